This design comes from an exercise in tuning for a short achievable clock period and few clock cycles on the open sky130 flow, not from production work.
At most, simulation tests tie the RTL to the original design; equivalence was not proved.
The runs stand in the order in which they began. Some may have run side by side, so a run need not build on the results above it, and the first need not be the original design.
Not every run is shown, and edits may drop behaviour that the tests do not exercise.
For runs 2 and 3, only the layout was checked, not whether the RTL still works.
Power and IR drop assume default switching activity.

## config.mk

```make
export PLATFORM = sky130hd
export DESIGN_NAME = CPU
export DESIGN_NICKNAME = CPU
export VERILOG_FILES = /design/flow/design.v
export SDC_FILE = /design/flow/constraint.sdc
export NUM_CORES = 4
export LEC_CHECK = 0
export CAP_MARGIN = 20
export CORE_MARGIN = 2
export CORE_UTILIZATION = 40
export SETUP_SLACK_MARGIN = 0.5
export SLEW_MARGIN = 20
```

## constraint.sdc

```tcl
create_clock -name core_clock -period 11.0 [get_ports {clk}]
set_input_delay 2.2000 -clock core_clock [delete_from_list [all_inputs] [get_ports {clk}]]
set_output_delay 2.2000 -clock core_clock [all_outputs]
set_load 0.01 [all_outputs]
```

## design.v

```verilog
`timescale 1ns / 1ps
module CPU(
    input clk,
    input rst,
    output [31:0] imem_addr,
    input  [31:0] imem_rdata,
    output [31:0] dmem_addr,
    output [31:0] dmem_wdata,
    output dmem_we,
    input  [31:0] dmem_rdata
    );
    wire [31:0] nextPC,inst;
    reg [31:0] newPC;
    wire [5:0] opcode,funct;
    wire [4:0] rs,rt,rd,shamt;
    wire [15:0] imm;
    wire [25:0] addr;
    reg [4:0] rd_rt_ra;
    reg [31:0] f_mem_pc;
    wire [31:0] dataA,dataB;
    wire [31:0] f,imme,b_imme;
    wire [31:0] mem;
    wire [2:0] ALU_OP;
    wire [1:0] rd_rt_ra_s;
    wire [1:0] f_mem_pc_s;
    wire [1:0] pc_jr_b_ja_s;
    wire WriteReg;
    wire b_imme_s;
    wire imme_s;
    wire MemWrite;
    wire ZF, OF;
    InstGetter getter (
        .clk(clk),
        .rst(rst),
        .newPC(newPC),
        .imem_rdata(imem_rdata),
        .inst(inst),
        .nextPC(nextPC),
        .PCo(imem_addr)
    );
    assign {opcode,rs,rt,rd,shamt,funct} = inst;  
    assign imm = inst[15:0];  
    assign addr = inst[25:0];  
    always @(*)
        case (pc_jr_b_ja_s)
            2'b00 : newPC = nextPC;
            2'b01 : newPC = dataA;
            2'b10 : newPC = nextPC + (imme<<2);
            default: newPC = {nextPC[31:28],addr,2'b00};
        endcase
    RegHeap regs (
        .clk(clk),
        .rst(rst),
        .WriteReg(WriteReg),
        .addrA(rs),
        .addrB(rt),
        .addrW(rd_rt_ra),
        .dataW(f_mem_pc),
        .dataA(dataA),
        .dataB(dataB)
    );
    always @(*)
        case (rd_rt_ra_s)
            2'b00 : rd_rt_ra = rd;
            2'b01 : rd_rt_ra = rt;
            2'b10 : rd_rt_ra = 5'h1f;
            default: rd_rt_ra = 5'b0;
        endcase
    always @(*)
        case (f_mem_pc_s)
            2'b00 : f_mem_pc = f;
            2'b01 : f_mem_pc = mem;
            2'b10 : f_mem_pc = nextPC;
            default: f_mem_pc = 32'h0;
        endcase
    SimpleALU alu (
        .ALU_OP(ALU_OP),
        .A(dataA),
        .B(b_imme),
        .ZF(ZF),
        .OF(OF),
        .F(f)
    );
    assign imme = imme_s ? {imm[15]?16'hffff:16'h0,imm} : {16'h0,imm};
    assign b_imme = b_imme_s ? imme : dataB;
    assign dmem_addr = f;
    assign dmem_wdata = dataB;
    assign dmem_we = MemWrite;
    assign mem = dmem_rdata;
    Controller controller(
        .opcode(opcode),
        .funct(funct),
        .ZF(ZF),
        .w_r_s(rd_rt_ra_s),
        .imm_s(imme_s),
        .w_r_data_s(f_mem_pc_s),
        .rt_imm_s(b_imme_s),
        .ALU_OP(ALU_OP),
        .WriteReg(WriteReg),
        .MemWrite(MemWrite),
        .PC_s(pc_jr_b_ja_s)
    );
endmodule
`timescale 1ns / 1ps
module InstGetter(
    input clk,
    input rst,
    input [31:0] newPC,
    input [31:0] imem_rdata,
    output [31:0] inst,
    output [31:0] nextPC,
    output [31:0] PCo
    );
    reg [31:0] PC;
    assign nextPC = PC + 4;
    assign PCo = PC;
    assign inst = imem_rdata;
    always @ (posedge clk or posedge rst)
        if (rst) PC <= 32'b0;
        else PC <= newPC;
endmodule
`timescale 1ns / 1ps
module Controller(
    input [5:0] opcode,
    input [5:0] funct,
    input ZF,
    output reg [1:0] w_r_s,
    output reg imm_s,
    output reg [1:0] w_r_data_s,
    output reg rt_imm_s,
    output reg [2:0] ALU_OP,
    output reg MemWrite,
    output reg WriteReg,
    output reg [1:0] PC_s
);
    always @(*) begin
        casex (opcode)
            6'b000_000: begin  
                {w_r_s,w_r_data_s,rt_imm_s,MemWrite} = 0;
                imm_s = 1'b0;
                WriteReg = 1;
                casex(funct)
                    6'b100_000 : ALU_OP = 3'b100;
                    6'b100_010 : ALU_OP = 3'b101;
                    6'b100_1xx : ALU_OP = {1'b0,funct[1:0]};
                    6'b101_011 : ALU_OP = 3'b110;
                    6'b000_100 : ALU_OP = 3'b111;
                    default : ALU_OP = 3'b000;
                endcase
                PC_s = funct == 6'b001000;  
            end
            6'b001xxx : begin   
                {rt_imm_s,WriteReg,MemWrite,w_r_data_s,w_r_s,PC_s} = 9'b1100001_00;
                imm_s = opcode[2:0] == 3'b000;
                case(opcode[2:0])
                    3'b000 : ALU_OP = 3'b100;
                    3'b100 : ALU_OP = 3'b000;
                    3'b110 : ALU_OP = 3'b010;
                    3'b011 : ALU_OP = 3'b110;
                    default: ALU_OP = 3'b000;
                endcase
            end
            6'b100011 : {w_r_s,imm_s,w_r_data_s,rt_imm_s,MemWrite,PC_s,WriteReg,ALU_OP} = 13'b0110110001100;
            6'b101011 : {w_r_s,imm_s,w_r_data_s,rt_imm_s,MemWrite,PC_s,WriteReg,ALU_OP} = 13'b0010011000100;
            6'b00010x : begin
                {w_r_s,imm_s,rt_imm_s,w_r_data_s,ALU_OP,WriteReg,MemWrite} = 11'b00_1_0_00_101_0_0;
                PC_s = {ZF^opcode[0],1'b0};
            end
            6'b000_01x: begin
                {imm_s,rt_imm_s,ALU_OP,MemWrite,PC_s} = 8'b0_0_000_0_11;
                w_r_s = {opcode[0],1'b0};
                w_r_data_s = {opcode[0],1'b0};
                WriteReg = opcode[0];
            end
            default : {w_r_s,imm_s,w_r_data_s,rt_imm_s,MemWrite,PC_s,WriteReg,ALU_OP} = 0;
        endcase
    end
endmodule
`timescale 1ns / 1ps
module SimpleALU(
    input [2:0] ALU_OP,
    input [31:0] A,
    input [31:0] B,
    output reg ZF,
    output reg OF,
    output reg [31:0] F
    );
	 wire exSign,as;
	 wire [31:0] FAdd;
	 assign as = ALU_OP[1] ^ ALU_OP[0];
	 assign {exSign,FAdd} = A+(as?~B:B)+as;
    always @(*) begin
        casex(ALU_OP)
            3'b000 : F = A & B;
            3'b001 : F = A | B;
            3'b010 : F = A ^ B;
            3'b011 : F = ~(A | B);
            3'b10x : F = FAdd;
            3'b110 : F = {31'b0,A<B};
            3'b111 : F = B<<A;
            default: F = 32'b0;
        endcase
        ZF = ~| F;
    end
	always @(*) begin
		casex(ALU_OP)
			3'b10x : OF = A[31] ^ B[31] ^ FAdd[31] ^ exSign;
			default: OF = 0;
		endcase
	end
endmodule
`timescale 1ns / 1ps
module RegHeap(
    input [4:0] addrA,
    input [4:0] addrB,
    input [4:0] addrW,
    input [31:0] dataW,
    input WriteReg,
    input clk,
    input rst,
    output [31:0] dataA,
    output [31:0] dataB
    );
    reg [31:0] heap[31:0];
    assign dataA = heap[addrA];
    assign dataB = heap[addrB];
    integer i;
    always @(posedge clk or posedge rst)
        if (rst) for (i=0;i<32;i=i+1) heap[i] <=0;
        else if (WriteReg && addrW) heap[addrW] <= dataW;
endmodule
```

## run.sh

```bash
#!/bin/bash
# synth_recipe.tcl (not shown) runs the flow's synth.tcl, then flattens the netlist and writes it again
# the make line also repeats each setting of config.mk as NAME=value (left out here)
make -C /OpenROAD-flow-scripts/flow DESIGN_CONFIG=/design/flow/config.mk WORK_HOME=/design/flow/orfs CLKGATE_MAP_FILE= SYNTH_SCRIPT=/design/flow/synth_recipe.tcl finish
```

==> qor.yml, run 1 <==
sta:
  hold_viol: 0
  setup_viol: 0
  fin_crit_ps: 10500
  grt_setup_unrepaired: "true"
  timing.setup.tns_ps: 0
  period_share: 0.955
  finalClockSkew_ps: 73.6
  report.final.slew_viol_count: 0
  max_freq_mhz: 95.2
  slew_headroom: 0.186
  worst_pin_slew_ps: 1220
yosys:
  synth_area_mm2: 0.0636
  netlist_instances: 7746
  synth_warnings: 6
  async_flop_share: 1.00
  synthDistinctLibCells: 98
  synth-seq-cells: 1056
  avgSynthCellArea_um2: 8.21
  synth_top_flop_cell: "dfrtp_1"
  synth_edf_count: 0
  seq_area_frac_synth: 0.416
run:
  drv_cap: 0
worst_hold_path:
  hold_class: "reg2reg"
  min-delay-start: "regs.heap[0][22]"
place:
  hpwl_mm: 293
  gp_congestion: 1.06
  io_buffers: 162
clock_network:
  numCtsBuffers: 115
  h-tree-depth: 3
  clockBufferDepth: 3
  clk_pin_slew_ps: 60
  clock-sinks: 1056
  cts_tree: "yes"
  clockRootBuffer: "clkbuf_16"
  insertion_delay_ps: 830
pwr:
  intPower_mw: 7.57
  p_leak_nw: 34.2
  power_mw: 11.5
  power.switching_mw: 3.90
  switching_share: 0.340
  power.density_mw_per_mm2: 151
  combinationalPowerShare: 0.223
  max-vdd-ir-drop_uv: 158
  sequentialPowerShare: 0.394
  p_clk_frac: 0.384
route:
  vias: 71000
  drc: 0
  vias_per_cell: 6.98
  first_pass_iters: 9
  ant_nets: 0
  postRouteWirelength_mm: 414
  avgRoutedWirePerCell_um: 40.7
  drtIter0Drc: 12400
floorplanning:
  die_x_um: 403
  num_io_pins: 163
  die_h_um: 403
  die_area_mm2: 0.162
  start_util: 0.402
  core_area_mm2: 0.158
  rows: 146
setup_path:
  crit_arrival_ps: 8300
  worstSetupPathType: "in2out"
  start_kind: "input pin"
  crit_fanout: 17
  required_ps: 8800
  cp-startpoint: "imem_rdata[23]"
  worstSetupEndpointType: "output port"
  reg2reg_from: "regs.heap[18][1]"
cells_and_area:
  area_delta_synth_final_pct: 19.6
  fin_nets: 8210
  drive_gt1_frac: 0.146
  final_cell_mix: "nand2_1, o21ai_0, dfrtp_1"
  final_common_cell: "nand2_1"
global_route:
  grt.total_usage: 0.497
  antenna_found_initial: 32
  overflow: 0
  grt_max_degree: 162
  grt_pass1_wl_mm: 558
  grt_pass1_vias: 65600
run_status:
  status: "complete, no violations"
worst paths after layout:
kind / endpoint / slack (ps) / cells after the start
max: dmem_addr[31] / 500 / 26
max in group asynchronous: getter.PC[31] / 6750 / 5
min in group asynchronous: regs.heap[13][27] / 1800 / 2
max reg2reg: getter.PC[7] / 3060 / 28
min reg2reg: regs.heap[0][22] / 400 / 0
min: regs.heap[0][22] / 400 / 0
what timing repair did:
| item | CTS | global route |
|---|---|---|
| buffers inserted | 8 | 5 |
| resized for setup | 43 | 61 |
| hold buffers | 0 | 0 |
| pin swaps | 4 | 6 |
| endpoints found under the setup margin | 15 | 24 |
| gates cloned | 0 | 0 |
registers in the layout, summed over array words and instances, names as in the netlist:
| register | cells |
|---|---|
| getter.PC | 32 |
| regs.heap | 1024 |
worst max-delay path: stages:
cell and delay [ps]:
clkbuf_4 230, buf_4 210, and3b_2 350, and3_1 230
a2111oi_0 400, buf_4 200, nand4_1 160, o32ai_1 390
buf_4 230, inv_1 80, ha_1 300, buf_4 120
and3_1 170, nand4_1 140, or3_1 380, a211oi_2 210
buf_4 170, nor2_1 100, o311a_4 440, nor4_4 290
o31a_1 220, mux2i_1 230, a311oi_1 70, buf_4 170
inv_1 70, clkdlybuf4s50_1 530
per-layer routing:
metal | track usage | wire (um)
met1 | 0.622 | 151000
met2 | 0.706 | 168000
met3 | 0.177 | 57300
met4 | 0.362 | 37300
met5 | 0.00149 | 163
cells in the mapped netlist (21+ instances only):
cell type | instances | area share
a211oi_1 | 48 | 0.0057
inv_1 | 134 | 0.0079
nor4_1 | 57 | 0.0056
o211ai_1 | 33 | 0.0039
nand3b_1 | 24 | 0.0028
and2_1 | 21 | 0.0021
mux2i_1 | 63 | 0.0099
a221oi_1 | 55 | 0.0076
or4_1 | 24 | 0.0028
a21o_1 | 31 | 0.0037
dfrtp_1 | 1056 | 0.42
a31oi_1 | 25 | 0.0025
or3_1 | 29 | 0.0029
xor2_1 | 52 | 0.0072
nor3_1 | 65 | 0.0051
a2111oi_0 | 97 | 0.013
a21oi_1 | 221 | 0.017
clkbuf_1 | 607 | 0.036
and4_1 | 36 | 0.0050
nand3_1 | 622 | 0.049
xnor2_1 | 48 | 0.0066
buf_1 | 27 | 0.0016
a22oi_1 | 348 | 0.041
nand2_1 | 1232 | 0.073
a22o_1 | 48 | 0.0066
nand4_1 | 229 | 0.023
nand2b_1 | 36 | 0.0035
nor2_1 | 324 | 0.019
ha_1 | 159 | 0.031
and3_1 | 379 | 0.037
o21ai_0 | 1124 | 0.088
buf_2 | 96 | 0.0076
kinds of logic after synthesis:
group / count (synthesis) / synth area share
AO/OA/AOI/OAI: 2297 / 0.228
XOR/XNOR: 100 / 0.0138
adder cells (fa/ha/maj): 161 / 0.0319
buffers and inverters: 881 / 0.0550
flip-flops: 1056 / 0.416
multiplexers: 78 / 0.0129
AND/OR/NAND/NOR: 3173 / 0.243
through the flow:
stage	instances	utilization	hold slack (ps)	setup slack [ps]	cell area, um^2
4_1_cts	10100	0.479	399	490	75700
2_1_floorplan	7746	-	444	-5760	63600
6_report	10200	0.481	399	500	76100
3_3_place_gp	9924	0.450	383	-189	71300
5_1_grt	10100	0.480	416	348	76000
3_5_place_dp	9925	0.451	384	-111	71300
layout make-up:
type | instances | area, um^2
Inverter | 137 | 518
Multi-Input combinational cell | 5809 | 34800
Timing Repair Buffer | 864 | 7440
Fill cell | 15400 | 82100
Antenna cell | 26 | 65.1
Sequential cell | 1056 | 26400
Clock buffer | 144 | 3130
Tap cell | 2072 | 2590
Clock inverter | 63 | 1060
power by group through the flow:
stage / clock network [mW] / logic [mW] / registers, mW
after detailed placement: 0 / 2.44 / 4.55
after floorplan: 0 / 1.28 / 4.42
after global routing: 4.54 / 2.67 / 4.52
after global placement: 0 / 2.41 / 4.55
final: 4.40 / 2.55 / 4.52
after CTS: 4.39 / 2.46 / 4.48
Testbench counts, summed over its fixed seeds: cycles 425,573.
==> inputs of run 2 (changes only) <==
==> design.v (replaced) <==
`timescale 1ns / 1ps
module CPU(
    input clk,
    input rst,
    output [31:0] imem_addr,
    input  [31:0] imem_rdata,
    output [31:0] dmem_addr,
    output [31:0] dmem_wdata,
    output dmem_we,
    input  [31:0] dmem_rdata
    );
    wire        stall;         
    wire        mis;           
    wire [31:0] mis_pc;        
    wire [9:0]  f_idx;
    wire [9:0]  ras_top;
    wire [31:0] f_pc;          
    InstGetter getter (
        .clk(clk),
        .rst(rst),
        .inst(imem_rdata),
        .stall(stall),
        .mis(mis),
        .mis_pc(mis_pc),
        .idx(f_idx),
        .ras_top(ras_top)
    );
    assign imem_addr = {20'b0, f_idx, 2'b00};
    reg         d_valid;
    reg  [31:0] d_ir;
    reg  [31:0] d_pc;
    reg  [9:0]  d_ras;
    reg  [31:0] r_pc;          
    always @(posedge clk or posedge rst)
        if (rst) begin
            d_valid <= 1'b0;
            r_pc <= 32'b0;
        end else begin
            if (mis) begin
                d_valid <= 1'b0;
                r_pc <= mis_pc;
            end else if (!stall)
                d_valid <= 1'b1;
        end
    always @(posedge clk)
        if (!stall) begin
            d_ir  <= imem_rdata;
            d_pc  <= f_pc;
            d_ras <= ras_top;
        end
    wire [4:0]  rs = d_ir[25:21];
    wire [4:0]  rt = d_ir[20:16];
    wire        c_wr, c_load, c_store, c_br, c_bne, c_jr, c_j, c_link;
    wire        c_use_rs, c_use_rt, c_bimm, c_pred;
    wire [4:0]  c_rd;
    wire [31:0] c_imm;
    wire [8:0]  c_alu;
    Controller controller (
        .inst(d_ir),
        .wr(c_wr), .rd(c_rd), .load(c_load), .store(c_store),
        .br(c_br), .bne(c_bne), .pred(c_pred), .jr(c_jr), .j(c_j), .link(c_link),
        .use_rs(c_use_rs), .use_rt(c_use_rt), .bimm(c_bimm), .imm(c_imm),
        .alu(c_alu)
    );
    wire [31:0] pc4   = d_pc + 32'd4;
    wire [31:0] pcbr  = pc4 + {c_imm[29:0], 2'b00};
    wire [31:0] pcjr  = {d_pc[31:12], d_ras, 2'b00};
    wire [31:0] id_next = c_j ? {pc4[31:28], d_ir[25:0], 2'b00} :
                          (c_br & c_pred) ? pcbr :
                          (c_jr & rs == 5'd31) ? pcjr : pc4;
    assign f_pc = d_valid ? id_next : r_pc;
    reg         w_wr;
    reg  [4:0]  w_rd;
    reg  [31:0] w_res;
    wire [31:0] rf_a, rf_b;
    RegHeap regs (
        .clk(clk),
        .rst(rst),
        .WriteReg(w_wr),
        .addrA(rs),
        .addrB(rt),
        .addrW(w_rd),
        .dataW(w_res),
        .dataA(rf_a),
        .dataB(rf_b)
    );
    wire [31:0] id_a = (w_wr && w_rd == rs) ? w_res : rf_a;
    wire [31:0] id_t = (w_wr && w_rd == rt) ? w_res : rf_b;
    reg         e_wr, e_load, e_store, e_br, e_bne, e_pred, e_jr, e_link;
    reg  [4:0]  e_rd;
    reg         m_wr, m_load;
    reg  [4:0]  m_rd;
    wire        d_wr = d_valid & c_wr;
    assign stall = d_valid & e_load & e_wr &
                   ((c_use_rs & rs == e_rd) | (c_use_rt & rt == e_rd));
    wire fa_m = e_wr & (e_rd == rs);
    wire fa_w = m_wr & (m_rd == rs);
    wire ft_m = e_wr & (e_rd == rt);
    wire ft_w = m_wr & (m_rd == rt);
    reg  [31:0] e_a, e_b, e_t, e_alt, e_pnext, e_link_v;
    reg  [8:0]  e_alu;
    reg         e_fa_m, e_fa_w, e_fb_m, e_fb_w, e_ft_m, e_ft_w;
    wire        bubble = !d_valid | stall | mis;
    always @(posedge clk or posedge rst)
        if (rst) begin
            {e_wr, e_load, e_store, e_br, e_bne, e_pred, e_jr, e_link} <= 8'b0;
            e_rd <= 5'b0;
            e_alu <= 9'b0;
            {e_fa_m, e_fa_w, e_fb_m, e_fb_w, e_ft_m, e_ft_w} <= 6'b0;
        end else if (bubble) begin
            {e_wr, e_load, e_store, e_br, e_bne, e_pred, e_jr, e_link} <= 8'b0;
            e_rd <= 5'b0;
            e_alu <= 9'b0;
            {e_fa_m, e_fa_w, e_fb_m, e_fb_w, e_ft_m, e_ft_w} <= 6'b0;
        end else begin
            e_wr <= c_wr;
            e_load <= c_load;
            e_store <= c_store;
            e_br <= c_br;
            e_bne <= c_bne;
            e_pred <= c_pred;
            e_jr <= c_jr;
            e_link <= c_link;
            e_rd <= c_rd;
            e_alu <= c_alu;
            e_fa_m <= fa_m;
            e_fa_w <= fa_w & !fa_m;
            e_fb_m <= !c_bimm & ft_m;
            e_fb_w <= !c_bimm & ft_w & !ft_m;
            e_ft_m <= ft_m;
            e_ft_w <= ft_w & !ft_m;
        end
    always @(posedge clk) begin
        e_a <= id_a;
        e_b <= c_bimm ? c_imm : id_t;
        e_t <= id_t;
        e_alt <= c_pred ? pc4 : pcbr;
        e_pnext <= id_next;
        e_link_v <= pc4;
    end
    reg  [31:0] m_res;
    wire [31:0] A = e_fa_m ? m_res : e_fa_w ? w_res : e_a;
    wire [31:0] B = e_fb_m ? m_res : e_fb_w ? w_res : e_b;
    wire [31:0] T = e_ft_m ? m_res : e_ft_w ? w_res : e_t;
    wire [31:0] alu_f, alu_sum;
    SimpleALU alu (
        .op(e_alu),
        .A(A),
        .B(B),
        .link(e_link_v),
        .F(alu_f),
        .sum(alu_sum)
    );
    wire eq = (A == T);
    wire br_mis = e_br & ((eq ^ e_bne) ^ e_pred);
    wire jr_mis = e_jr & (A != e_pnext);
    assign mis = br_mis | jr_mis;
    assign mis_pc = e_jr ? A : e_alt;
    reg  [31:0] m_addr, m_wdata;
    reg         m_we;
    always @(posedge clk or posedge rst)
        if (rst) begin
            m_wr <= 1'b0;
            m_load <= 1'b0;
            m_we <= 1'b0;
            m_rd <= 5'b0;
        end else begin
            m_wr <= e_wr;
            m_load <= e_load;
            m_we <= e_store;
            m_rd <= e_rd;
        end
    always @(posedge clk) begin
        m_res <= alu_f;
        m_addr <= alu_sum;
        m_wdata <= T;
    end
    assign dmem_addr = m_addr;
    assign dmem_wdata = m_wdata;
    assign dmem_we = m_we;
    always @(posedge clk or posedge rst)
        if (rst) begin
            w_wr <= 1'b0;
            w_rd <= 5'b0;
        end else begin
            w_wr <= m_wr;
            w_rd <= m_rd;
        end
    always @(posedge clk)
        w_res <= m_load ? dmem_rdata : m_res;
endmodule
`timescale 1ns / 1ps
module InstGetter(
    input clk,
    input rst,
    input [31:0] inst,
    input stall,
    input mis,
    input [31:0] mis_pc,
    output [9:0] idx,
    output [9:0] ras_top
    );
    reg  [9:0] idx_r;
    assign idx = idx_r;
    wire [5:0] op = inst[31:26];
    wire is_j   = op[5:1] == 5'b00001;
    wire is_jal = op == 6'b000011;
    wire is_br  = op[5:1] == 5'b00010;
    wire br_tk  = is_br & ((inst[25:21] == inst[20:16]) ^ op[0]);
    wire is_ret = op == 6'b000000 && inst[5:0] == 6'b001000 && inst[25:21] == 5'd31;
    reg  [9:0] ras0, ras1, ras2, ras3;      
    reg  [9:0] cr0, cr1, cr2, cr3;          
    wire [9:0] seq = idx + 10'd1;
    wire [9:0] tgt = seq + inst[9:0];
    wire [9:0] nxt = is_j ? inst[9:0] : br_tk ? tgt : is_ret ? ras0 : seq;
    assign ras_top = ras0;
    reg        e_push, e_pop;
    reg  [9:0] e_ret;
    reg        d_push, d_pop;
    reg  [9:0] d_ret;
    wire [9:0] cn0 = e_push ? e_ret : e_pop ? cr1 : cr0;
    wire [9:0] cn1 = e_push ? cr0   : e_pop ? cr2 : cr1;
    wire [9:0] cn2 = e_push ? cr1   : e_pop ? cr3 : cr2;
    wire [9:0] cn3 = e_push ? cr2   : e_pop ? 10'd0 : cr3;
    always @(posedge clk or posedge rst)
        if (rst) begin
            idx_r <= 10'd0;
            {ras0, ras1, ras2, ras3} <= 40'b0;
            {cr0, cr1, cr2, cr3} <= 40'b0;
            {d_push, d_pop, e_push, e_pop} <= 4'b0;
            d_ret <= 10'd0;
            e_ret <= 10'd0;
        end else begin
            idx_r <= mis ? mis_pc[11:2] : stall ? idx : nxt;
            {cr0, cr1, cr2, cr3} <= {cn0, cn1, cn2, cn3};
            if (mis) begin
                {ras0, ras1, ras2, ras3} <= {cn0, cn1, cn2, cn3};
                {d_push, d_pop, e_push, e_pop} <= 4'b0;
            end else if (stall) begin
                e_push <= 1'b0;
                e_pop <= 1'b0;
            end else begin
                if (is_jal) {ras0, ras1, ras2, ras3} <= {seq, ras0, ras1, ras2};
                else if (is_ret) {ras0, ras1, ras2, ras3} <= {ras1, ras2, ras3, 10'd0};
                d_push <= is_jal;
                d_pop <= is_ret;
                d_ret <= seq;
                e_push <= d_push;
                e_pop <= d_pop;
                e_ret <= d_ret;
            end
        end
endmodule
`timescale 1ns / 1ps
module Controller(
    input [31:0] inst,
    output wr,
    output [4:0] rd,
    output load,
    output store,
    output br,
    output bne,
    output pred,
    output jr,
    output j,
    output link,
    output use_rs,
    output use_rt,
    output bimm,
    output [31:0] imm,
    output reg [8:0] alu
);
    wire [5:0] op = inst[31:26];
    wire [5:0] fn = inst[5:0];
    wire rtype = op == 6'b000000;
    wire itype = op[5:3] == 3'b001;
    assign load  = op == 6'b100011;
    assign store = op == 6'b101011;
    assign br    = op[5:1] == 5'b00010;
    assign bne   = op[0];
    assign pred  = br & ((inst[25:21] == inst[20:16]) ^ op[0]);
    assign jr    = rtype & fn == 6'b001000;
    assign j     = op[5:1] == 5'b00001;
    assign link  = op == 6'b000011;
    assign rd = rtype ? inst[15:11] : link ? 5'd31 : inst[20:16];
    assign wr = (rtype | itype | load | link) & (rd != 5'd0);
    assign use_rs = rtype | itype | load | store | br;
    assign use_rt = rtype | store | br;
    assign bimm   = itype | load | store;
    wire sext = !itype | op[2:0] == 3'b000;
    assign imm = {sext & inst[15] ? 16'hffff : 16'h0000, inst[15:0]};
    always @(*) begin
        alu = 9'b0;
        if (link) alu[8] = 1'b1;
        else if (rtype)
            casez (fn)
                6'b100000: alu[0] = 1'b1;
                6'b100010: alu[1] = 1'b1;
                6'b100100: alu[2] = 1'b1;
                6'b100101: alu[3] = 1'b1;
                6'b100110: alu[4] = 1'b1;
                6'b100111: alu[5] = 1'b1;
                6'b101011: alu[6] = 1'b1;
                6'b000100: alu[7] = 1'b1;
                default:   alu[2] = 1'b1;
            endcase
        else if (itype)
            case (op[2:0])
                3'b000:  alu[0] = 1'b1;
                3'b110:  alu[4] = 1'b1;
                3'b011:  alu[6] = 1'b1;
                default: alu[2] = 1'b1;
            endcase
        else alu[0] = 1'b1;
    end
endmodule
`timescale 1ns / 1ps
module SimpleALU(
    input [8:0] op,
    input [31:0] A,
    input [31:0] B,
    input [31:0] link,
    output [31:0] F,
    output [31:0] sum
    );
    assign sum = A + B;
    wire [31:0] diff = A - B;
    wire        lt = A < B;
    wire [31:0] shl = (|A[31:5]) ? 32'b0 : (B << A[4:0]);
    assign F = ({32{op[0]}} & sum)
             | ({32{op[1]}} & diff)
             | ({32{op[2]}} & (A & B))
             | ({32{op[3]}} & (A | B))
             | ({32{op[4]}} & (A ^ B))
             | ({32{op[5]}} & ~(A | B))
             | ({32{op[6]}} & {31'b0, lt})
             | ({32{op[7]}} & shl)
             | ({32{op[8]}} & link);
endmodule
`timescale 1ns / 1ps
module RegHeap(
    input [4:0] addrA,
    input [4:0] addrB,
    input [4:0] addrW,
    input [31:0] dataW,
    input WriteReg,
    input clk,
    input rst,
    output [31:0] dataA,
    output [31:0] dataB
    );
    reg [31:0] heap[31:1];
    reg [31:1] written;
    assign dataA = (addrA == 5'd0 || !written[addrA]) ? 32'b0 : heap[addrA];
    assign dataB = (addrB == 5'd0 || !written[addrB]) ? 32'b0 : heap[addrB];
    always @(posedge clk or posedge rst)
        if (rst) written <= 31'b0;
        else if (WriteReg && addrW != 5'd0) written[addrW] <= 1'b1;
    always @(posedge clk)
        if (WriteReg && addrW != 5'd0) heap[addrW] <= dataW;
endmodule
==> qor.yml, run 2 <==
setup_path:
  crit_arrival_ps: 6930
  crit_fanout: 39
  worstSetupPathType: "reg2reg"
  critPathSlowestCell: "a31oi_1"
  required_ps: 11720
  worstSetupEndpointType: "flop"
  crit_top_cell: "buf_4"
  worstPathCellList: "buf_4, o21a_1, buf_4, inv_1, buf_4, fa_1, a211oi_1, nor2_1, o41ai_2, o211ai_1, a31oi_1, o21ai_0, a21oi_1, o311ai_0, o221ai_1, or3b_1"
  ff2ff_path_depth: 16
  max_stage_delay_ps: 700
  start_kind: "flop"
pwr:
  power.density_mw_per_mm2: 198
  p_clk_frac: 0.326
  power.switching_mw: 5.70
  p_leak_nw: 32.4
  max-vdd-ir-drop_uv: 168
  switching_share: 0.317
  sequentialPowerShare: 0.453
  intPower_mw: 12.3
  combinationalPowerShare: 0.221
sta:
  setup_viol: 0
  worst_pin_slew_ps: 1190
  max_freq_mhz: 161
  finalClockSkew_ps: 63.2
  timing.hold.ws_ps: 356
  grt_setup_unrepaired: "false"
  setup_slack_ps: 4790
  slew_headroom: 0.200
  fin_crit_ps: 6210
  hold_viol: 0
  period_share: 0.565
  timing.setup.tns_ps: 0
  report.final.slew_viol_count: 0
yosys:
  seq_area_frac_synth: 0.545
  synth_most_common_cell: "edfxtp_1"
  async_flop_share: 0.136
  synth_area_mm2: 0.0809
  synth_top_flop_cell: "edfxtp_1"
  netlist_instances: 5912
  avgSynthCellArea_um2: 13.7
  netlist_top_cells_count: "edfxtp_1, mux4_2, nand2_1, nor2_1, mux2i_1"
  yosys-top-cells-area: "edfxtp_1, mux4_2, dfxtp_1, dfrtp_1, mux2i_1"
  yosys.area.top_type: "edfxtp_1"
  synth_edf_count: 1066
  synth-seq-cells: 1613
  synthDistinctLibCells: 95
  synth_top_cell_area_share: 0.396
  synth_warnings: 4
place:
  preCtsSetupSlack_ps: 4940
  io_buffers: 140
  placed_area_mm2: 0.0854
  gp_congestion: 0.983
  hpwl_mm: 178
global_route:
  overflow: 0
  grt_pass1_vias: 53500
  antenna_found_initial: 6
  grt.total_usage: 0.261
  grt_pass1_wl_mm: 389
  grt_max_degree: 119
clock_network:
  numCtsBuffers: 173
  cts_tree: "yes"
  cts_resized: 0
  clockRootBuffer: "clkbuf_16"
  postCtsSetupRepairBufs: 0
  clk_pin_slew_ps: 60
  clock-sinks: 1613
  cts_hold_buf: 0
  h-tree-depth: 4
  insertion_delay_ps: 850
  clockBufferDepth: 3
cells_and_area:
  final_common_cell: "edfxtp_1"
  fin_nets: 6190
  design_area_mm2: 0.0912
  final_cell_mix: "edfxtp_1, mux4_2, nand2_1"
  area_delta_synth_final_pct: 12.7
  regMostFlops: "regs.heap"
  largest_reg_flops: 992
  drive_gt1_frac: 0.205
worst_hold_path:
  hold_class: "reg2reg"
  hold_depth: 0
floorplanning:
  num_io_pins: 163
  die_h_um: 454
  die_x_um: 454
  start_util: 0.401
  core_area_mm2: 0.202
  die_area_mm2: 0.206
  rows: 165
route:
  drtIter0Drc: 6762
  drc: 0
  ant_nets: 0
  avgRoutedWirePerCell_um: 30.9
  vias_per_cell: 6.14
  first_pass_iters: 8
  postRouteWirelength_mm: 272
  vias: 54000
run:
  drv_cap: 0
run_status:
  status: "complete, no violations"
-- run 2: cell types whose count changed after synthesis, sizes merged, moves of 102 or more --
cell,change
a22oi,-335
and3,-350
clkbuf,-310
dfrtp,-837
dfxtp,+328
edfxtp,+1066
mux2,+111
mux2i,+299
mux4,+590
nand2,-731
nand3,-561
nand4,-185
o21ai,-796
xnor2,+102
-- run 2: final cells by class --
cell class | count | area [um^2]
fillers | 17700 | 111000
inverters | 148 | 564
clock inverters | 94 | 1040
well taps | 2672 | 3340
flip-flops and latches | 1613 | 44100
multi-input cells | 3740 | 34800
diodes | 4 | 10.0
clock buffers | 225 | 4690
repair buffers | 293 | 2590
-- run 2: layer usage --
metal / vias up / routed length, um / track usage
li1: 22900 / - / -
met1: 28000 / 112000 / 0.361
met2: 2559 / 124000 / 0.404
met3: 529 / 20400 / 0.0405
met4: 4 / 14900 / 0.127
met5: - / 27 / 0
-- run 2: through the flow --
step,total power [mW],std cells,utilization
floorplan,10.5,5933,-
global route,18.7,8785,0.452
CTS,18.0,8785,0.452
global placement,12.1,8465,0.423
finish,18.0,8789,0.452
detailed placement,12.2,8466,0.424
-- run 2: critical path, delay by kind of cell (launching register included) --
| family | cells | cell delay [ps] |
|---|---|---|
| AOI/OAI and AO/OA | 9 | 2940 |
| buffers and inverters | 4 | 1560 |
| DFF | 1 | 630 |
| adders and majority gates | 1 | 470 |
| and+or+nand+nor | 2 | 470 |
-- run 2: power by group through the flow --
| stage | clock network [mW] | registers, mW | logic (mW) |
|---|---|---|---|
| floorplan | 0 | 7.97 | 2.52 |
| finish | 5.88 | 8.16 | 3.97 |
| CTS | 5.97 | 8.14 | 3.92 |
| global placement | 0 | 8.25 | 3.87 |
| global route | 6.21 | 8.22 | 4.28 |
| detailed placement | 0 | 8.26 | 3.90 |
-- run 2: path summary, 6_finish.rpt --
path / slack [ps] / endpoint / from
max in group asynchronous: 7690 / e_fa_m / rst
hold reg to reg: 360 / m_we / e_store
setup reg to reg: 4790 / m_res[28] / e_fa_m
hold / removal: 360 / m_we / e_store
setup / recovery: 4790 / m_res[28] / e_fa_m
min in group asynchronous: 1930 / getter.e_pop / rst
-- run 2: logic make-up after synthesis --
| kind of cell | synth area share |
|---|---|
| adder cells (fa/ha/maj) | 0.0243 |
| flip-flops | 0.545 |
| AO/OA/AOI/OAI | 0.0837 |
| buffers and inverters | 0.0291 |
| XOR/XNOR | 0.0258 |
| AND/OR/NAND/NOR | 0.0638 |
| multiplexers | 0.229 |
| other | 0.0000464 |
==> inputs of run 3 (changes only) <==
--- a/config.mk
+++ b/config.mk
@@ -7,2 +7,3 @@
 export LEC_CHECK = 0
+export ABC_CLOCK_PERIOD_IN_PS = 3000
 export CAP_MARGIN = 20
@@ -10,3 +11,3 @@
 export CORE_UTILIZATION = 40
-export SETUP_SLACK_MARGIN = 0.5
+export SETUP_SLACK_MARGIN = 5
 export SLEW_MARGIN = 20
==> qor.yml, run 3 <==
setup_path:
  required_ps: 11710
  worstSetupEndpointType: "flop"
  start_kind: "flop"
  crit_arrival_ps: 6480
  worstSetupPathType: "reg2reg"
  crit_fanout: 39
place:
  dp_cells: 8470
  gp_congestion: 0.994
  preCtsSetupSlack_ps: 5020
  hpwl_mm: 174
  io_buffers: 140
yosys:
  synth_area_mm2: 0.0809
  netlist_instances: 5912
  synth_top_flop_cell: "edfxtp_1"
  synthDistinctLibCells: 95
  async_flop_share: 0.136
  synth_top_cell_area_share: 0.396
  avgSynthCellArea_um2: 13.7
  synth_most_common_cell: "edfxtp_1"
  yosys-top-cells-area: "edfxtp_1, mux4_2, dfxtp_1, dfrtp_1, mux2i_1"
  synth-seq-cells: 1613
  seq_area_frac_synth: 0.545
  synth_warnings: 4
  yosys.area.top_type: "edfxtp_1"
  netlist_top_cells_count: "edfxtp_1, mux4_2, nand2_1, nor2_1, mux2i_1"
  synth_edf_count: 1066
sta:
  worst_pin_slew_ps: 1220
  hold_viol: 0
  timing.setup.tns_ps: 0
  setup_viol: 0
  setup_slack_ps: 5230
  period_share: 0.525
  grt_setup_unrepaired: "true"
  slew_headroom: 0.176
  max_freq_mhz: 173
  fin_crit_ps: 5770
  finalClockSkew_ps: 43.3
  report.final.slew_viol_count: 0
cells_and_area:
  final_common_cell: "edfxtp_1"
  fin_cells: 8790
  area_delta_synth_final_pct: 12.8
  regMostFlops: "regs.heap"
  drive_gt1_frac: 0.207
  fin_nets: 6191
  largest_reg_flops: 992
  final_cell_mix: "edfxtp_1, mux4_2, nand2_1"
floorplanning:
  die_area_mm2: 0.206
  start_util: 0.401
  rows: 165
  core_area_mm2: 0.202
  num_io_pins: 163
  die_x_um: 454
  die_h_um: 454
route:
  ant_nets: 0
  drtIter0Drc: 6438
  vias: 53900
  drc: 0
  first_pass_iters: 8
  avgRoutedWirePerCell_um: 30.5
  postRouteWirelength_mm: 268
  vias_per_cell: 6.13
clock_network:
  postCtsSetupRepairBufs: 0
  clockRootBuffer: "clkbuf_16"
  insertion_delay_ps: 830
  clk_pin_slew_ps: 70
  numCtsBuffers: 170
  h-tree-depth: 4
  clockBufferDepth: 3
  clock-sinks: 1613
  cts_tree: "yes"
pwr:
  power.density_mw_per_mm2: 197
  max-vdd-ir-drop_uv: 192
  p_leak_nw: 32.5
global_route:
  antenna_found_initial: 4
  grt_pass1_wl_mm: 384
  overflow: 0
  grt_max_degree: 163
  grt.total_usage: 0.258
  grt_pass1_vias: 53200
run_status:
  status: "complete, no violations"
worst_hold_path:
  hold_class: "reg2reg"
run:
  drv_cap: 0
[run 3: critical path, cell delays in order (launching register included)]
cell,delay (ps)
dfrtp_4,650
buf_4,560
o21a_1,210
buf_4,410
inv_1,80
buf_4,270
fa_1,470
a211oi_1,230
nor2_1,130
o41ai_2,450
o211ai_1,360
a31oi_2,490
o21ai_0,230
a21oi_1,360
o311ai_0,180
o221ai_1,110
or3b_1,370
[run 3: cells by family (layout without fill, tap and decap cells)]
kind of cell / Yosys count / after routing / share of synthesized area
buf+inv: 580 / 760 / 0.0291
mux: 1078 / 1078 / 0.229
other cells: 1 / 27 / 0.0000464
compound gates: 1076 / 1076 / 0.0837
flops: 1613 / 1613 / 0.545
fa+ha+maj: 155 / 155 / 0.0243
xor+xnor: 236 / 236 / 0.0258
simple gates: 1173 / 1173 / 0.0638
[run 3: worst paths after layout]
check | startpoint | endpoint | slack [ps] | cells past startpoint
setup / recovery | e_fa_m | m_res[28] | 5230 | 16
hold / removal | e_store | m_we | 370 | 0
setup reg to reg | e_fa_m | m_res[28] | 5230 | 16
hold reg to reg | e_store | m_we | 370 | 0
max in group asynchronous | rst | d_valid | 7600 | 4
min in group asynchronous | rst | m_we | 2000 | 3
[run 3: area by class of cell]
class	count	area [um^2]
Fill cell	17700	110000
Sequential cell	1613	44100
Multi-Input combinational cell	3740	34900
Clock buffer	229	4730
Tap cell	2672	3340
Timing Repair Buffer	297	2630
Clock inverter	86	1020
Inverter	148	561
Antenna cell	5	12.5
[run 3: through the flow]
stage | power, mW | hold WS [ps] | util | cell area [um^2]
6_report | 18.0 | 369 | 0.452 | 91300
4_1_cts | 18.0 | 367 | 0.452 | 91200
5_1_grt | 18.7 | 383 | 0.452 | 91300
3_3_place_gp | 12.1 | 343 | 0.424 | 85500
2_1_floorplan | 10.5 | 331 | - | 81000
3_5_place_dp | 12.1 | 346 | 0.424 | 85500
[run 3: repair_timing]
item	4_1_cts	5_1_grt
resized for setup	1	2
hold endpoints to repair	0	0
hold buffers	0	0
pin swaps	0	0
endpoints found under the setup margin	1	3
[run 3: routing by layer]
layer  global-route usage  vias to the layer above  part of all wire  wire length [um]
li1                     -                    22900                 -                 -
met1                0.359                    27700              0.41            110000
met2                0.392                     2613              0.45            121000
met3               0.0451                      572             0.084             22500
met4                0.125                        8             0.055             14800
met5                    0                        -           0.00019                50
[run 3: where the power goes]
part,total [mW],internal [mW],switching [mW]
clock network,5.89,3.33,2.56
registers,8.07,7.39,0.677
logic,4.00,1.59,2.41
==> inputs of run 4 (changes only) <==
--- a/design.v
+++ b/design.v
@@ -12,7 +12,13 @@
     wire        stall;         
-    wire        mis;           
+    wire        ex_mis;        
+    wire        id_mis;        
+    wire        mis = ex_mis | id_mis;
     wire [31:0] mis_pc;        
     wire [9:0]  f_idx;
-    wire [9:0]  ras_top;
+    wire        f_jrp_v;
+    wire [9:0]  f_jrp;
     wire [31:0] f_pc;          
+    wire        li_v;
+    wire [4:0]  li_rd;
+    wire [9:0]  li_idx;
     InstGetter getter (
@@ -24,4 +30,8 @@
         .mis_pc(mis_pc),
+        .li_v(li_v),
+        .li_rd(li_rd),
+        .li_idx(li_idx),
         .idx(f_idx),
-        .ras_top(ras_top)
+        .jrp_v(f_jrp_v),
+        .jrp(f_jrp)
     );
@@ -31,3 +41,5 @@
     reg  [31:0] d_pc;
-    reg  [9:0]  d_ras;
+    reg  [31:0] d_boff;        
+    reg         d_jrp_v;
+    reg  [9:0]  d_jrp;
     reg  [31:0] r_pc;          
@@ -46,5 +58,7 @@
         if (!stall) begin
-            d_ir  <= imem_rdata;
-            d_pc  <= f_pc;
-            d_ras <= ras_top;
+            d_ir    <= imem_rdata;
+            d_pc    <= f_pc;
+            d_boff  <= {{14{imem_rdata[15]}}, imem_rdata[15:0], 2'b00} + 32'd4;
+            d_jrp_v <= f_jrp_v;
+            d_jrp   <= f_jrp;
         end
@@ -64,8 +78,12 @@
     );
+    assign li_v = d_valid & d_ir[31:26] == 6'b001000 & rs == 5'd0 & rt != 5'd0;
+    assign li_rd = rt;
+    assign li_idx = d_ir[11:2];
     wire [31:0] pc4   = d_pc + 32'd4;
-    wire [31:0] pcbr  = pc4 + {c_imm[29:0], 2'b00};
-    wire [31:0] pcjr  = {d_pc[31:12], d_ras, 2'b00};
+    wire [31:0] pcbr  = d_pc + d_boff;
+    wire [31:0] pcjr  = {d_pc[31:12], d_jrp, 2'b00};
     wire [31:0] id_next = c_j ? {pc4[31:28], d_ir[25:0], 2'b00} :
                           (c_br & c_pred) ? pcbr :
-                          (c_jr & rs == 5'd31) ? pcjr : pc4;
+                          (c_jr & d_jrp_v) ? pcjr : pc4;
+    wire [31:0] id_alt = c_pred ? pc4 : pcbr;
     assign f_pc = d_valid ? id_next : r_pc;
@@ -88,28 +106,34 @@
     wire [31:0] id_t = (w_wr && w_rd == rt) ? w_res : rf_b;
-    reg         e_wr, e_load, e_store, e_br, e_bne, e_pred, e_jr, e_link;
+    reg         e_wr, e_load, e_store, e_br, e_bne, e_pred, e_jr, e_link, e_addi;
     reg  [4:0]  e_rd;
+    reg  [31:0] e_a, e_b, e_t;
     reg         m_wr, m_load;
     reg  [4:0]  m_rd;
-    wire        d_wr = d_valid & c_wr;
+    reg  [31:0] m_res;
+    wire [31:0] alu_f;
     assign stall = d_valid & e_load & e_wr &
                    ((c_use_rs & rs == e_rd) | (c_use_rt & rt == e_rd));
-    wire fa_m = e_wr & (e_rd == rs);
-    wire fa_w = m_wr & (m_rd == rs);
-    wire ft_m = e_wr & (e_rd == rt);
-    wire ft_w = m_wr & (m_rd == rt);
-    reg  [31:0] e_a, e_b, e_t, e_alt, e_pnext, e_link_v;
+    wire fa_e = e_wr & (e_rd == rs);
+    wire fa_m = m_wr & (m_rd == rs);
+    wire ft_e = e_wr & (e_rd == rt);
+    wire ft_m = m_wr & (m_rd == rt);
+    wire [31:0] mem_v = m_load ? dmem_rdata : m_res;
+    wire [31:0] nx_a = fa_e ? alu_f : fa_m ? mem_v : id_a;
+    wire [31:0] nx_t = ft_e ? alu_f : ft_m ? mem_v : id_t;
+    reg  [31:0] e_negimm;
+    wire        fz = e_addi & ((rt == 5'd0 & fa_e) | (rs == 5'd0 & ft_e));
+    wire        fz_eq = (e_a == e_negimm);
+    assign id_mis = d_valid & c_br & fz & ((fz_eq ^ c_bne) ^ c_pred) & !ex_mis;
+    reg  [31:0] e_alt, e_pnext, e_link_v;
     reg  [8:0]  e_alu;
-    reg         e_fa_m, e_fa_w, e_fb_m, e_fb_w, e_ft_m, e_ft_w;
-    wire        bubble = !d_valid | stall | mis;
+    wire        bubble = !d_valid | stall | ex_mis;
     always @(posedge clk or posedge rst)
         if (rst) begin
-            {e_wr, e_load, e_store, e_br, e_bne, e_pred, e_jr, e_link} <= 8'b0;
+            {e_wr, e_load, e_store, e_br, e_bne, e_pred, e_jr, e_link, e_addi} <= 9'b0;
             e_rd <= 5'b0;
             e_alu <= 9'b0;
-            {e_fa_m, e_fa_w, e_fb_m, e_fb_w, e_ft_m, e_ft_w} <= 6'b0;
         end else if (bubble) begin
-            {e_wr, e_load, e_store, e_br, e_bne, e_pred, e_jr, e_link} <= 8'b0;
+            {e_wr, e_load, e_store, e_br, e_bne, e_pred, e_jr, e_link, e_addi} <= 9'b0;
             e_rd <= 5'b0;
             e_alu <= 9'b0;
-            {e_fa_m, e_fa_w, e_fb_m, e_fb_w, e_ft_m, e_ft_w} <= 6'b0;
         end else begin
@@ -118,3 +142,3 @@
             e_store <= c_store;
-            e_br <= c_br;
+            e_br <= c_br & !fz;
             e_bne <= c_bne;
@@ -123,28 +147,20 @@
             e_link <= c_link;
+            e_addi <= c_wr & c_bimm & c_alu[0] & !c_load & !c_store;
             e_rd <= c_rd;
             e_alu <= c_alu;
-            e_fa_m <= fa_m;
-            e_fa_w <= fa_w & !fa_m;
-            e_fb_m <= !c_bimm & ft_m;
-            e_fb_w <= !c_bimm & ft_w & !ft_m;
-            e_ft_m <= ft_m;
-            e_ft_w <= ft_w & !ft_m;
         end
     always @(posedge clk) begin
-        e_a <= id_a;
-        e_b <= c_bimm ? c_imm : id_t;
-        e_t <= id_t;
-        e_alt <= c_pred ? pc4 : pcbr;
+        e_a <= nx_a;
+        e_b <= c_bimm ? c_imm : nx_t;
+        e_t <= nx_t;
+        e_alt <= id_alt;
         e_pnext <= id_next;
         e_link_v <= pc4;
+        e_negimm <= 32'd0 - c_imm;
     end
-    reg  [31:0] m_res;
-    wire [31:0] A = e_fa_m ? m_res : e_fa_w ? w_res : e_a;
-    wire [31:0] B = e_fb_m ? m_res : e_fb_w ? w_res : e_b;
-    wire [31:0] T = e_ft_m ? m_res : e_ft_w ? w_res : e_t;
-    wire [31:0] alu_f, alu_sum;
+    wire [31:0] alu_sum;
     SimpleALU alu (
         .op(e_alu),
-        .A(A),
-        .B(B),
+        .A(e_a),
+        .B(e_b),
         .link(e_link_v),
@@ -153,7 +169,7 @@
     );
-    wire eq = (A == T);
+    wire eq = (e_a == e_t);
     wire br_mis = e_br & ((eq ^ e_bne) ^ e_pred);
-    wire jr_mis = e_jr & (A != e_pnext);
-    assign mis = br_mis | jr_mis;
-    assign mis_pc = e_jr ? A : e_alt;
+    wire jr_mis = e_jr & (e_a != e_pnext);
+    assign ex_mis = br_mis | jr_mis;
+    assign mis_pc = !ex_mis ? id_alt : e_jr ? e_a : e_alt;
     reg  [31:0] m_addr, m_wdata;
@@ -175,3 +191,3 @@
         m_addr <= alu_sum;
-        m_wdata <= T;
+        m_wdata <= e_t;
     end
@@ -189,3 +205,3 @@
     always @(posedge clk)
-        w_res <= m_load ? dmem_rdata : m_res;
+        w_res <= mem_v;
 endmodule
@@ -199,4 +215,8 @@
     input [31:0] mis_pc,
+    input li_v,              
+    input [4:0] li_rd,
+    input [9:0] li_idx,      
     output [9:0] idx,
-    output [9:0] ras_top
+    output jrp_v,            
+    output [9:0] jrp
     );
@@ -209,3 +229,5 @@
     wire br_tk  = is_br & ((inst[25:21] == inst[20:16]) ^ op[0]);
-    wire is_ret = op == 6'b000000 && inst[5:0] == 6'b001000 && inst[25:21] == 5'd31;
+    wire is_jr  = op == 6'b000000 && inst[5:0] == 6'b001000;
+    wire is_ret = is_jr && inst[25:21] == 5'd31;
+    wire is_jli = is_jr && li_v && inst[25:21] == li_rd;
     reg  [9:0] ras0, ras1, ras2, ras3;      
@@ -214,4 +236,5 @@
     wire [9:0] tgt = seq + inst[9:0];
-    wire [9:0] nxt = is_j ? inst[9:0] : br_tk ? tgt : is_ret ? ras0 : seq;
-    assign ras_top = ras0;
+    assign jrp_v = is_jli | is_ret;
+    assign jrp = is_jli ? li_idx : ras0;
+    wire [9:0] nxt = is_j ? inst[9:0] : br_tk ? tgt : jrp_v ? jrp : seq;
     reg        e_push, e_pop;
==> flow/run.sh (new file) <==
#!/bin/bash
# Standard layout, with the resizer's setup repair aiming further below the
# clock period (same clock and constraints; only repair_timing's margin).
set -euo pipefail
bash standard.sh SETUP_SLACK_MARGIN=7.5 finish > standard_flow.log 2>&1
==> standard.sh (new file) <==
#!/bin/bash
# synth_recipe.tcl (not shown) runs the flow's synth.tcl, then flattens the netlist and writes it again
# the make line also repeats each setting of config.mk as NAME=value (left out here)
make -C /OpenROAD-flow-scripts/flow DESIGN_CONFIG=/design/flow/config.mk WORK_HOME=/design/flow/orfs CLKGATE_MAP_FILE= SYNTH_SCRIPT=/design/flow/synth_recipe.tcl "${@:-finish}"
removed: run.sh
==> qor.yml, run 4 <==
run_status:
  status: "complete, no violations"
floorplanning:
  core_area_mm2: 0.207
  die_area_mm2: 0.213
  num_io_pins: 163
  die_h_um: 461
  die_x_um: 461
  start_util: 0.403
  rows: 167
clock_network:
  clk_pin_slew_ps: 60
  cts_hold_buf: 0
  clock-sinks: 1658
  cts_tree: "yes"
  insertion_delay_ps: 880
  clockBufferDepth: 3
  h-tree-depth: 4
  clockRootBuffer: "clkbuf_16"
  numCtsBuffers: 172
cells_and_area:
  regMostFlops: "regs.heap"
  seq_area_mm2: 0.0453
  drive_gt1_frac: 0.295
  final_common_cell: "edfxtp_1"
  area_delta_synth_final_pct: 18.0
  final_cell_mix: "edfxtp_1, mux4_2, nand2_1"
  fillers: 17900
  largest_reg_flops: 992
  fin_nets: 6614
  multi_input_comb_area_mm2: 0.0382
worst_hold_path:
  min-delay-start: "e_store"
  hold_class: "reg2reg"
  min_to: "m_we"
  hold_depth: 0
place:
  hpwl_mm: 185
  gp_congestion: 0.983
  io_buffers: 140
yosys:
  synth-seq-cells: 1658
  synth_area_mm2: 0.0836
  netlist_instances: 6194
  synth_warnings: 4
  async_flop_share: 0.129
  yosys.area.top_type: "edfxtp_1"
  synth_top_flop_cell: "edfxtp_1"
  avgSynthCellArea_um2: 13.5
  synth_most_common_cell: "edfxtp_1"
  yosys-top-cells-area: "edfxtp_1, mux4_2, dfxtp_1, dfrtp_1, mux2i_1"
  seq_area_frac_synth: 0.540
  synth_edf_count: 1084
  synthDistinctLibCells: 91
  synth_top_cell_area_share: 0.389
  netlist_top_cells_count: "edfxtp_1, mux4_2, nand2_1, nor2_1, dfxtp_1"
route:
  dr_wl_met2_mm: 135
  first_pass_iters: 8
  routed.top_layer: "met5"
  drt-met1-wl_mm: 117
  drtIter0Drc: 7995
  ant_nets: 0
  drc: 0
  met3_wirelength_mm: 29.2
  avgRoutedWirePerCell_um: 32.2
  vias: 58700
  postRouteWirelength_mm: 300
  vias_per_cell: 6.29
setup_path:
  crit_arrival_ps: 4490
  worstSetupPathType: "reg2reg"
  worstSetupEndpointType: "flop"
  reg2reg_from: "getter.idx_r[0]"
  worst-r2r-setup-slack_ps: 7260
  required_ps: 11750
  ff2ff_path_depth: 13
  r2r-end: "getter.idx_r[9]"
  crit_fanout: 8
  cp-startpoint: "getter.idx_r[0]"
  start_kind: "flop"
sta:
  slew_headroom: 0.225
  report.final.slew_viol_count: 0
  worst_pin_slew_ps: 1160
  timing.hold.ws_ps: 346
  grt_setup_unrepaired: "true"
  fin_crit_ps: 3740
  finalClockSkew_ps: 72.6
  hold_viol: 0
  timing.setup.tns_ps: 0
  max_freq_mhz: 268
  period_share: 0.340
  setup_viol: 0
run:
  drv_cap: 0
global_route:
  grt_pass1_vias: 56800
  grt_pass1_wl_mm: 421
  grt.total_usage: 0.277
  overflow: 0
  grt_max_degree: 150
  antenna_found_initial: 16
pwr:
  power.density_mw_per_mm2: 201
  max-vdd-ir-drop_uv: 136
  p_leak_nw: 35.3
## run 4: changes by cell type in the layout (fill, tap and decap cells not counted), sizes merged, moves of 29 or more
cell           change
a21o              -32
a31oi             +31
and3              +31
buf              +235
clkdlybuf4s50     -99
dfxtp             +32
inv               +47
mux2i            -115
nand2             -58
nand3             +34
nor2              +48
nor4              +29
o21ai            -102
xor2              +57
## run 4: cell families after synthesis
logic type	Yosys count	synth area share
xor gates and xnor gates	296	0.0312
DFF	1658	0.540
adders and majority gates	160	0.0243
muxes	997	0.214
AOI/OAI and AO/OA	1078	0.0853
and+or+nand+nor	1332	0.0731
other	1	0.0000449
buffers and inverters	672	0.0323
## run 4: worst max-delay path by stage
| stage | endpoint | depth (start not counted) |
|---|---|---|
| final | getter.idx_r[9] | 13 |
| after global routing | getter.idx_r[9] | 13 |
| after CTS | dmem_we | 1 |
| after detailed placement | getter.idx_r[1] | 10 |
| after global placement | getter.idx_r[1] | 10 |
| after floorplan | d_valid | 1 |
## run 4: area by class of cell
| class | instances | share of cell area |
|---|---|---|
| Sequential cell | 1658 | 0.460 |
| Multi-Input combinational cell | 3893 | 0.387 |
| Timing Repair Buffer | 464 | 0.0491 |
| Clock buffer | 217 | 0.0478 |
| Tap cell | 2788 | 0.0354 |
| Clock inverter | 101 | 0.0120 |
| Inverter | 199 | 0.00816 |
| Antenna cell | 12 | 0.000305 |
## run 4: through the flow
step | instance area (um^2) | util | worst slack (ps) | std cells | power [mW]
after floorplan | 84200 | - | 6020 | 6215 | 11.2
after global placement | 88300 | 0.426 | 4930 | 8800 | 13.0
after detailed placement | 88300 | 0.426 | 4950 | 8801 | 13.0
after CTS | 96800 | 0.467 | 7290 | 9242 | 19.4
after global routing | 98600 | 0.475 | 7220 | 9322 | 20.4
final | 98600 | 0.475 | 7260 | 9332 | 19.8
## run 4: power by group
part / internal [mW] / total, mW / switching (mW) / leakage, nW
combinational: 2.11 / 4.94 / 2.83 / 16.7
clock: 3.41 / 6.04 / 2.64 / 2.87
sequential: 7.74 / 8.79 / 1.06 / 15.8
## run 4: repair_timing
item | CTS | global route
cloned | 20 | 5
pin swaps | 48 | 69
buffers inserted | 103 | 73
setup endpoints to repair | 490 | 392
gates resized for setup | 760 | 237
## run 4: critical path: stages (launching register included)
cell and delay (ps):
dfrtp_2 460, buf_4 230, ha_1 260, nand3_1 150
nor2_1 90, xnor2_1 800, inv_1 120, ha_2 400
nor2_1 70, o41ai_2 330, xnor2_1 180, a211oi_1 80
or4_1 410, nand3_1 100
## run 4: per-layer routing
layer | GRT usage | vias to the layer above
met3 | 0.0576 | 686
met2 | 0.423 | 3268
li1 | - | 24400
met5 | 0 | -
met1 | 0.370 | 30400
met4 | 0.151 | 6
Testbench counts for the RTL of run 4, summed over its fixed seeds: cycles 435,520.
==> inputs of run 5 (changes only) <==
--- a/design.v
+++ b/design.v
@@ -17,2 +17,3 @@
     wire [9:0]  f_idx;
+    wire [9:0]  f_imem_idx;
     wire        f_jrp_v;
@@ -30,2 +31,3 @@
         .mis_pc(mis_pc),
+        .rst_s(rst),
         .li_v(li_v),
@@ -34,2 +36,3 @@
         .idx(f_idx),
+        .imem_idx(f_imem_idx),
         .jrp_v(f_jrp_v),
@@ -37,3 +40,3 @@
     );
-    assign imem_addr = {20'b0, f_idx, 2'b00};
+    assign imem_addr = {20'b0, f_imem_idx, 2'b00};
     reg         d_valid;
@@ -180,3 +183,2 @@
             m_load <= 1'b0;
-            m_we <= 1'b0;
             m_rd <= 5'b0;
@@ -185,5 +187,6 @@
             m_load <= e_load;
-            m_we <= e_store;
             m_rd <= e_rd;
         end
+    always @(posedge clk)
+        m_we <= e_store;
     always @(posedge clk) begin
@@ -215,2 +218,3 @@
     input [31:0] mis_pc,
+    input rst_s,             
     input li_v,              
@@ -219,2 +223,3 @@
     output [9:0] idx,
+    output [9:0] imem_idx,
     output jrp_v,            
@@ -223,11 +228,10 @@
     reg  [9:0] idx_r;
+    reg  [9:0] idx_o;         
     assign idx = idx_r;
+    assign imem_idx = idx_o;
     wire [5:0] op = inst[31:26];
-    wire is_j   = op[5:1] == 5'b00001;
     wire is_jal = op == 6'b000011;
-    wire is_br  = op[5:1] == 5'b00010;
-    wire br_tk  = is_br & ((inst[25:21] == inst[20:16]) ^ op[0]);
     wire is_jr  = op == 6'b000000 && inst[5:0] == 6'b001000;
     wire is_ret = is_jr && inst[25:21] == 5'd31;
-    wire is_jli = is_jr && li_v && inst[25:21] == li_rd;
+    wire li_hit = li_v && inst[25:21] == li_rd;
     reg  [9:0] ras0, ras1, ras2, ras3;      
@@ -236,5 +240,13 @@
     wire [9:0] tgt = seq + inst[9:0];
-    assign jrp_v = is_jli | is_ret;
-    assign jrp = is_jli ? li_idx : ras0;
-    wire [9:0] nxt = is_j ? inst[9:0] : br_tk ? tgt : jrp_v ? jrp : seq;
+    assign jrp_v = is_jr;
+    assign jrp = li_hit ? li_idx : ras0;
+    wire       ctl  = op[5:3] == 3'b000 && !(op[2] && op[1]);
+    wire       jr_f = !op[0] && inst[5:0] == 6'b001000;
+    wire       br_t = (inst[25:21] == inst[20:16]) ^ op[0];
+    wire [9:0] c_br = br_t ? tgt : seq;
+    wire [9:0] c_jr = jr_f ? jrp : seq;
+    wire [9:0] cand = op[2] ? c_br : op[1] ? inst[9:0] : c_jr;
+    wire [9:0] nxt  = ctl ? cand : seq;
+    wire       go   = !stall & !mis;
+    wire       hold = stall & !mis;
     reg        e_push, e_pop;
@@ -247,2 +259,5 @@
     wire [9:0] cn3 = e_push ? cr2   : e_pop ? 10'd0 : cr3;
+    wire [9:0] idx_nx = ({10{mis}} & mis_pc[11:2]) | ({10{hold}} & idx) | ({10{go}} & nxt);
+    always @(posedge clk)
+        idx_o <= rst_s ? 10'd0 : idx_nx;
     always @(posedge clk or posedge rst)
@@ -256,3 +271,3 @@
         end else begin
-            idx_r <= mis ? mis_pc[11:2] : stall ? idx : nxt;
+            idx_r <= idx_nx;
             {cr0, cr1, cr2, cr3} <= {cn0, cn1, cn2, cn3};
@@ -265,4 +280,4 @@
             end else begin
-                if (is_jal) {ras0, ras1, ras2, ras3} <= {seq, ras0, ras1, ras2};
-                else if (is_ret) {ras0, ras1, ras2, ras3} <= {ras1, ras2, ras3, 10'd0};
+                if (d_push) {ras0, ras1, ras2, ras3} <= {d_ret, ras0, ras1, ras2};
+                else if (d_pop) {ras0, ras1, ras2, ras3} <= {ras1, ras2, ras3, 10'd0};
                 d_push <= is_jal;
==> qor.yml, run 5 <==
yosys:
  synthAdderAreaFrac: 0.0243
  synthXorXnorAreaFrac: 0.0305
  yosys.area_share.simple: 0.0652
  synth_top_family_by_area: "multiplexers"
  yosys.area.top_type: "edfxtp_1"
  netlist_top_cells_count: "edfxtp_1, mux4_2, nand2_1, a21oi_1, dfxtp_1"
  synth_edf_count: 1084
  synth_top_flop_cell: "edfxtp_1"
  async_flop_share: 0.128
  synth.area.mux_share: 0.216
  yosys-top-cells-area: "edfxtp_1, mux4_2, dfxtp_1, dfrtp_1, mux2i_1"
  seq_area_frac_synth: 0.543
  synth_warnings: 4
  netlist_instances: 6139
  avgSynthCellArea_um2: 13.6
  synth_compound_area_frac: 0.0888
  synth_most_common_cell: "edfxtp_1"
  synth-seq-cells: 1668
  synth_area_mm2: 0.0835
  synthDistinctLibCells: 106
  synth_top_cell_area_share: 0.390
cells_and_area:
  regMostFlops: "regs.heap"
  drive_gt1_frac: 0.290
  final_common_cell: "edfxtp_1"
  area_delta_synth_final_pct: 18.2
  fillers: 17900
  fin_cells: 9309
  final_cell_mix: "edfxtp_1, mux4_2, nand2_1"
  fin_nets: 6602
  largest_reg_flops: 992
pwr:
  power_mw: 19.9
  max-vdd-ir-drop_uv: 172
  power.density_mw_per_mm2: 202
  p_leak_nw: 35.5
floorplanning:
  die_area_mm2: 0.212
  rows: 167
  core_area_mm2: 0.207
  die_h_um: 461
  die_x_um: 461
  start_util: 0.403
  num_io_pins: 163
run_status:
  status: "complete, no violations"
clock_network:
  cts_tree: "yes"
  insertion_delay_ps: 860
  numCtsBuffers: 175
  clk_pin_slew_ps: 60
  clockRootBuffer: "clkbuf_16"
  h-tree-depth: 4
  clock-sinks: 1668
  cts_hold_buf: 0
  clockBufferDepth: 3
route:
  first_pass_iters: 6
  postRouteWirelength_mm: 290
  drc: 0
  vias_per_cell: 6.14
  drtIter0Drc: 7177
  ant_nets: 0
  avgRoutedWirePerCell_um: 31.2
  vias: 57200
sta:
  period_share: 0.342
  max_freq_mhz: 266
  finalClockSkew_ps: 68.8
  timing.setup.tns_ps: 0
  fin_crit_ps: 3770
  hold_viol: 0
  report.final.slew_viol_count: 0
  slew_headroom: 0.221
  worst_pin_slew_ps: 1170
  grt_setup_unrepaired: "true"
  setup_viol: 0
setup_path:
  worstSetupPathType: "in2reg"
  crit_buf_inv: 4
  start_kind: "input pin"
  worst-r2r-setup-slack_ps: 7240
  required_ps: 11730
  crit_arrival_ps: 4490
  critPathSlowestCell: "or4b_4"
  crit_family: "simple AND/OR/NAND/NOR gates"
  worstSetupEndpointType: "flop"
  worstPathCellList: "buf_12, inv_12, ha_4, or4b_4, nor3b_4, buf_6, nand2_8, o221a_4, buf_6, nor3_4, nor3_2, nor3_2, o21ai_1, and2_1"
  reg2reg_from: "e_a[0]"
  max_stage_delay_ps: 470
  r2r-end: "e_b[16]"
  ff2ff_path_depth: 17
  crit_fanout: 4
worst_hold_path:
  min-delay-start: "e_t[16]"
  min_to: "m_wdata[16]"
  hold_class: "reg2reg"
  hold_depth: 0
place:
  gp_congestion: 0.957
  io_buffers: 140
  dp_cells: 8781
  hpwl_mm: 185
global_route:
  grt_pass1_wl_mm: 409
  grt_max_degree: 94
  antenna_found_initial: 8
  grt_pass1_vias: 56000
  overflow: 0
  grt.total_usage: 0.268
run:
  drv_cap: 0
run 5: cell types whose count changed after synthesis, moves of 26 or more:
cell	change
a21oi_1	+117
mux2i_1	+98
nor2_1	-57
mux2_2	-50
nand2_1	-38
o31ai_1	-32
xnor2_1	-32
a211oi_1	-31
a31oi_1	-29
buf_1	-27
xor2_1	+26
run 5: worst max path at each step:
stage / start / end / slack [ps] / cells after the start
floorplan: rst / getter.idx_o[0] / 5080 / 2
global placement: imem_rdata[0] / getter.idx_o[0] / 5020 / 12
detailed placement: imem_rdata[0] / getter.idx_o[0] / 5030 / 12
CTS: e_a[0] / e_b[16] / 7230 / 17
global route: e_a[0] / e_a[26] / 7130 / 19
finish: imem_rdata[0] / getter.idx_o[0] / 7230 / 14
run 5: timing repair:
action	4_1_cts	5_1_grt
cloned	9	3
gates resized for setup	811	216
hold endpoints to repair	0	0
setup endpoints to repair	588	318
setup buffers	125	69
pin swaps	96	90
run 5: final cells by class:
| type | count | area [um^2] | area share |
|---|---|---|---|
| sequential | 1668 | 45500 | 0.461 |
| multi-input combinational | 3833 | 37900 | 0.385 |
| clock buffer | 243 | 4970 | 0.0504 |
| timing repair buffer | 495 | 4900 | 0.0497 |
| tap | 2788 | 3490 | 0.0354 |
| clock inverter | 74 | 975 | 0.00988 |
| inverter | 201 | 848 | 0.00860 |
| timing repair inverter | 2 | 12.5 | 0.000127 |
| antenna | 5 | 12.5 | 0.000127 |
run 5: logic make-up after synthesis:
logic type,after synthesis
compound gates,1149
xor+xnor,290
fa+ha+maj,160
buf+inv,661
flops,1668
mux,1033
other cells,1
simple gates,1177
run 5: metrics by stage:
| step | utilization | area (um^2) | setup WS (ps) | hold WS (ps) |
|---|---|---|---|---|
| 5_1_grt | 0.476 | 98600 | 7130 | 363 |
| 4_1_cts | 0.468 | 97000 | 7230 | 356 |
| 3_3_place_gp | 0.425 | 88200 | 5020 | 353 |
| 3_5_place_dp | 0.425 | 88200 | 5030 | 360 |
| 6_report | 0.476 | 98600 | 7230 | 351 |
| 2_1_floorplan | - | 83800 | 5080 | 324 |
run 5: per-layer routing:
metal	part of all wire	vias to the layer above	global-route usage
met5	0.000024	-	0
met4	0.056	2	0.133
met3	0.089	561	0.0511
met2	0.46	2877	0.419
met1	0.39	29600	0.359
li1	-	24100	-
run 5: power breakdown:
| part | internal, mW | switching, mW | leakage (nW) |
|---|---|---|---|
| logic | 2.16 | 2.82 | 16.6 |
| clock network | 3.56 | 2.58 | 2.89 |
| registers | 7.77 | 0.995 | 15.9 |
| total | 13.5 | 6.40 | 35.5 |
Testbench counts for the RTL of run 5, summed over its fixed seeds: cycles 435,520.
==> inputs of run 6 (changes only) <==
--- a/design.v
+++ b/design.v
@@ -19,2 +19,5 @@
     wire        f_jrp_v;
+    wire        f_bpred;
+    wire        lx_set, lx_next;
+    wire [9:0]  lx_pc;
     wire [9:0]  f_jrp;
@@ -38,2 +41,6 @@
         .jrp_v(f_jrp_v),
+        .bpred(f_bpred),
+        .lx_set(lx_set),
+        .lx_next(lx_next),
+        .lx_pc(lx_pc),
         .jrp(f_jrp)
@@ -47,2 +54,3 @@
     reg  [9:0]  d_jrp;
+    reg         d_bpred;       
     reg  [31:0] r_pc;          
@@ -65,2 +73,3 @@
             d_jrp_v <= f_jrp_v;
+            d_bpred <= f_bpred;
             d_jrp   <= f_jrp;
@@ -88,5 +97,5 @@
     wire [31:0] id_next = c_j ? {pc4[31:28], d_ir[25:0], 2'b00} :
-                          (c_br & c_pred) ? pcbr :
+                          (c_br & d_bpred) ? pcbr :
                           (c_jr & d_jrp_v) ? pcjr : pc4;
-    wire [31:0] id_alt = c_pred ? pc4 : pcbr;
+    wire [31:0] id_alt = d_bpred ? pc4 : pcbr;
     assign f_pc = d_valid ? id_next : r_pc;
@@ -123,4 +132,17 @@
     wire [31:0] mem_v = m_load ? dmem_rdata : m_res;
-    wire [31:0] nx_a = fa_e ? alu_f : fa_m ? mem_v : id_a;
-    wire [31:0] nx_t = ft_e ? alu_f : ft_m ? mem_v : id_t;
+    wire        sa_e = fa_e;
+    wire        sa_l = !fa_e & fa_m & m_load;
+    wire        sa_m = !fa_e & fa_m & !m_load;
+    wire        sa_r = !fa_e & !fa_m;
+    wire        st_e = ft_e;
+    wire        st_l = !ft_e & ft_m & m_load;
+    wire        st_m = !ft_e & ft_m & !m_load;
+    wire        st_r = !ft_e & !ft_m;
+    wire [31:0] nx_a = ({32{sa_e}} & alu_f) | ({32{sa_l}} & dmem_rdata)
+                     | ({32{sa_m}} & m_res) | ({32{sa_r}} & id_a);
+    wire [31:0] nx_t = ({32{st_e}} & alu_f) | ({32{st_l}} & dmem_rdata)
+                     | ({32{st_m}} & m_res) | ({32{st_r}} & id_t);
+    wire [31:0] nx_b = ({32{c_bimm}} & c_imm)
+                     | ({32{!c_bimm & st_e}} & alu_f) | ({32{!c_bimm & st_l}} & dmem_rdata)
+                     | ({32{!c_bimm & st_m}} & m_res) | ({32{!c_bimm & st_r}} & id_t);
     reg  [31:0] e_negimm;
@@ -128,3 +150,9 @@
     wire        fz_eq = (e_a == e_negimm);
-    assign id_mis = d_valid & c_br & fz & ((fz_eq ^ c_bne) ^ c_pred) & !ex_mis;
+    wire        fz_tk = fz_eq ^ c_bne;
+    assign id_mis = d_valid & c_br & fz & (fz_tk ^ d_bpred) & !ex_mis;
+    reg  [31:0] e_neg2imm;
+    wire        fz_nx = (e_a == e_neg2imm);
+    assign lx_set = d_valid & c_br & fz & !ex_mis;
+    assign lx_next = fz_tk & !(fz_nx ^ c_bne) & c_pred;
+    assign lx_pc = d_pc[11:2];
     reg  [31:0] e_alt, e_pnext, e_link_v;
@@ -134,9 +162,5 @@
         if (rst) begin
-            {e_wr, e_load, e_store, e_br, e_bne, e_pred, e_jr, e_link, e_addi} <= 9'b0;
-            e_rd <= 5'b0;
-            e_alu <= 9'b0;
+            {e_wr, e_load, e_store, e_br, e_jr} <= 5'b0;
         end else if (bubble) begin
-            {e_wr, e_load, e_store, e_br, e_bne, e_pred, e_jr, e_link, e_addi} <= 9'b0;
-            e_rd <= 5'b0;
-            e_alu <= 9'b0;
+            {e_wr, e_load, e_store, e_br, e_jr} <= 5'b0;
         end else begin
@@ -146,13 +170,15 @@
             e_br <= c_br & !fz;
-            e_bne <= c_bne;
-            e_pred <= c_pred;
             e_jr <= c_jr;
-            e_link <= c_link;
-            e_addi <= c_wr & c_bimm & c_alu[0] & !c_load & !c_store;
-            e_rd <= c_rd;
-            e_alu <= c_alu;
         end
     always @(posedge clk) begin
+        e_bne <= c_bne;
+        e_pred <= d_bpred;
+        e_link <= c_link;
+        e_addi <= c_wr & c_bimm & c_alu[0] & !c_load & !c_store;
+        e_rd <= c_rd;
+        e_alu <= c_alu;
+    end
+    always @(posedge clk) begin
         e_a <= nx_a;
-        e_b <= c_bimm ? c_imm : nx_t;
+        e_b <= nx_b;
         e_t <= nx_t;
@@ -162,2 +188,3 @@
         e_negimm <= 32'd0 - c_imm;
+        e_neg2imm <= 32'd0 - {c_imm[30:0], 1'b0};
     end
@@ -224,2 +251,6 @@
     output [9:0] imem_idx,
+    output bpred,            
+    input lx_set,            
+    input lx_next,           
+    input [9:0] lx_pc,
     output jrp_v,            
@@ -227,2 +258,17 @@
     );
+    function [9:0] ks_add10(input [9:0] a, input [9:0] b);
+        reg [9:0] g, p, g1, p1, g2, p2, g3, p3, g4;
+        begin
+            g = a & b;
+            p = a ^ b;
+            g1 = g | (p & {g[8:0], 1'b0});
+            p1 = p & {p[8:0], 1'b0};
+            g2 = g1 | (p1 & {g1[7:0], 2'b0});
+            p2 = p1 & {p1[7:0], 2'b0};
+            g3 = g2 | (p2 & {g2[5:0], 4'b0});
+            p3 = p2 & {p2[5:0], 4'b0};
+            g4 = g3 | (p3 & {g3[1:0], 8'b0});
+            ks_add10 = p ^ {g4[8:0], 1'b0};
+        end
+    endfunction
     reg  [9:0] idx_r;
@@ -239,3 +285,3 @@
     wire [9:0] seq = idx + 10'd1;
-    wire [9:0] tgt = seq + inst[9:0];
+    wire [9:0] tgt = ks_add10(seq, inst[9:0]);
     assign jrp_v = is_jr;
@@ -244,3 +290,7 @@
     wire       jr_f = !op[0] && inst[5:0] == 6'b001000;
-    wire       br_t = (inst[25:21] == inst[20:16]) ^ op[0];
+    reg        lx_v;
+    reg  [9:0] lx_idx;
+    wire       lx_hit = lx_v && idx == lx_idx;
+    wire       br_t = !lx_hit && ((inst[25:21] == inst[20:16]) ^ op[0]);
+    assign bpred = op[5:1] == 5'b00010 && br_t;
     wire [9:0] c_br = br_t ? tgt : seq;
@@ -251,2 +301,5 @@
     wire       hold = stall & !mis;
+    wire       go_o   = go & !rst_s;
+    wire       hold_o = hold & !rst_s;
+    wire       mis_o  = mis & !rst_s;
     reg        e_push, e_pop;
@@ -261,3 +314,3 @@
     always @(posedge clk)
-        idx_o <= rst_s ? 10'd0 : idx_nx;
+        idx_o <= ({10{mis_o}} & mis_pc[11:2]) | ({10{hold_o}} & idx) | ({10{go_o}} & nxt);
     always @(posedge clk or posedge rst)
@@ -269,2 +322,4 @@
             d_ret <= 10'd0;
+            lx_v <= 1'b0;
+            lx_idx <= 10'd0;
             e_ret <= 10'd0;
@@ -272,2 +327,6 @@
             idx_r <= idx_nx;
+            if (lx_set) begin
+                lx_v <= lx_next;
+                lx_idx <= lx_pc;
+            end
             {cr0, cr1, cr2, cr3} <= {cn0, cn1, cn2, cn3};
==> qor.yml, run 6 <==
clock_network:
  clk_pin_slew_ps: 60
  clockBufferDepth: 3
  numCtsBuffers: 178
  h-tree-depth: 4
  cts_tree: "yes"
  cts_hold_buf: 0
  clockRootBuffer: "clkbuf_16"
  insertion_delay_ps: 860
  clock-sinks: 1680
pwr:
  power_mw: 20.0
  max-vdd-ir-drop_uv: 193
  power.density_mw_per_mm2: 201
  p_leak_nw: 35.6
yosys:
  async_flop_share: 0.123
  synth-seq-cells: 1680
  synth_area_mm2: 0.0849
  synth_warnings: 4
  seq_area_frac_synth: 0.536
  netlist_instances: 6285
  synth_top_cell_area_share: 0.384
  synth_edf_count: 1085
  synthDistinctLibCells: 105
  yosys-top-cells-area: "edfxtp_1, mux4_2, dfxtp_1, dfrtp_1, mux2i_1"
  yosys.area.top_type: "edfxtp_1"
  netlist_top_cells_count: "edfxtp_1, mux4_2, dfxtp_1, nor2_1, nand2_1"
  synth_top_flop_cell: "edfxtp_1"
  avgSynthCellArea_um2: 13.5
  synth_most_common_cell: "edfxtp_1"
sta:
  fin_crit_ps: 3680
  hold_viol: 0
  grt_setup_unrepaired: "true"
  worst_pin_slew_ps: 1170
  slew_headroom: 0.220
  period_share: 0.334
  max_freq_mhz: 272
  timing.setup.tns_ps: 0
  finalClockSkew_ps: 61.5
  setup_viol: 0
  report.final.slew_viol_count: 0
setup_path:
  worstSetupPathType: "reg2reg"
  crit_fanout: 6
  crit_arrival_ps: 4430
  required_ps: 11750
  worstSetupEndpointType: "flop"
  start_kind: "flop"
cells_and_area:
  drive_gt1_frac: 0.287
  fin_util: 0.471
  largest_reg_flops: 992
  design_area_mm2: 0.0997
  final_cell_mix: "edfxtp_1, mux4_2, nand2_1"
  seq_area_mm2: 0.0458
  fin_nets: 6696
  multi_input_comb_area_mm2: 0.0389
  final_common_cell: "edfxtp_1"
  regMostFlops: "regs.heap"
  fillers: 18300
  area_delta_synth_final_pct: 17.4
  diodes: 0
route:
  drc: 0
  ant_nets: 0
  drtIter0Drc: 8189
  vias: 59200
  avgRoutedWirePerCell_um: 32.2
  postRouteWirelength_mm: 304
  first_pass_iters: 6
  vias_per_cell: 6.27
floorplanning:
  core_area_mm2: 0.212
  die_area_mm2: 0.216
  die_h_um: 465
  num_io_pins: 163
  start_util: 0.401
  rows: 169
  die_x_um: 465
global_route:
  grt_pass1_vias: 57500
  grt.total_usage: 0.274
  grt_max_degree: 95
  grt_pass1_wl_mm: 428
  antenna_found_initial: 16
  overflow: 0
place:
  io_buffers: 140
  placed_area_mm2: 0.0896
  gp_congestion: 0.973
  hpwl_mm: 192
worst_hold_path:
  hold_class: "reg2reg"
run:
  drv_cap: 0
run_status:
  status: "complete, no violations"
[run 6: final timing paths]
check,slack [ps],end,start,cells past startpoint
setup / recovery,7320,regs.written[23],w_rd[0],15
hold / removal,340,m_we,e_store,0
setup reg to reg,7320,regs.written[23],w_rd[0],15
hold reg to reg,340,m_we,e_store,0
max in group asynchronous,7760,getter.e_push,rst,5
min in group asynchronous,2330,getter.idx_r[5],rst,2
[run 6: timing repair]
item                       in CTS  in global routing
pin swaps                      48                102
setup buffers                  74                 85
setup endpoints to repair     599                305
gates cloned                   12                  6
resized for setup             770                281
[run 6: power breakdown]
group          switching, mW  total (mW)  internal, mW
combinational           2.86        5.04          2.18
clock                   2.66        6.14          3.48
sequential              1.03        8.82          7.79
total                   6.55        20.0          13.5
[run 6: area by class of cell]
cell class | count | area share
multi-input cells | 3962 | 0.390
inverters | 182 | 0.00742
flip-flops and latches | 1680 | 0.459
well taps | 2821 | 0.0354
repair inverters | 3 | 0.000213
repair buffers | 463 | 0.0478
clock inverters | 89 | 0.00801
clock buffers | 245 | 0.0519
[run 6: logic make-up after synthesis]
kind of cell	Yosys count	synth area share
AO/OA/AOI/OAI	1171	0.0906
other	1	0.0000442
buffers and inverters	665	0.0329
XOR/XNOR	321	0.0331
multiplexers	1045	0.214
flip-flops	1680	0.536
AND/OR/NAND/NOR	1242	0.0689
adder cells (fa/ha/maj)	160	0.0239
[run 6: per-stage QoR]
step / cells / hold slack, ps / worst slack (ps)
floorplan: 6306 / 324 / 5180
global placement: 8934 / 335 / 5530
detailed placement: 8934 / 327 / 5540
CTS: 9354 / 341 / 7370
global route: 9445 / 347 / 7110
finish: 9445 / 342 / 7320
[run 6: critical path, cell delays in order, from the launching register on]
cell and delay [ps]:
dfrtp_4 460, inv_4 50, ha_4 170, nor2_4 100, o21ai_2 70, a21oi_2 120
a31oi_1 80, nor2_2 280, nand3_1 120, ha_1 330, or4_4 530, nor2_4 100
a41oi_2 120, nor4b_2 320, or4b_4 560, o21bai_1 160
[run 6: routing by layer]
metal	vias to the layer above	track usage	routed length, um	share of wire
met1	30500	0.367	120000	0.39
met3	678	0.0540	28300	0.093
met5	-	0	45	0.00015
li1	24700	-	-	-
met4	8	0.134	17000	0.056
met2	3303	0.427	139000	0.46
Testbench counts for the RTL of run 6, summed over its fixed seeds: cycles 432,174.
==> inputs of run 7 (changes only) <==
--- a/design.v
+++ b/design.v
@@ -33,2 +33,3 @@
         .mis(mis),
+        .ex_mis(ex_mis),
         .mis_pc(mis_pc),
@@ -61,7 +62,7 @@
         end else begin
-            if (mis) begin
+            if (mis)
                 d_valid <= 1'b0;
-                r_pc <= mis_pc;
-            end else if (!stall)
+            else if (!stall)
                 d_valid <= 1'b1;
+            r_pc <= mis_pc;
         end
@@ -116,4 +117,5 @@
     );
-    wire [31:0] id_a = (w_wr && w_rd == rs) ? w_res : rf_a;
-    wire [31:0] id_t = (w_wr && w_rd == rt) ? w_res : rf_b;
+    wire        fa_w, ft_w;
+    wire [31:0] id_a = fa_w ? w_res : rf_a;
+    wire [31:0] id_t = ft_w ? w_res : rf_b;
     reg         e_wr, e_load, e_store, e_br, e_bne, e_pred, e_jr, e_link, e_addi;
@@ -125,9 +127,24 @@
     wire [31:0] alu_f;
-    assign stall = d_valid & e_load & e_wr &
-                   ((c_use_rs & rs == e_rd) | (c_use_rt & rt == e_rd));
-    wire fa_e = e_wr & (e_rd == rs);
-    wire fa_m = m_wr & (m_rd == rs);
-    wire ft_e = e_wr & (e_rd == rt);
-    wire ft_m = m_wr & (m_rd == rt);
+    reg  fa_e, fa_m, fa_w_r, ft_e, ft_m, ft_w_r;
+    assign fa_w = fa_w_r;
+    assign ft_w = ft_w_r;
+    wire [4:0] f_rs = imem_rdata[25:21];
+    wire [4:0] f_rt = imem_rdata[20:16];
+    wire d_wr = d_valid & c_wr;
+    always @(posedge clk or posedge rst)
+        if (rst) begin
+            {fa_e, fa_m, fa_w_r, ft_e, ft_m, ft_w_r} <= 6'b0;
+        end else if (stall) begin
+            {fa_e, fa_m, fa_w_r} <= {1'b0, fa_e, fa_m};
+            {ft_e, ft_m, ft_w_r} <= {1'b0, ft_e, ft_m};
+        end else begin
+            fa_e <= d_wr & (c_rd == f_rs);
+            fa_m <= e_wr & (e_rd == f_rs);
+            fa_w_r <= m_wr & (m_rd == f_rs);
+            ft_e <= d_wr & (c_rd == f_rt);
+            ft_m <= e_wr & (e_rd == f_rt);
+            ft_w_r <= m_wr & (m_rd == f_rt);
+        end
     wire [31:0] mem_v = m_load ? dmem_rdata : m_res;
+    assign stall = d_valid & e_load & ((c_use_rs & fa_e) | (c_use_rt & ft_e));
     wire        sa_e = fa_e;
@@ -244,2 +261,3 @@
     input mis,
+    input ex_mis,            
     input [31:0] mis_pc,
@@ -282,4 +300,3 @@
     wire li_hit = li_v && inst[25:21] == li_rd;
-    reg  [9:0] ras0, ras1, ras2, ras3;      
-    reg  [9:0] cr0, cr1, cr2, cr3;          
+    reg  [9:0] ras0, ras1, ras2, ras3;
     wire [9:0] seq = idx + 10'd1;
@@ -295,6 +312,2 @@
     assign bpred = op[5:1] == 5'b00010 && br_t;
-    wire [9:0] c_br = br_t ? tgt : seq;
-    wire [9:0] c_jr = jr_f ? jrp : seq;
-    wire [9:0] cand = op[2] ? c_br : op[1] ? inst[9:0] : c_jr;
-    wire [9:0] nxt  = ctl ? cand : seq;
     wire       go   = !stall & !mis;
@@ -304,13 +317,12 @@
     wire       mis_o  = mis & !rst_s;
-    reg        e_push, e_pop;
-    reg  [9:0] e_ret;
-    reg        d_push, d_pop;
+    wire       tk   = ctl && op[2] && br_t;
+    wire [9:0] c_jr = jr_f ? jrp : seq;
+    wire [9:0] oth  = (ctl && !op[2]) ? (op[1] ? inst[9:0] : c_jr) : seq;
+    wire [9:0] rest   = ({10{mis}} & mis_pc[11:2]) | ({10{hold}} & idx) | ({10{go}} & oth);
+    wire [9:0] rest_o = ({10{mis_o}} & mis_pc[11:2]) | ({10{hold_o}} & idx) | ({10{go_o}} & oth);
+    reg        d_push, d_pop;     
     reg  [9:0] d_ret;
-    wire [9:0] cn0 = e_push ? e_ret : e_pop ? cr1 : cr0;
-    wire [9:0] cn1 = e_push ? cr0   : e_pop ? cr2 : cr1;
-    wire [9:0] cn2 = e_push ? cr1   : e_pop ? cr3 : cr2;
-    wire [9:0] cn3 = e_push ? cr2   : e_pop ? 10'd0 : cr3;
-    wire [9:0] idx_nx = ({10{mis}} & mis_pc[11:2]) | ({10{hold}} & idx) | ({10{go}} & nxt);
+    wire [9:0] idx_nx = (go & tk) ? tgt : rest;
     always @(posedge clk)
-        idx_o <= ({10{mis_o}} & mis_pc[11:2]) | ({10{hold_o}} & idx) | ({10{go_o}} & nxt);
+        idx_o <= (go_o & tk) ? tgt : rest_o;
     always @(posedge clk or posedge rst)
@@ -319,4 +331,3 @@
             {ras0, ras1, ras2, ras3} <= 40'b0;
-            {cr0, cr1, cr2, cr3} <= 40'b0;
-            {d_push, d_pop, e_push, e_pop} <= 4'b0;
+            {d_push, d_pop} <= 2'b0;
             d_ret <= 10'd0;
@@ -324,3 +335,2 @@
             lx_idx <= 10'd0;
-            e_ret <= 10'd0;
         end else begin
@@ -331,12 +341,9 @@
             end
-            {cr0, cr1, cr2, cr3} <= {cn0, cn1, cn2, cn3};
-            if (mis) begin
-                {ras0, ras1, ras2, ras3} <= {cn0, cn1, cn2, cn3};
-                {d_push, d_pop, e_push, e_pop} <= 4'b0;
-            end else if (stall) begin
-                e_push <= 1'b0;
-                e_pop <= 1'b0;
-            end else begin
+            if (!ex_mis && !stall) begin
                 if (d_push) {ras0, ras1, ras2, ras3} <= {d_ret, ras0, ras1, ras2};
                 else if (d_pop) {ras0, ras1, ras2, ras3} <= {ras1, ras2, ras3, 10'd0};
+            end
+            if (mis) begin
+                {d_push, d_pop} <= 2'b0;
+            end else if (!stall) begin
                 d_push <= is_jal;
@@ -344,5 +351,2 @@
                 d_ret <= seq;
-                e_push <= d_push;
-                e_pop <= d_pop;
-                e_ret <= d_ret;
             end
==> qor.yml, run 7 <==
run_status:
  status: "complete, no violations"
route:
  first_pass_iters: 7
  drtIter0Drc: 7146
  vias_per_cell: 6.23
  vias: 56000
  avgRoutedWirePerCell_um: 32.1
  ant_nets: 0
  postRouteWirelength_mm: 288
  drc: 0
sta:
  period_share: 0.325
  hold_viol: 0
  worst_pin_slew_ps: 1120
  fin_crit_ps: 3570
  report.final.slew_viol_count: 0
  timing.setup.tns_ps: 0
  grt_setup_unrepaired: "true"
  finalClockSkew_ps: 79.6
  slew_headroom: 0.251
  max_freq_mhz: 280
  setup_viol: 0
setup_path:
  ff2ff_path_depth: 11
  required_ps: 11730
  r2r-end: "e_b[27]"
  start_kind: "flop"
  worstSetupEndpointType: "flop"
  worstSetupPathType: "reg2reg"
  crit_fanout: 8
  reg2reg_from: "e_a[0]"
  worst-r2r-setup-slack_ps: 7430
  crit_arrival_ps: 4300
cells_and_area:
  final_cell_mix: "edfxtp_1, mux4_2, a21oi_1"
  largest_reg_flops: 992
  fin_nets: 6369
  area_delta_synth_final_pct: 17.1
  regMostFlops: "regs.heap"
  fin_util: 0.470
  drive_gt1_frac: 0.285
  final_common_cell: "edfxtp_1"
  fillers: 17700
worst_hold_path:
  hold_depth: 0
  hold_class: "reg2reg"
  min_to: "m_wdata[1]"
  min-delay-start: "e_t[1]"
yosys:
  synthDistinctLibCells: 96
  synthXorXnorAreaFrac: 0.0363
  avgSynthCellArea_um2: 13.8
  synth_area_mm2: 0.0819
  synth_top_family_by_area: "multiplexers"
  netlist_top_cells_count: "edfxtp_1, mux4_2, dfxtp_1, a21oi_1, nor2_1"
  yosys-top-cells-area: "edfxtp_1, mux4_2, dfxtp_1, dfrtp_1, mux2i_1"
  synthAdderAreaFrac: 0.0248
  async_flop_share: 0.0985
  synth-seq-cells: 1634
  netlist_instances: 5932
  synth_warnings: 4
  yosys.area_share.simple: 0.0625
  synth_compound_area_frac: 0.0849
  synth_top_cell_area_share: 0.398
  synth_edf_count: 1085
  seq_area_frac_synth: 0.542
  synth_top_flop_cell: "edfxtp_1"
  synth_most_common_cell: "edfxtp_1"
  yosys.area.top_type: "edfxtp_1"
  synth.area.mux_share: 0.217
global_route:
  grt_pass1_vias: 54600
  antenna_found_initial: 13
  grt_pass1_wl_mm: 404
  grt_max_degree: 115
  overflow: 0
  grt.total_usage: 0.269
floorplanning:
  die_area_mm2: 0.208
  die_h_um: 456
  die_x_um: 456
  rows: 166
  start_util: 0.401
  num_io_pins: 163
  core_area_mm2: 0.204
place:
  gp_congestion: 0.965
  io_buffers: 140
  hpwl_mm: 176
pwr:
  power.density_mw_per_mm2: 200
  max-vdd-ir-drop_uv: 193
  p_leak_nw: 34.3
clock_network:
  h-tree-depth: 4
  clockRootBuffer: "clkbuf_16"
  cts_hold_buf: 0
  clock-sinks: 1634
  clockBufferDepth: 3
  insertion_delay_ps: 870
  numCtsBuffers: 171
  cts_tree: "yes"
  clk_pin_slew_ps: 60
run:
  drv_cap: 0
-- run 7: cell types whose count changed in the layout (fill, tap and decap cells not counted), moves of 16 or more --
cell | before | now
a211oi_1 | 59 | 25
nand2_1 | 346 | 306
o21ai_0 | 229 | 185
xnor2_2 | 17 | 1
o22ai_1 | 31 | 14
a22o_1 | 18 | 37
a21oi_1 | 303 | 324
and2_1 | 28 | 11
nor2_1 | 343 | 303
dfrtp_1 | 198 | 151
clkbuf_8 | 25 | 6
buf_6 | 85 | 64
mux2i_1 | 308 | 281
xor2_1 | 112 | 139
-- run 7: cells by family after synthesis --
group / count (synthesis)
flip-flops: 1634
XOR/XNOR: 338
buffers and inverters: 645
adder cells (fa/ha/maj): 160
other: 1
AND/OR/NAND/NOR: 1088
multiplexers: 1003
AO/OA/AOI/OAI: 1063
-- run 7: power breakdown --
group / internal (mW) / switching (mW) / leakage [nW] / total, mW
Sequential: 7.61 / 0.958 / 15.3 / 8.57
Clock: 3.16 / 2.58 / 2.67 / 5.74
Combinational: 2.11 / 2.79 / 16.3 / 4.90
-- run 7: worst max path at each step --
stage | start | depth (start not counted) | endpoint | slack, ps
6_report | e_a[0] | 11 | e_b[27] | 7430
5_1_grt | imem_rdata[0] | 13 | getter.idx_o[8] | 7390
4_1_cts | m_wdata[1] | 1 | dmem_wdata[1] | 7390
3_5_place_dp | imem_rdata[25] | 9 | getter.idx_o[8] | 5440
3_3_place_gp | imem_rdata[25] | 9 | getter.idx_o[8] | 5460
2_1_floorplan | rst | 2 | getter.idx_o[6] | 5900
-- run 7: worst max-delay path: stages (launching register included) --
cell and delay (ps):
dfxtp_4 360, buf_12 110, buf_4 200, mux4_2 560
mux2i_1 310, nor2_1 70, a21oi_1 460, o22ai_1 230
nor2_1 220, o2111ai_1 310, a41o_1 330, a211o_1 280
-- run 7: cell type report --
class | count | area [um^2] | area share
timing repair buffer | 464 | 4840 | 0.0505
timing repair inverter | 1 | 5.00 | 0.0000522
tap | 2688 | 3360 | 0.0351
sequential | 1634 | 44600 | 0.465
inverter | 195 | 776 | 0.00809
antenna | 7 | 17.5 | 0.000183
multi-input combinational | 3676 | 36700 | 0.383
clock buffer | 228 | 4680 | 0.0488
clock inverter | 93 | 815 | 0.00850
-- run 7: layer usage --
metal / global-route usage / part of all wire / vias to the layer above
met4: 0.127 / 0.052 / 4
met1: 0.361 / 0.39 / 28900
li1: - / - / 23400
met5: 0 / 0.000080 / -
met3: 0.0497 / 0.094 / 605
met2: 0.423 / 0.47 / 3098
-- run 7: stage by stage --
stage                     total power [mW]  instance area (um^2)  hold slack [ps]  instances  setup WS, ps
final                                 19.2                 95800              360       8986          7430
after floorplan                       11.1                 82200              324       5953          5900
after CTS                             18.8                 93800              361       8873          7390
after global placement                12.8                 86300              357       8466          5460
after detailed placement              12.8                 86300              362       8468          5440
after global routing                  19.9                 95800              372       8981          7390
-- run 7: repair_timing --
item                                    in CTS  in global routing
endpoints found under the setup margin     568                232
hold endpoints to repair                     0                  0
cloned                                      14                  7
pin swaps                                   50                 87
resized for setup                          677                271
buffers inserted                            70                 98
Testbench counts for the RTL of run 7, summed over its fixed seeds: cycles 432,174.
==> inputs of run 8 (changes only) <==
--- a/design.v
+++ b/design.v
@@ -56,2 +56,4 @@
     reg         d_bpred;       
+    reg  [31:0] d_rs_oh;       
+    reg  [31:0] d_rt_oh;
     reg  [31:0] r_pc;          
@@ -75,2 +77,4 @@
             d_bpred <= f_bpred;
+            d_rs_oh <= 32'd1 << imem_rdata[25:21];
+            d_rt_oh <= 32'd1 << imem_rdata[20:16];
             d_jrp   <= f_jrp;
@@ -102,5 +106,4 @@
     assign f_pc = d_valid ? id_next : r_pc;
-    reg         w_wr;
-    reg  [4:0]  w_rd;
     reg  [31:0] w_res;
+    reg  [31:1] w_en;          
     wire [31:0] rf_a, rf_b;
@@ -109,6 +112,5 @@
         .rst(rst),
-        .WriteReg(w_wr),
-        .addrA(rs),
-        .addrB(rt),
-        .addrW(w_rd),
+        .selA(d_rs_oh),
+        .selB(d_rt_oh),
+        .wen(w_en),
         .dataW(w_res),
@@ -243,9 +245,9 @@
     assign dmem_we = m_we;
+    integer wi;
     always @(posedge clk or posedge rst)
         if (rst) begin
-            w_wr <= 1'b0;
-            w_rd <= 5'b0;
+            w_en <= 31'b0;
         end else begin
-            w_wr <= m_wr;
-            w_rd <= m_rd;
+            for (wi = 1; wi < 32; wi = wi + 1)
+                w_en[wi] <= m_wr && m_rd == wi;
         end
@@ -442,11 +444,10 @@
 module RegHeap(
-    input [4:0] addrA,
-    input [4:0] addrB,
-    input [4:0] addrW,
+    input [31:0] selA,
+    input [31:0] selB,
+    input [31:1] wen,
     input [31:0] dataW,
-    input WriteReg,
     input clk,
     input rst,
-    output [31:0] dataA,
-    output [31:0] dataB
+    output reg [31:0] dataA,
+    output reg [31:0] dataB
     );
@@ -454,9 +455,17 @@
     reg [31:1] written;
-    assign dataA = (addrA == 5'd0 || !written[addrA]) ? 32'b0 : heap[addrA];
-    assign dataB = (addrB == 5'd0 || !written[addrB]) ? 32'b0 : heap[addrB];
+    integer k;
+    always @(*) begin
+        dataA = 32'b0;
+        dataB = 32'b0;
+        for (k = 1; k < 32; k = k + 1) begin
+            dataA = dataA | ({32{selA[k] & written[k]}} & heap[k]);
+            dataB = dataB | ({32{selB[k] & written[k]}} & heap[k]);
+        end
+    end
     always @(posedge clk or posedge rst)
         if (rst) written <= 31'b0;
-        else if (WriteReg && addrW != 5'd0) written[addrW] <= 1'b1;
+        else written <= written | wen;
     always @(posedge clk)
-        if (WriteReg && addrW != 5'd0) heap[addrW] <= dataW;
+        for (k = 1; k < 32; k = k + 1)
+            if (wen[k]) heap[k] <= dataW;
 endmodule
==> qor.yml, run 8 <==
sta:
  max_freq_mhz: 271
  hold_viol: 0
  grt_setup_unrepaired: "true"
  period_share: 0.336
  slew_headroom: 0.127
  finalClockSkew_ps: 46.1
  report.final.slew_viol_count: 0
  worst_pin_slew_ps: 1300
  setup_viol: 0
  fin_crit_ps: 3690
  timing.setup.tns_ps: 0
  timing.hold.ws_ps: 388
clock_network:
  clockRootBuffer: "clkbuf_16"
  numCtsBuffers: 178
  insertion_delay_ps: 870
  cts_tree: "yes"
  clockBufferDepth: 3
  h-tree-depth: 4
  clock-sinks: 1711
  clk_pin_slew_ps: 60
yosys:
  seq_area_frac_synth: 0.597
  synth_top_cell_area_share: 0.441
  synth_warnings: 5
  synthDistinctLibCells: 97
  synth-seq-cells: 1711
  synth_most_common_cell: "edfxtp_1"
  netlist_top_cells_count: "edfxtp_1, a22oi_1, clkbuf_1, dfxtp_1, nand2_1"
  yosys-top-cells-area: "edfxtp_1, dfxtp_1, dfrtp_1, a22oi_1, a221oi_1"
  synth_edf_count: 1147
  synth_area_mm2: 0.0781
  async_flop_share: 0.109
  netlist_instances: 6357
  avgSynthCellArea_um2: 12.3
  yosys.area.top_type: "edfxtp_1"
  synth_top_flop_cell: "edfxtp_1"
route:
  avgRoutedWirePerCell_um: 40.0
  postRouteWirelength_mm: 371
  drc: 0
  drtIter0Drc: 14300
  ant_nets: 0
  first_pass_iters: 11
  vias_per_cell: 7.11
  vias: 65900
setup_path:
  max_stage_delay_ps: 620
  start_kind: "flop"
  crit_fanout: 46
  required_ps: 11720
  critPathSlowestCell: "dfxtp_1"
  crit_arrival_ps: 4410
  worstSetupPathType: "reg2reg"
  worstPathCellList: "xnor2_1, nand4_1, nor4_4, a21oi_1, a311oi_4, buf_8, buf_12, nor2_1, a21o_1, a221o_1, and2_1"
  worstSetupEndpointType: "flop"
  worst-r2r-setup-slack_ps: 7310
cells_and_area:
  area_delta_synth_final_pct: 17.9
  largest_reg_flops: 992
  regMostFlops: "regs.heap"
  final_cell_mix: "edfxtp_1, a22oi_1, buf_4"
  fin_nets: 6756
  design_area_mm2: 0.0921
  drive_gt1_frac: 0.203
  final_common_cell: "edfxtp_1"
global_route:
  grt_pass1_vias: 61300
  grt_pass1_wl_mm: 498
  grt.total_usage: 0.360
  antenna_found_initial: 36
  grt_max_degree: 109
  overflow: 0
floorplanning:
  die_x_um: 446
  die_h_um: 446
  die_area_mm2: 0.199
  num_io_pins: 163
  rows: 162
  core_area_mm2: 0.195
  start_util: 0.401
pwr:
  power_mw: 19.6
  power.density_mw_per_mm2: 213
  p_leak_nw: 33.1
  max-vdd-ir-drop_uv: 163
place:
  hpwl_mm: 214
  io_buffers: 140
  gp_congestion: 0.966
  placed_area_mm2: 0.0824
run:
  drv_cap: 0
worst_hold_path:
  hold_class: "reg2reg"
run_status:
  status: "complete, no violations"
## run 8: cell types whose count changed after synthesis, sizes merged, moves of 52 or more
| cell | change |
|---|---|
| edfxtp | +62 |
| nand3 | +91 |
| nor2 | -60 |
| and2 | +67 |
| a21oi | -114 |
| a221oi | +256 |
| mux2i | -170 |
| a22oi | +441 |
| nand4 | +134 |
| mux4 | -577 |
| buf | -52 |
| clkbuf | +111 |
| a22o | +234 |
## run 8: timing repair
item	4_1_cts	5_1_grt
setup buffers	99	73
pin swaps	78	93
gates cloned	8	0
gates resized for setup	716	205
hold buffers	0	0
endpoints found under the setup margin	589	278
## run 8: stage by stage
step | std cells | worst slack [ps] | util
detailed placement | 8726 | 5350 | 0.424
floorplan | 6378 | 5470 | -
global route | 9250 | 7300 | 0.473
global placement | 8726 | 5360 | 0.424
CTS | 9167 | 7410 | 0.465
finish | 9259 | 7310 | 0.473
## run 8: final timing paths
| path | startpoint | end | cells past startpoint |
|---|---|---|---|
| max | e_t[3] | getter.idx_o[8] | 11 |
| min | e_t[13] | m_wdata[13] | 0 |
| max reg2reg | e_t[3] | getter.idx_o[8] | 11 |
| min reg2reg | e_t[13] | m_wdata[13] | 0 |
| max in group asynchronous | rst | ft_w_r | 4 |
| min in group asynchronous | rst | getter.lx_idx[4] | 3 |
## run 8: cell families (layout without fill, tap and decap cells)
family,after synthesis,count (layout),share of synthesized area
compound gates,1866,1866,0.180
flops,1711,1711,0.597
simple gates,1374,1374,0.0886
buf+inv,671,991,0.0339
xor+xnor,331,331,0.0371
mux,257,257,0.0390
fa+ha+maj,146,146,0.0238
other cells,1,41,0.0000480
## run 8: area by class of cell
cell class                      count  area (um^2)
Clock inverter                    105         1230
Timing Repair Buffer              494         4380
Clock buffer                      229         4970
Sequential cell                  1711        46900
Timing Repair inverter              1         5.00
Multi-Input combinational cell   3996        30700
Antenna cell                       19         47.5
Inverter                          162          659
Fill cell                       17200       102000
Tap cell                         2542         3180
## run 8: report_power, final
part	switching, mW	leakage [nW]	total, mW	internal [mW]
Combinational	2.56	13.7	4.41	1.85
Sequential	0.887	16.4	8.73	7.84
Clock	2.71	3.04	6.46	3.75
## run 8: per-layer routing
metal,track usage,vias up,part of all wire
met4,0.259,32,0.092
met1,0.455,32000,0.35
li1,-,25200,-
met5,0.00488,-,0.00061
met3,0.142,1923,0.16
met2,0.497,6753,0.40
## run 8: critical path, delay by kind of cell (launching register included)
kind / cells / cell delay, ps
flops: 1 / 620
buf+inv: 2 / 530
xor+xnor: 1 / 170
compound gates: 4 / 1180
simple gates: 4 / 1040
Testbench counts for the RTL of run 8, summed over its fixed seeds: cycles 432,174.
==> inputs of run 9 (changes only) <==
--- a/design.v
+++ b/design.v
@@ -58,2 +58,5 @@
     reg  [31:0] d_rt_oh;
+    reg  [31:0] d_rs_en;       
+    reg  [31:0] d_rt_en;
+    wire [31:1] rf_wn;
     reg  [31:0] r_pc;          
@@ -81,2 +84,10 @@
         end
+    always @(posedge clk)
+        if (stall) begin
+            d_rs_en <= d_rs_oh & {rf_wn, 1'b0};
+            d_rt_en <= d_rt_oh & {rf_wn, 1'b0};
+        end else begin
+            d_rs_en <= (32'd1 << imem_rdata[25:21]) & {rf_wn, 1'b0};
+            d_rt_en <= (32'd1 << imem_rdata[20:16]) & {rf_wn, 1'b0};
+        end
     wire [4:0]  rs = d_ir[25:21];
@@ -112,4 +123,4 @@
         .rst(rst),
-        .selA(d_rs_oh),
-        .selB(d_rt_oh),
+        .selA(d_rs_en),
+        .selB(d_rt_en),
         .wen(w_en),
@@ -117,3 +128,4 @@
         .dataA(rf_a),
-        .dataB(rf_b)
+        .dataB(rf_b),
+        .written_next(rf_wn)
     );
@@ -451,3 +463,4 @@
     output reg [31:0] dataA,
-    output reg [31:0] dataB
+    output reg [31:0] dataB,
+    output [31:1] written_next
     );
@@ -460,9 +473,10 @@
         for (k = 1; k < 32; k = k + 1) begin
-            dataA = dataA | ({32{selA[k] & written[k]}} & heap[k]);
-            dataB = dataB | ({32{selB[k] & written[k]}} & heap[k]);
+            dataA = dataA | ({32{selA[k]}} & heap[k]);
+            dataB = dataB | ({32{selB[k]}} & heap[k]);
         end
     end
+    assign written_next = written | wen;
     always @(posedge clk or posedge rst)
         if (rst) written <= 31'b0;
-        else written <= written | wen;
+        else written <= written_next;
     always @(posedge clk)
==> qor.yml, run 9 <==
run_status:
  status: "complete, no violations"
route:
  drc: 0
  vias_per_cell: 7.08
  vias: 68800
  postRouteWirelength_mm: 381
  ant_nets: 0
  drt-met1-wl_mm: 132
  drtIter0Drc: 13600
  met3_wirelength_mm: 56.1
  avgRoutedWirePerCell_um: 39.2
  routed.top_layer: "met5"
  first_pass_iters: 10
  dr_wl_met2_mm: 156
yosys:
  synth_top_cell_area_share: 0.430
  synthDistinctLibCells: 112
  synth_area_mm2: 0.0802
  yosys-top-cells-area: "edfxtp_1, dfxtp_1, dfrtp_1, a22oi_1, a221oi_1"
  netlist_instances: 6629
  synth_top_flop_cell: "edfxtp_1"
  synth_edf_count: 1147
  yosys.area.top_type: "edfxtp_1"
  async_flop_share: 0.105
  synth-seq-cells: 1773
  synth_warnings: 5
  synth_most_common_cell: "edfxtp_1"
  seq_area_frac_synth: 0.597
  netlist_top_cells_count: "edfxtp_1, a22oi_1, dfxtp_1, nand2_1, nor2_1"
  avgSynthCellArea_um2: 12.1
pwr:
  p_leak_nw: 34.1
  power_mw: 19.5
  max-vdd-ir-drop_uv: 156
  power.density_mw_per_mm2: 207
place:
  io_buffers: 140
  placed_area_mm2: 0.0849
  hpwl_mm: 229
  gp_congestion: 0.981
setup_path:
  reg2reg_from: "d_rt_en[28]"
  ff2ff_path_depth: 9
  worst-r2r-setup-slack_ps: 7410
  worstSetupEndpointType: "flop"
  required_ps: 11740
  crit_arrival_ps: 4500
  cp-startpoint: "imem_rdata[0]"
  crit_fanout: 2
  cp-endpoint: "getter.idx_o[8]"
  worstSetupPathType: "in2reg"
  r2r-end: "e_b[20]"
  start_kind: "input pin"
cells_and_area:
  fin_nets: 7074
  fin_util: 0.472
  multi_input_comb_area_mm2: 0.0312
  largest_reg_flops: 992
  final_common_cell: "edfxtp_1"
  seq_area_mm2: 0.0482
  regMostFlops: "regs.heap"
  design_area_mm2: 0.0942
  fillers: 17800
  drive_gt1_frac: 0.191
  final_cell_mix: "edfxtp_1, a22oi_1, nand2_1"
  area_delta_synth_final_pct: 17.4
sta:
  slew_headroom: 0.128
  finalClockSkew_ps: 53.8
  hold_viol: 0
  grt_setup_unrepaired: "true"
  worst_pin_slew_ps: 1300
  fin_crit_ps: 3760
  report.final.slew_viol_count: 0
  max_freq_mhz: 266
  period_share: 0.342
  timing.setup.tns_ps: 0
  setup_viol: 0
run:
  drv_cap: 0
clock_network:
  clockBufferDepth: 3
  insertion_delay_ps: 880
  cts_tree: "yes"
  h-tree-depth: 4
  clockRootBuffer: "clkbuf_16"
  clock-sinks: 1773
  cts_hold_buf: 0
  clk_pin_slew_ps: 60
  numCtsBuffers: 180
global_route:
  grt_max_degree: 93
  grt.total_usage: 0.359
  overflow: 0
  grt_pass1_wl_mm: 515
  grt_pass1_vias: 63700
  antenna_found_initial: 32
floorplanning:
  die_area_mm2: 0.204
  start_util: 0.402
  core_area_mm2: 0.199
  rows: 164
  die_h_um: 452
  num_io_pins: 163
  die_x_um: 452
worst_hold_path:
  hold_class: "reg2reg"
## run 9: worst min path at each step
stage / slack [ps] / from / depth (start not counted) / to
2_1_floorplan: 320 / e_store / 0 / m_we
3_3_place_gp: 330 / e_store / 0 / m_we
3_5_place_dp: 330 / e_store / 0 / m_we
4_1_cts: 350 / e_store / 0 / m_we
5_1_grt: 350 / e_store / 0 / m_we
6_report: 350 / e_store / 0 / m_we
## run 9: worst max-delay path, cell delays in order
cell	delay, ps
buf_12	100
ha_4	150
fa_2	340
a21o_1	190
a21oi_2	170
o21bai_2	90
a2111oi_2	310
nor3_1	100
xor2_1	170
o221a_2	240
mux2_4	270
and2_4	150
## run 9: cells by family after synthesis
| group | after synthesis | synth area share |
|---|---|---|
| compound gates | 1924 | 0.178 |
| xor+xnor | 321 | 0.0351 |
| fa+ha+maj | 146 | 0.0232 |
| buf+inv | 667 | 0.0339 |
| flops | 1773 | 0.597 |
| mux | 282 | 0.0401 |
| other cells | 1 | 0.0000468 |
| simple gates | 1515 | 0.0922 |
## run 9: routing by layer
metal / track usage / up-vias
li1: - / 26200
met1: 0.440 / 33600
met2: 0.510 / 6807
met3: 0.138 / 2057
met4: 0.274 / 14
met5: 0.00303 / -
## run 9: timing repair
action                                  4_1_cts  5_1_grt
cloned                                        9        2
setup buffers                                74       74
gates resized for setup                     683      207
endpoints found under the setup margin      543      275
pin swaps                                    65       90
## run 9: layout make-up
cell class | instances | share of cell area
Tap cell | 2656 | 0.0353
Timing Repair Buffer | 498 | 0.0472
Inverter | 194 | 0.00814
Clock inverter | 85 | 0.00970
Antenna cell | 36 | 0.000957
Clock buffer | 255 | 0.0550
Sequential cell | 1773 | 0.512
Timing Repair inverter | 2 | 0.000106
Multi-Input combinational cell | 4213 | 0.332
## run 9: stage by stage
step           instances  hold slack [ps]  setup slack, ps
5_1_grt             9685              348             7190
3_3_place_gp        9176              334             5350
3_5_place_dp        9176              330             5310
2_1_floorplan       6650              324             5490
4_1_cts             9599              347             7220
6_report            9712              348             7240
## run 9: power by group
| part | switching (mW) | total, mW | internal, mW |
|---|---|---|---|
| combinational | 2.44 | 4.14 | 1.70 |
| clock | 2.81 | 6.34 | 3.53 |
| sequential | 0.935 | 9.02 | 8.08 |
Testbench counts for the RTL of run 9, summed over its fixed seeds: cycles 432,174.
==> inputs of run 10 (changes only) <==
--- a/design.v
+++ b/design.v
@@ -290,17 +290,2 @@
     );
-    function [9:0] ks_add10(input [9:0] a, input [9:0] b);
-        reg [9:0] g, p, g1, p1, g2, p2, g3, p3, g4;
-        begin
-            g = a & b;
-            p = a ^ b;
-            g1 = g | (p & {g[8:0], 1'b0});
-            p1 = p & {p[8:0], 1'b0};
-            g2 = g1 | (p1 & {g1[7:0], 2'b0});
-            p2 = p1 & {p1[7:0], 2'b0};
-            g3 = g2 | (p2 & {g2[5:0], 4'b0});
-            p3 = p2 & {p2[5:0], 4'b0};
-            g4 = g3 | (p3 & {g3[1:0], 8'b0});
-            ks_add10 = p ^ {g4[8:0], 1'b0};
-        end
-    endfunction
     reg  [9:0] idx_r;
@@ -316,3 +301,3 @@
     wire [9:0] seq = idx + 10'd1;
-    wire [9:0] tgt = ks_add10(seq, inst[9:0]);
+    wire [9:0] tgt = idx + inst[9:0] + 10'd1;
     assign jrp_v = is_jr;
@@ -364,4 +349,5 @@
                 d_pop <= is_ret;
-                d_ret <= seq;
             end
+            if (!stall)
+                d_ret <= seq;
         end
==> qor.yml, run 10 <==
run_status:
  status: "complete, no violations"
pwr:
  sequentialPowerShare: 0.463
  power.switching_mw: 6.35
  p_clk_frac: 0.322
  power.density_mw_per_mm2: 211
  combinationalPowerShare: 0.215
  max-vdd-ir-drop_uv: 151
  intPower_mw: 13.6
  p_leak_nw: 34.1
  switching_share: 0.319
route:
  vias_per_cell: 7.02
  drtIter0Drc: 14200
  avgRoutedWirePerCell_um: 38.9
  drc: 0
  vias: 68700
  first_pass_iters: 11
  postRouteWirelength_mm: 381
  ant_nets: 0
floorplanning:
  num_io_pins: 163
  rows: 164
  start_util: 0.402
  die_area_mm2: 0.204
  die_x_um: 452
  core_area_mm2: 0.199
  die_h_um: 452
yosys:
  synth_top_flop_cell: "edfxtp_1"
  synth-seq-cells: 1773
  yosys-top-cells-area: "edfxtp_1, dfxtp_1, a22oi_1, dfrtp_1, xnor2_1"
  synth_most_common_cell: "edfxtp_1"
  netlist_top_cells_count: "edfxtp_1, a22oi_1, dfxtp_1, nand2_1, nor2_1"
  synth_edf_count: 1147
  netlist_instances: 6705
  avgSynthCellArea_um2: 12.0
  yosys.area.top_type: "edfxtp_1"
  synth_top_cell_area_share: 0.430
  seq_area_frac_synth: 0.597
  async_flop_share: 0.105
  synthDistinctLibCells: 99
  synth_area_mm2: 0.0802
  synth_warnings: 5
place:
  gp_congestion: 0.989
  io_buffers: 140
  hpwl_mm: 228
  placed_area_mm2: 0.0849
  dp_cells: 9238
clock_network:
  clockRootBuffer: "clkbuf_16"
  cts_tree: "yes"
  numCtsBuffers: 181
  clock-sinks: 1773
  insertion_delay_ps: 860
  h-tree-depth: 4
  clk_pin_slew_ps: 60
  clockBufferDepth: 3
sta:
  slew_headroom: 0.112
  max_freq_mhz: 274
  report.final.slew_viol_count: 0
  fin_crit_ps: 3640
  timing.setup.tns_ps: 0
  setup_viol: 0
  period_share: 0.331
  worst_pin_slew_ps: 1320
  grt_setup_unrepaired: "true"
  finalClockSkew_ps: 41.4
  hold_viol: 0
cells_and_area:
  final_common_cell: "edfxtp_1"
  final_cell_mix: "edfxtp_1, a22oi_1, nand2_1"
  drive_gt1_frac: 0.186
  design_area_mm2: 0.0943
  fillers: 17800
  regMostFlops: "regs.heap"
  fin_cells: 9787
  largest_reg_flops: 992
  fin_nets: 7151
  area_delta_synth_final_pct: 17.5
global_route:
  antenna_found_initial: 30
  grt_pass1_wl_mm: 515
  grt.total_usage: 0.359
  grt_max_degree: 108
  grt_pass1_vias: 63700
  overflow: 0
setup_path:
  worstSetupPathType: "reg2reg"
  start_kind: "flop"
  crit_arrival_ps: 4390
  worst-r2r-setup-slack_ps: 7360
  required_ps: 11750
  ff2ff_path_depth: 8
  worstSetupEndpointType: "flop"
  crit_fanout: 25
worst_hold_path:
  hold_class: "reg2reg"
  hold_depth: 0
run:
  drv_cap: 0
==> run 10: cell type report <==
class	instances	area [um^2]	share of cell area
Inverter	214	858	0.00911
Tap cell	2656	3320	0.0353
Sequential cell	1773	48300	0.512
Clock inverter	89	905	0.00960
Multi-Input combinational cell	4272	31100	0.330
Clock buffer	253	5260	0.0558
Antenna cell	33	82.6	0.000876
Timing Repair Buffer	495	4420	0.0469
Timing Repair inverter	2	10.0	0.000106
==> run 10: cells by family (layout without fill, tap and decap cells) <==
family                   after synthesis  in the layout  share of synthesized area
AO/OA/AOI/OAI                       1927           1927                      0.175
XOR/XNOR                             318            318                     0.0347
adder cells (fa/ha/maj)              146            146                     0.0232
buffers and inverters                684           1053                     0.0337
flip-flops                          1773           1773                      0.597
multiplexers                         282            282                     0.0409
other                                  1             55                  0.0000468
AND/OR/NAND/NOR                     1574           1577                     0.0949
==> run 10: worst paths after layout <==
| kind | from | to |
|---|---|---|
| setup / recovery | ft_w_r | e_b[13] |
| hold / removal | e_store | m_we |
| setup reg to reg | ft_w_r | e_b[13] |
| hold reg to reg | e_store | m_we |
| max in group asynchronous | rst | r_pc[29] |
| min in group asynchronous | rst | w_en[30] |
==> run 10: worst max-delay path, stage by stage (launching register included) <==
cell	delay, ps
dfrtp_4	780
buf_6	480
clkinv_2	420
buf_4	400
nor2_1	200
nor3_1	110
a211oi_1	650
a31oi_1	120
mux2_2	310
==> run 10: stage by stage <==
step / hold slack, ps / setup slack, ps / util / power, mW
CTS: 354 / 7380 / 0.465 / 19.4
finish: 356 / 7360 / 0.473 / 19.9
global placement: 332 / 5170 / 0.426 / 12.8
detailed placement: 339 / 5360 / 0.426 / 12.8
floorplan: 324 / 5520 / - / 11.1
global route: 361 / 7360 / 0.472 / 20.4
==> run 10: repair_timing <==
item	4_1_cts	5_1_grt
buffers inserted	80	78
gates resized for setup	696	184
hold buffers	0	0
setup endpoints to repair	550	191
pin swaps	43	59
cloned	12	4
==> run 10: routing by layer <==
layer	track usage	vias to the layer above	wire length [um]
li1	-	26400	-
met1	0.448	33300	131000
met2	0.516	6851	156000
met3	0.127	2108	57100
met4	0.258	8	36100
met5	0.00257	-	70
==> run 10: power groups by stage <==
stage	clock (mW)	sequential, mW	combinational (mW)
2_1_floorplan	0	8.75	2.38
3_3_place_gp	0	9.26	3.54
3_5_place_dp	0	9.28	3.56
4_1_cts	6.40	9.16	3.87
5_1_grt	6.66	9.24	4.51
6_report	6.42	9.21	4.28
Testbench counts for the RTL of run 10, summed over its fixed seeds: cycles 432,174.

## port drivers added, routing unchanged
No port has a modelled driver above. Below, the same layouts with a new extraction and two added sets of constraints.
Step 1 (the two cells are an assumption about what drives the block):
set clk [get_ports {clk}]
set_driving_cell -lib_cell sky130_fd_sc_hd__clkbuf_16 $clk
set_driving_cell -lib_cell sky130_fd_sc_hd__buf_2 [delete_from_list [all_inputs] $clk]
Step 2 times the ports against the registers' clock, not the clock port: input delays grow and output delays shrink by t, the midpoint of the rising clock arrivals with the driver on.
Slacks: no drivers / after step 1 / after step 2; pairs: no drivers / after step 1.
run	t (ns)	setup WS [ns]	clock arrival spread, ns
run 1	0.877	0.500 / 0.474 / 0.474	0.073 / 0.074
run 2	0.908	4.788 / 4.788 / 4.788	0.076 / 0.076
run 3	0.911	5.230 / 5.230 / 5.230	0.047 / 0.047
run 4	0.926	7.264 / 7.247 / 6.419	0.075 / 0.075
run 5	0.916	7.235 / 7.242 / 6.356	0.069 / 0.069
run 6	0.928	7.321 / 7.321 / 6.646	0.065 / 0.066
run 7	0.913	7.427 / 7.348 / 6.586	0.080 / 0.080
run 8	0.936	7.306 / 7.306 / 6.400	0.049 / 0.049
run 9	0.955	7.242 / 7.292 / 6.337	0.066 / 0.066
run 10	0.944	7.355 / 7.294 / 6.514	0.067 / 0.067
After both steps every run listed still meets setup and hold. The setup slack of run 8, which loses most, moves by 0.000 ns with the drivers and by -0.906 ns with both steps.
